What follows belongs to an exercise in optimizing a design on an open flow for small area; a production flow would make more cautious choices. Only simulation tests tie the RTL to the original design; equivalence was not proved. The runs stand in the order in which they began. Some may have run side by side, so a run need not build on the results above it, and the first need not be the original design. Not every run is shown, and edits may drop behaviour that the tests do not exercise. Power and IR drop assume default switching activity.

[design/flow/run.sh]
#!/bin/bash
# synth_recipe.tcl (not shown) runs the flow's synth.tcl, then flattens the netlist and writes it again
# the make line also repeats each setting of config.mk as NAME=value (left out here)
make -C /OpenROAD-flow-scripts/flow DESIGN_CONFIG=/design/flow/config.mk WORK_HOME=/design/flow/orfs CLKGATE_MAP_FILE= SYNTH_SCRIPT=/design/flow/synth_recipe.tcl finish
[design/flow/config.mk]
export PLATFORM = sky130hd
export DESIGN_NAME = sd_data_engine
export DESIGN_NICKNAME = sd_data_engine
export VERILOG_FILES = /design/flow/design.v
export SDC_FILE = /design/flow/constraint.sdc
export NUM_CORES = 4
export LEC_CHECK = 0
export CAP_MARGIN = 20
export CORE_MARGIN = 2
export CORE_UTILIZATION = 40
export PLACE_DENSITY = 0.6
export SLEW_MARGIN = 20
[design/flow/constraint.sdc]
create_clock -name core_clock -period 12.0 [get_ports {clk}]
set_input_delay 2.4000 -clock core_clock [delete_from_list [all_inputs] [get_ports {clk}]]
set_output_delay 2.4000 -clock core_clock [all_outputs]
set_load 0.01 [all_outputs]
[design/flow/design.v]
module sd_data_fsm(
    in_sd_clk,               
    hrst_n,                  
    in_soft_reset,           
    in_data_ready,           
    sd_fifo_full,
    in_sd_data,              
    in_data_direction,       
    need_to_receive_byte,    
    need_to_receive_block,  
    need_to_send_byte,       
    need_to_send_block,      
    in_data_width,           
    in_read_to,              
    current_state,           
    next_state,              
    has_send_bit_counter_en, 
    send_crc_counter,        
    has_send_bit,            
    receive_crc_status_counter,  
    has_receive_bit,         
    out_transfer_complete,   
    interval_counter,        
    out_read_to_error,       
    one_bk_re_end
);                      
input           in_sd_clk;               
input           hrst_n;                  
input           in_soft_reset;           
input           in_data_ready;
input           sd_fifo_full;
input [3:0]     in_sd_data;              
input           in_data_direction;       
input [10:0]    need_to_receive_byte;    
input [31:0]    need_to_receive_block;  
input [31:0]    need_to_send_byte;       
input [31:0]    need_to_send_block;      
input           in_data_width;           
input [31:0]    in_read_to;              
output [3:0]    current_state;         
output [3:0]    next_state;             
output          has_send_bit_counter_en; 
output [3:0]    send_crc_counter;        
output [13:0]   has_send_bit;            
output [1:0]    receive_crc_status_counter;  
output [13:0]   has_receive_bit;         
output reg     out_transfer_complete;   
output [1:0]    interval_counter;        
output          out_read_to_error;       
output          one_bk_re_end; 
reg     [3:0]       current_state;
reg     [3:0]       next_state;
reg                 has_receive_bit_counter_en;
reg                 has_send_bit_counter_en;
reg                 has_receive_block_counter_en;
reg                 has_send_block_counter_en;
reg                 receive_crc_counter_en;
reg                 read_resp_time_counter_en;
reg                 send_crc_counter_en;
reg                 interval_counter_en;
reg                 receive_crc_status_counter_en;
reg     [13:0]      has_receive_bit;
reg     [13:0]      has_send_bit;
reg     [31:0]      has_receive_block;
reg     [31:0]      has_send_block;
reg     [3:0]       receive_crc_counter;
reg     [31:0]      read_resp_time_counter;
reg     [3:0]       send_crc_counter;
reg     [1:0]       interval_counter;
reg     [1:0]       receive_crc_status_counter;
reg                 out_read_to_error;
wire                one_bk_re_end_tp;
reg                 one_bk_re_end;
wire    [13:0]      need_to_send_bit;
wire    [13:0]      need_to_receive_bit;
wire    [13:0]      need_to_send_bit_4;
wire    [13:0]      need_to_receive_bit_4;
assign      need_to_send_bit = {need_to_send_byte,3'b0};
assign      need_to_receive_bit = {need_to_receive_byte,3'b0};
assign      need_to_send_bit_4 = {2'b0,need_to_send_byte,1'b0};
assign      need_to_receive_bit_4 = {2'b0,need_to_receive_byte,1'b0};
always @ (posedge in_sd_clk or negedge hrst_n) begin
    if(!hrst_n)
        current_state <= 4'b0000;
    else if(!in_soft_reset)
        current_state <= 4'b0000;
    else 
        current_state <= next_state;
end
always @(*) begin
    out_read_to_error = 1'b0;
    out_transfer_complete = 1'b0;
    case (current_state)
        4'b0000:  
        begin
            has_receive_bit_counter_en      = 1'b0;
            has_send_bit_counter_en         = 1'b0;
            has_receive_block_counter_en    = 1'b0;
            has_send_block_counter_en       = 1'b0;
            receive_crc_counter_en          = 1'b0;
            read_resp_time_counter_en       = 1'b0; 
            send_crc_counter_en             = 1'b0;
            interval_counter_en             = 1'b0;
            receive_crc_status_counter_en   = 1'b0;
            out_transfer_complete           = 1'b0;
            if(in_data_ready)
                next_state = 4'b0001;
            else
                next_state = 4'b0000;
        end
        4'b0001:  
        begin
            has_receive_bit_counter_en      = 1'b0;
            has_send_bit_counter_en         = 1'b0;
            has_receive_block_counter_en    = 1'b0;
            has_send_block_counter_en       = 1'b0;
            receive_crc_counter_en          = 1'b0;
            read_resp_time_counter_en       = 1'b0; 
            send_crc_counter_en             = 1'b0;
            interval_counter_en             = 1'b0;
            receive_crc_status_counter_en   = 1'b0;
            out_transfer_complete           = 1'b0;
            if(!in_data_direction)
                next_state = 4'b0010;
            else
                next_state = 4'b0110;
        end
        4'b0010:  
        begin
            has_receive_bit_counter_en      = 1'b0;
            has_send_bit_counter_en         = 1'b0;
            has_receive_block_counter_en    = 1'b0;
            has_send_block_counter_en       = 1'b0;
            receive_crc_counter_en          = 1'b0;
            read_resp_time_counter_en       = 1'b0; 
            send_crc_counter_en             = 1'b0;
            interval_counter_en             = 1'b0;
            receive_crc_status_counter_en   = 1'b0;
            if (has_receive_block == need_to_receive_block)
            begin
                next_state = 4'b0000;
                out_transfer_complete = 1'b1;
            end
            else if (read_resp_time_counter == in_read_to)
            begin
                next_state = 4'b0000;
                out_read_to_error = 1'b1;
            end
            else begin
                if(!in_sd_data[0])
                    next_state = 4'b0011;
                else begin
                    next_state = 4'b0010;
                    read_resp_time_counter_en = 1'b1;
                end
            end
        end
        4'b0011:  
        begin
            has_send_bit_counter_en         = 1'b0;
            has_receive_block_counter_en    = 1'b0;
            has_send_block_counter_en       = 1'b0;
            receive_crc_counter_en          = 1'b0;
            read_resp_time_counter_en       = 1'b0; 
            send_crc_counter_en             = 1'b0;
            interval_counter_en             = 1'b0;
            receive_crc_status_counter_en   = 1'b0;
            out_transfer_complete           = 1'b0;
            if(!in_data_width) begin
                if (has_receive_bit == need_to_receive_bit - 1)
                begin
                    next_state = 4'b0100;
                    has_receive_bit_counter_en = 1'b0;
                end
                else begin
                    next_state = 4'b0011;
                    has_receive_bit_counter_en = 1'b1;
                end
            end
            else begin
                if (has_receive_bit == (need_to_receive_bit_4 - 1))
                begin
                    next_state = 4'b0100;
                    has_receive_bit_counter_en = 1'b0;
                end
                else begin
                    next_state = 4'b0011;
                    has_receive_bit_counter_en = 1'b1;
                end
            end
        end
        4'b0100:  
        begin
            has_receive_bit_counter_en      = 1'b0;
            has_send_bit_counter_en         = 1'b0;
            has_receive_block_counter_en    = 1'b0;
            has_send_block_counter_en       = 1'b0;
            read_resp_time_counter_en       = 1'b0; 
            send_crc_counter_en             = 1'b0;
            interval_counter_en             = 1'b0;
            receive_crc_status_counter_en   = 1'b0;
            out_transfer_complete           = 1'b0;
            if(receive_crc_counter == 15) begin
                next_state =4'b0101;
                receive_crc_counter_en = 1'b0;
            end
            else begin
                next_state = 4'b0100;
                receive_crc_counter_en = 1'b1;
            end
        end
        4'b0101:  
        begin
            has_receive_bit_counter_en      = 1'b0;
            has_send_bit_counter_en         = 1'b0;
            has_send_block_counter_en       = 1'b0;
            receive_crc_counter_en          = 1'b0;
            read_resp_time_counter_en       = 1'b0; 
            send_crc_counter_en             = 1'b0;
            interval_counter_en             = 1'b0;
            receive_crc_status_counter_en   = 1'b0;
            out_transfer_complete           = 1'b0;
            if(has_receive_block == (need_to_receive_block - 1)) begin
                next_state = 4'b0000;
                has_receive_block_counter_en = 1'b0;
                out_transfer_complete = 1'b1;
            end
            else begin
                next_state = 4'b0010;
                has_receive_block_counter_en = 1'b1;
            end
        end
        4'b0110:  
        begin
            has_receive_bit_counter_en      = 1'b0;
            has_send_bit_counter_en         = 1'b0;
            has_receive_block_counter_en    = 1'b0;
            has_send_block_counter_en       = 1'b0;
            receive_crc_counter_en          = 1'b0;
            read_resp_time_counter_en       = 1'b0; 
            send_crc_counter_en             = 1'b0;
            interval_counter_en             = 1'b0;
            receive_crc_status_counter_en   = 1'b0;
            out_transfer_complete           = 1'b0;
            if(sd_fifo_full) begin
                if(has_send_block == need_to_send_block)
                begin
                    next_state = 4'b0000;
                    out_transfer_complete = 1'b1;
                end
                else begin
				    if (!in_sd_data[0])
                        next_state = 4'b0110;
                    else
                        next_state = 4'b1101;
                end
            end
            else
                next_state = 4'b0110;
        end
        4'b0111:  
        begin
            has_receive_bit_counter_en      = 1'b0;
            has_receive_block_counter_en    = 1'b0;
            has_send_block_counter_en       = 1'b0;
            receive_crc_counter_en          = 1'b0;
            read_resp_time_counter_en       = 1'b0; 
            send_crc_counter_en             = 1'b0;
            interval_counter_en             = 1'b0;
            receive_crc_status_counter_en   = 1'b0;
            out_transfer_complete           = 1'b0;
            if (!in_data_width)
            begin
                if (has_send_bit == (need_to_send_bit - 1)) 
                begin
                    next_state = 4'b1000;
                    has_send_bit_counter_en = 1'b0;
                end
                else begin
                    next_state = 4'b0111;
                    has_send_bit_counter_en = 1'b1;
                end
            end
            else begin
                if (has_send_bit == (need_to_send_bit_4 - 1))
                begin
                    next_state = 4'b1000;
                    has_send_bit_counter_en = 1'b0;
                end
                else begin
                    next_state = 4'b0111;
                    has_send_bit_counter_en = 1'b1;
                end
            end
        end
        4'b1000:  
        begin
            has_receive_bit_counter_en      = 1'b0;
            has_send_bit_counter_en         = 1'b0;
            has_receive_block_counter_en    = 1'b0;
            has_send_block_counter_en       = 1'b0;
            receive_crc_counter_en          = 1'b0;
            read_resp_time_counter_en       = 1'b0; 
            interval_counter_en             = 1'b0;
            receive_crc_status_counter_en   = 1'b0;
            out_transfer_complete           = 1'b0;
            if (send_crc_counter == 15)
            begin
                next_state = 4'b1001;
                send_crc_counter_en = 1'b0;
            end
            else begin
                next_state = 4'b1000;
                send_crc_counter_en = 1'b1;
            end
        end
        4'b1001:  
        begin
            has_receive_bit_counter_en      = 1'b0;
            has_send_bit_counter_en         = 1'b0;
            has_receive_block_counter_en    = 1'b0;
            has_send_block_counter_en       = 1'b0;
            receive_crc_counter_en          = 1'b0;
            read_resp_time_counter_en       = 1'b0; 
            send_crc_counter_en             = 1'b0;
            interval_counter_en             = 1'b0;
            receive_crc_status_counter_en   = 1'b0;
            out_transfer_complete           = 1'b0;
            if (interval_counter == 3)
            begin
                next_state = 4'b1010;
                interval_counter_en = 1'b0;
            end
            else begin
                next_state = 4'b1001;
                interval_counter_en = 1'b1;
            end
        end
        4'b1010 : 
        begin
            has_receive_bit_counter_en      = 1'b0;
            has_send_bit_counter_en         = 1'b0;
            has_receive_block_counter_en    = 1'b0;
            has_send_block_counter_en       = 1'b0;
            receive_crc_counter_en          = 1'b0;
            read_resp_time_counter_en       = 1'b0; 
            send_crc_counter_en             = 1'b0;
            interval_counter_en             = 1'b0;
            receive_crc_status_counter_en   = 1'b0;
            out_transfer_complete           = 1'b0;
            if (receive_crc_status_counter == 3)
            begin
                next_state = 4'b1011;
                receive_crc_status_counter_en = 1'b0;
            end
            else begin
                next_state = 4'b1010;
                receive_crc_status_counter_en = 1'b1;
            end
        end
        4'b1011:  
        begin
            has_receive_bit_counter_en      = 1'b0;
            has_send_bit_counter_en         = 1'b0;
            has_receive_block_counter_en    = 1'b0;
            receive_crc_counter_en          = 1'b0;
            read_resp_time_counter_en       = 1'b0; 
            send_crc_counter_en             = 1'b0;
            interval_counter_en             = 1'b0;
            receive_crc_status_counter_en   = 1'b0;
            out_transfer_complete           = 1'b0;
            if (has_send_block == (need_to_send_block - 1))
            begin
                next_state = 4'b0000;
                has_send_block_counter_en = 1'b0;
                out_transfer_complete = 1'b1;
            end
            else begin
                next_state = 4'b0110;
                has_send_block_counter_en = 1'b1;
            end
        end
        4'b1100:  
        begin
            has_receive_bit_counter_en      = 1'b0;
            has_send_bit_counter_en         = 1'b0;
            has_receive_block_counter_en    = 1'b0;
            has_send_block_counter_en       = 1'b0;
            receive_crc_counter_en          = 1'b0;
            read_resp_time_counter_en       = 1'b0; 
            send_crc_counter_en             = 1'b0;
            interval_counter_en             = 1'b0;
            receive_crc_status_counter_en   = 1'b0;
            out_transfer_complete           = 1'b0;
            next_state = 4'b0111;
        end
        4'b1101:
        begin
            has_receive_bit_counter_en      = 1'b0;
            has_send_bit_counter_en         = 1'b0;
            has_receive_block_counter_en    = 1'b0;
            has_send_block_counter_en       = 1'b0;
            receive_crc_counter_en          = 1'b0;
            read_resp_time_counter_en       = 1'b0; 
            send_crc_counter_en             = 1'b0;
            interval_counter_en             = 1'b0;
            receive_crc_status_counter_en   = 1'b0;
            out_transfer_complete           = 1'b0;
            next_state = 4'b1110;
        end
        4'b1110:
        begin
            has_receive_bit_counter_en      = 1'b0;
            has_send_bit_counter_en         = 1'b0;
            has_receive_block_counter_en    = 1'b0;
            has_send_block_counter_en       = 1'b0;
            receive_crc_counter_en          = 1'b0;
            read_resp_time_counter_en       = 1'b0; 
            send_crc_counter_en             = 1'b0;
            interval_counter_en             = 1'b0;
            receive_crc_status_counter_en   = 1'b0;
            out_transfer_complete           = 1'b0;
            next_state = 4'b1100;
        end
        default:
        begin
            has_receive_bit_counter_en      = 1'b0;
            has_send_bit_counter_en         = 1'b0;
            has_receive_block_counter_en    = 1'b0;
            has_send_block_counter_en       = 1'b0;
            receive_crc_counter_en          = 1'b0;
            read_resp_time_counter_en       = 1'b0; 
            send_crc_counter_en             = 1'b0;
            interval_counter_en             = 1'b0;
            receive_crc_status_counter_en   = 1'b0;
            out_transfer_complete = 1'b0;
            next_state = 4'b0000;
        end
    endcase
end
assign  one_bk_re_end_tp = (current_state == 4'b0101);
always @(posedge in_sd_clk or negedge hrst_n) begin
    if (!hrst_n)
		one_bk_re_end <= 1'b0;
	else 
		one_bk_re_end <= one_bk_re_end_tp;
end
always @(posedge in_sd_clk or negedge hrst_n) begin
    if (!hrst_n)
        has_receive_bit <= 14'b0;
    else if (!in_soft_reset)
        has_receive_bit <= 14'b0;
    else if (current_state == 4'b0100)
        has_receive_bit <= 14'b0;
    else if (has_receive_bit_counter_en)
        has_receive_bit <= has_receive_bit + 1;
end
always @(posedge in_sd_clk or negedge hrst_n) begin
    if (!hrst_n)
        read_resp_time_counter <= 32'b0;
    else if (!in_soft_reset)
        read_resp_time_counter <= 32'b0;
    else if (current_state == 4'b0000)
        read_resp_time_counter <= 32'b0;
    else if (read_resp_time_counter == in_read_to)
        read_resp_time_counter <= 32'b0;
    else if (read_resp_time_counter_en)
        read_resp_time_counter <= read_resp_time_counter + 1;
end       
always @(posedge in_sd_clk or negedge hrst_n) begin
    if (!hrst_n)
        has_send_bit <= 14'b0;
    else if (!in_soft_reset)
        has_send_bit <= 14'b0;
    else if (current_state == 4'b1000)
        has_send_bit <= 14'b0;
    else if (has_send_bit_counter_en)
        has_send_bit <= has_send_bit + 1;
end
always @(posedge in_sd_clk or negedge hrst_n) begin
    if (!hrst_n)
        receive_crc_counter <= 14'b0;
    else if (!in_soft_reset)
        receive_crc_counter <= 14'b0;
    else if (receive_crc_counter == 15)
        receive_crc_counter <= 14'b0;
    else if (receive_crc_counter_en)
        receive_crc_counter <= receive_crc_counter + 1;
end
always @(posedge in_sd_clk or negedge hrst_n) begin
    if (!hrst_n)
        has_receive_block <= 32'b0;
    else if (!in_soft_reset)
        has_receive_block <= 32'b0;
    else if (current_state == 4'b0000)
        has_receive_block <= 32'b0;
    else if (has_receive_block_counter_en)
        has_receive_block <= has_receive_block + 1;
end
always @(posedge in_sd_clk or negedge hrst_n) begin
    if (!hrst_n)
        has_send_block <= 32'b0;
    else if (!in_soft_reset)
        has_send_block <= 32'b0;
    else if (current_state == 4'b0000)
        has_send_block <= 32'b0;
    else if (has_send_block_counter_en)
        has_send_block <= has_send_block + 1;
end
always @(posedge in_sd_clk or negedge hrst_n) begin
    if (!hrst_n)
        interval_counter <= 2'b0;
    else if (!in_soft_reset)
        interval_counter <= 2'b0;
    else if (interval_counter == 3)
        interval_counter <= 2'b0;
    else if (interval_counter_en)
        interval_counter <= interval_counter + 1;
end
always @(posedge in_sd_clk or negedge hrst_n) begin
    if (!hrst_n)
        receive_crc_status_counter <= 2'b0;
    else if (!in_soft_reset)
        receive_crc_status_counter <= 2'b0;
    else if (receive_crc_status_counter == 3)
        receive_crc_status_counter <= 14'b0;
    else if (receive_crc_status_counter_en)
        receive_crc_status_counter <= receive_crc_status_counter + 1;
end
always @(posedge in_sd_clk or negedge hrst_n) begin
    if (!hrst_n)
        send_crc_counter <= 14'b0;
    else if (!in_soft_reset)
        send_crc_counter <= 14'b0;
    else if (send_crc_counter == 15)
        send_crc_counter <= 14'b0;
    else if (send_crc_counter_en)
        send_crc_counter <= send_crc_counter + 1;
end
endmodule
module sd_data_send_shift_register (
        in_sd_clk,
        hrst_n,
        in_soft_reset,
        in_sd_data,
        sd_fifo_rdata,
        in_current_state,
        in_next_state,
        in_data_width,
        in_send_crc_counter,
        in_has_send_bit,
        in_interval_counter,
        out_serial_data,
        sd_fifo_re,
        out_crc_status_wrong,
        out_data_dir,
        out_data_half_delay
);
input               in_sd_clk;               
input               hrst_n;                  
input               in_soft_reset;           
input   [3:0]       in_sd_data;              
input   [31:0]      sd_fifo_rdata;           
input   [3:0]       in_current_state;        
input   [3:0]       in_next_state;           
input               in_data_width;           
input   [3:0]       in_send_crc_counter;     
input   [13:0]      in_has_send_bit;         
input   [1:0]       in_interval_counter;     
output  [3:0]       out_serial_data;         
output              sd_fifo_re;              
output              out_crc_status_wrong;    
output  [3:0]       out_data_dir;            
output  [3:0]       out_data_half_delay;     
reg [3:0]   out_serial_data;
reg [31:0]  shift_reg0;
reg [15:0]  crc_reg0;
reg [15:0]  crc_reg1;
reg [15:0]  crc_reg2;
reg [15:0]  crc_reg3;
reg [15:0]  crc_shift_reg0;
reg [15:0]  crc_shift_reg1;
reg [15:0]  crc_shift_reg2;
reg [15:0]  crc_shift_reg3;
reg [0:31]  data_for_send;
reg [3:0]   crc_status_reg;
reg         sd_fifo_re;
reg         out_crc_status_wrong;
wire [31:0] sd_fifo_rdata_tp;
wire [3:0]  data_dir_pos;
assign out_data_half_delay = out_serial_data;
assign data_dir_pos[0] = (  (in_current_state == 4'b1110)            ||
                            (in_current_state == 4'b1100)    ||
                            (in_current_state == 4'b0111)              ||
                            (in_current_state == 4'b1000)          ||
                            ((in_current_state == 4'b1001)     &&
                            ((in_interval_counter == 0) || (in_interval_counter == 1)))
                        );
assign data_dir_pos[1] = in_data_width && ((in_current_state == 4'b1110) ||
                            (in_current_state == 4'b1100)        ||
                            (in_current_state == 4'b0111)                  ||
                            (in_current_state == 4'b1000)              ||
                            ((in_current_state == 4'b1001)         &&
                            ((in_interval_counter == 0) || (in_interval_counter == 1)))
                        );
assign data_dir_pos[2] = in_data_width && ((in_current_state == 4'b1110) ||
                            (in_current_state == 4'b1100)        ||
                            (in_current_state == 4'b0111)                  ||
                            (in_current_state == 4'b1000)              ||
                            ((in_current_state == 4'b1001)         &&
                            ((in_interval_counter == 0) || (in_interval_counter == 1)))
                        );
assign data_dir_pos[3] = in_data_width && ((in_current_state == 4'b1110) ||
                            (in_current_state == 4'b1100)        ||
                            (in_current_state == 4'b0111)                  ||
                            (in_current_state == 4'b1000)              ||
                            ((in_current_state == 4'b1001)         &&
                            ((in_interval_counter == 0) || (in_interval_counter == 1)))
                        );
assign out_data_dir = data_dir_pos;
always @(posedge in_sd_clk or negedge hrst_n) begin
    if (!hrst_n) begin
        shift_reg0 <= 32'b0;
        out_serial_data <= 4'b1111;
        crc_status_reg <= 4'b0;
        crc_shift_reg0 <= 16'b0;
        crc_shift_reg1 <= 16'b0;
        crc_shift_reg2 <= 16'b0;
        crc_shift_reg3 <= 16'b0;
    end
    else if (!in_soft_reset) 
    begin
        shift_reg0 <= 32'b0;
        out_serial_data <= 4'b1111;
        crc_status_reg <= 4'b0;
        crc_shift_reg0 <= 16'b0;
        crc_shift_reg1 <= 16'b0;
        crc_shift_reg2 <= 16'b0;
        crc_shift_reg3 <= 16'b0;
    end
    else 
    begin
        if(!in_data_width)
        begin
            if (in_current_state == 4'b1100)
                out_serial_data[0] <= 1'b0;
            else if (in_current_state == 4'b0111)
            begin
                if (in_has_send_bit[4:0] == 5'b0)
                    {out_serial_data[0],shift_reg0} <= {sd_fifo_rdata_tp,1'b0};
                else 
                    {out_serial_data[0],shift_reg0} <= {shift_reg0,1'b0};
            end
            else if (in_current_state == 4'b1000)
            begin
                if (in_send_crc_counter == 0)
                    {out_serial_data[0],crc_shift_reg0} <= {crc_reg0,1'b0};
                else 
                    {out_serial_data[0],crc_shift_reg0} <= {crc_shift_reg0,1'b0};
            end
            else if (in_current_state == 4'b1001)
            begin
                out_serial_data[0] <= 1'b1;
            end
            else if (in_current_state == 4'b1010)
            begin
                crc_status_reg <= {crc_status_reg[2:0], in_sd_data[0]};
            end
            else if (in_current_state == 4'b0110)
            begin
                crc_status_reg <= 4'b0;
            end
        end
        else
        begin
            if (in_current_state == 4'b1100)
                out_serial_data <= 4'b0;
            else if (in_current_state == 4'b0111)
            begin
                if (in_has_send_bit[2:0] == 3'b0)
                    {out_serial_data,shift_reg0} <= {sd_fifo_rdata_tp,4'b0};
                else
                    {out_serial_data,shift_reg0} <= {shift_reg0,4'b0};
            end
            else if (in_current_state == 4'b1000)
            begin
                if(in_send_crc_counter == 0)
                begin
                    {out_serial_data[3],crc_shift_reg3} <= {crc_reg3,1'b0};
                    {out_serial_data[2],crc_shift_reg2} <= {crc_reg2,1'b0};
                    {out_serial_data[1],crc_shift_reg1} <= {crc_reg1,1'b0};
                    {out_serial_data[0],crc_shift_reg0} <= {crc_reg0,1'b0};
                end
                else
                begin
                    {out_serial_data[3],crc_shift_reg3} <= {crc_shift_reg3,1'b0};
                    {out_serial_data[2],crc_shift_reg2} <= {crc_shift_reg2,1'b0};
                    {out_serial_data[1],crc_shift_reg1} <= {crc_shift_reg1,1'b0};
                    {out_serial_data[0],crc_shift_reg0} <= {crc_shift_reg0,1'b0};
                end
            end
            else if (in_current_state == 4'b1001)
                out_serial_data <= 4'b1111;
            else if (in_current_state == 4'b1010)
            begin
                crc_status_reg <= {crc_status_reg[2:0],in_sd_data[0]};
            end
            else if (in_current_state ==4'b0110)
                crc_status_reg <= 4'b0;
        end
    end
end
always @(posedge in_sd_clk or negedge hrst_n) begin
    if (!hrst_n) begin
        crc_reg3 <= 16'b0;
        crc_reg2 <= 16'b0;
        crc_reg1 <= 16'b0;
        crc_reg0 <= 16'b0;
    end
    else if (!in_soft_reset) begin
        crc_reg3 <= 16'b0;
        crc_reg2 <= 16'b0;
        crc_reg1 <= 16'b0;
        crc_reg0 <= 16'b0;
    end
    else if (in_current_state == 4'b0110) begin
        crc_reg3 <= 16'b0;
        crc_reg2 <= 16'b0;
        crc_reg1 <= 16'b0;
        crc_reg0 <= 16'b0;
    end
    else if (in_current_state == 4'b0111)
    begin
        if (!in_data_width)
        begin
            crc_reg0[0] <= data_for_send[in_has_send_bit[4:0]] ^ crc_reg0[15];
            crc_reg0[1] <= crc_reg0[0];
            crc_reg0[2] <= crc_reg0[1];
            crc_reg0[3] <= crc_reg0[2];
            crc_reg0[4] <= crc_reg0[3];
            crc_reg0[5] <= crc_reg0[4] ^ data_for_send[in_has_send_bit[4:0]] ^ crc_reg0[15];
            crc_reg0[6] <= crc_reg0[5];
            crc_reg0[7] <= crc_reg0[6];
            crc_reg0[8] <= crc_reg0[7];
            crc_reg0[9] <= crc_reg0[8];
            crc_reg0[10] <= crc_reg0[9];
            crc_reg0[11] <= crc_reg0[10];
            crc_reg0[12] <= crc_reg0[11] ^ data_for_send[in_has_send_bit[4:0]] ^ crc_reg0[15];
            crc_reg0[13] <= crc_reg0[12];
            crc_reg0[14] <= crc_reg0[13];
            crc_reg0[15] <= crc_reg0[14];
        end
        else
        begin
            crc_reg3[0] <= data_for_send[{in_has_send_bit[2:0],2'b0}] ^ crc_reg3[15];
            crc_reg3[1] <= crc_reg3[0];
            crc_reg3[2] <= crc_reg3[1];
            crc_reg3[3] <= crc_reg3[2];
            crc_reg3[4] <= crc_reg3[3];
            crc_reg3[5] <= crc_reg3[4] ^ data_for_send[{in_has_send_bit[2:0],2'b0}] ^ crc_reg3[15];
            crc_reg3[6] <= crc_reg3[5];
            crc_reg3[7] <= crc_reg3[6];
            crc_reg3[8] <= crc_reg3[7];
            crc_reg3[9] <= crc_reg3[8];
            crc_reg3[10] <= crc_reg3[9];
            crc_reg3[11] <= crc_reg3[10];
            crc_reg3[12] <= crc_reg3[11] ^ data_for_send[{in_has_send_bit[2:0],2'b0}] ^ crc_reg3[15];
            crc_reg3[13] <= crc_reg3[12];
            crc_reg3[14] <= crc_reg3[13];
            crc_reg3[15] <= crc_reg3[14];
            crc_reg2[0] <= data_for_send[{in_has_send_bit[2:0],2'b0}+1] ^ crc_reg2[15];
            crc_reg2[1] <= crc_reg2[0];
            crc_reg2[2] <= crc_reg2[1];
            crc_reg2[3] <= crc_reg2[2];
            crc_reg2[4] <= crc_reg2[3];
            crc_reg2[5] <= crc_reg2[4] ^ data_for_send[{in_has_send_bit[2:0],2'b0}+1] ^ crc_reg2[15];
            crc_reg2[6] <= crc_reg2[5];
            crc_reg2[7] <= crc_reg2[6];
            crc_reg2[8] <= crc_reg2[7];
            crc_reg2[9] <= crc_reg2[8];
            crc_reg2[10] <= crc_reg2[9];
            crc_reg2[11] <= crc_reg2[10];
            crc_reg2[12] <= crc_reg2[11] ^ data_for_send[{in_has_send_bit[2:0],2'b0}+1] ^ crc_reg2[15];
            crc_reg2[13] <= crc_reg2[12];
            crc_reg2[14] <= crc_reg2[13];
            crc_reg2[15] <= crc_reg2[14];
            crc_reg1[0] <= data_for_send[{in_has_send_bit[2:0],2'b0}+2] ^ crc_reg1[15];
            crc_reg1[1] <= crc_reg1[0];
            crc_reg1[2] <= crc_reg1[1];
            crc_reg1[3] <= crc_reg1[2];
            crc_reg1[4] <= crc_reg1[3];
            crc_reg1[5] <= crc_reg1[4] ^ data_for_send[{in_has_send_bit[2:0],2'b0}+2] ^ crc_reg1[15];
            crc_reg1[6] <= crc_reg1[5];
            crc_reg1[7] <= crc_reg1[6];
            crc_reg1[8] <= crc_reg1[7];
            crc_reg1[9] <= crc_reg1[8];
            crc_reg1[10] <= crc_reg1[9];
            crc_reg1[11] <= crc_reg1[10];
            crc_reg1[12] <= crc_reg1[11] ^ data_for_send[{in_has_send_bit[2:0],2'b0}+2] ^ crc_reg1[15];
            crc_reg1[13] <= crc_reg1[12];
            crc_reg1[14] <= crc_reg1[13];
            crc_reg1[15] <= crc_reg1[14];
            crc_reg0[0] <= data_for_send[{in_has_send_bit[2:0],2'b0}+3] ^ crc_reg0[15];
            crc_reg0[1] <= crc_reg0[0];
            crc_reg0[2] <= crc_reg0[1];
            crc_reg0[3] <= crc_reg0[2];
            crc_reg0[4] <= crc_reg0[3];
            crc_reg0[5] <= crc_reg0[4] ^ data_for_send[{in_has_send_bit[2:0],2'b0}+3] ^ crc_reg0[15];
            crc_reg0[6] <= crc_reg0[5];
            crc_reg0[7] <= crc_reg0[6];
            crc_reg0[8] <= crc_reg0[7];
            crc_reg0[9] <= crc_reg0[8];
            crc_reg0[10] <= crc_reg0[9];
            crc_reg0[11] <= crc_reg0[10];
            crc_reg0[12] <= crc_reg0[11] ^ data_for_send[{in_has_send_bit[2:0],2'b0}+3] ^ crc_reg0[15];
            crc_reg0[13] <= crc_reg0[12];
            crc_reg0[14] <= crc_reg0[13];
            crc_reg0[15] <= crc_reg0[14];
        end
    end
end
assign sd_fifo_rdata_tp = {sd_fifo_rdata[7:0],sd_fifo_rdata[15:8],sd_fifo_rdata[23:16],sd_fifo_rdata[31:24]};
always @(*) begin
    data_for_send = 32'b0;
    if (in_current_state == 4'b0111)
        data_for_send = sd_fifo_rdata_tp;
end
always @(*) begin
    sd_fifo_re = 1'b0;
    if (!in_data_width)
    begin
        if(((in_current_state == 4'b1100) && (in_has_send_bit[4:0] == 5'b0)) ||
            ((in_current_state == 4'b0111) && (in_next_state == 4'b0111) && (in_has_send_bit[4:0] == 5'b11111)))
            sd_fifo_re = 1'b1;
    end
    else begin
        if(((in_current_state == 4'b1100) && (in_has_send_bit[2:0] == 3'b0)) ||
            ((in_current_state == 4'b0111) && (in_next_state == 4'b0111) && (in_has_send_bit[2:0] == 3'b111)))
            sd_fifo_re = 1'b1;
    end
end
always @(*) begin
    out_crc_status_wrong =1'b0;
    if((in_current_state == 4'b1011) && !(crc_status_reg == 4'b0010))
        out_crc_status_wrong =1'b1;
end
endmodule
module sd_data_receive_shift_register(
        in_sd_clk,                   
        hrst_n,                     
        in_soft_reset,               
        in_current_state,            
        in_serial_data,              
        in_data_width,               
        in_has_receive_bit,          
        sd_fifo_wdata,               
        sd_fifo_we,                  
        out_receive_data_crc_error   
);
input               in_sd_clk;                   
input               hrst_n;                     
input               in_soft_reset;               
input   [3:0]       in_current_state;            
input   [3:0]       in_serial_data;              
input               in_data_width;               
input   [13:0]      in_has_receive_bit;          
output  [31:0]      sd_fifo_wdata;               
output              sd_fifo_we;                  
output              out_receive_data_crc_error;   
reg                 out_receive_data_crc_error;
reg                 sd_fifo_we;
reg     [15:0]      crc_reg0;
reg     [15:0]      crc_reg1;
reg     [15:0]      crc_reg2;
reg     [15:0]      crc_reg3;
reg     [15:0]      generate_crc_reg0;
reg     [15:0]      generate_crc_reg1;
reg     [15:0]      generate_crc_reg2;
reg     [15:0]      generate_crc_reg3;
reg     [31:0]      shift_reg;
reg                 out_write_receive_fifo;
assign sd_fifo_wdata = {shift_reg[7:0],shift_reg[15:8],shift_reg[23:16],shift_reg[31:24]};
always @(posedge in_sd_clk or negedge hrst_n) begin
    if (!hrst_n)
        sd_fifo_we <= 1'b0;
    else if (!in_soft_reset)
        sd_fifo_we <= 1'b0;
    else 
        sd_fifo_we <= out_write_receive_fifo;
end
always @(posedge in_sd_clk or negedge hrst_n) begin
    if(!hrst_n)
        shift_reg <= 32'b0;
    else if (!in_soft_reset)
        shift_reg <= 32'b0;
    else begin
        if (in_current_state == 4'b0011)
        begin
            if(!in_data_width)
                shift_reg <= {shift_reg[30:0],in_serial_data[0]};
            else
                shift_reg <= {shift_reg[27:0],in_serial_data};
        end
    end
end
always @(*) begin
    out_write_receive_fifo = 1'b0;
    if (!in_data_width) 
    begin
        if ((in_current_state == 4'b0011) && (in_has_receive_bit[4:0] == 5'b11111))
            out_write_receive_fifo = 1'b1;
    end
    else begin
        if((in_current_state == 4'b0011) && (in_has_receive_bit[2:0] == 3'b111))
            out_write_receive_fifo = 1'b1;
    end
end
always @(posedge in_sd_clk or negedge hrst_n)begin
    if (!hrst_n)
    begin
        crc_reg0 <= 16'b0;
        crc_reg1 <= 16'b0;
        crc_reg2 <= 16'b0;
        crc_reg3 <= 16'b0;
    end
    else if (!in_soft_reset)
    begin
        crc_reg0 <= 16'b0;
        crc_reg1 <= 16'b0;
        crc_reg2 <= 16'b0;
        crc_reg3 <= 16'b0;
    end
    else if ((in_current_state == 4'b0101))
    begin
        crc_reg0 <= 16'b0;
        crc_reg1 <= 16'b0;
        crc_reg2 <= 16'b0;
        crc_reg3 <= 16'b0;
    end
    else if (in_current_state == 4'b0100)
    begin
        if(in_data_width == 1'b0)
            crc_reg0 <= {crc_reg0[14:0],in_serial_data[0]};
        else begin
            crc_reg0 <= {crc_reg0[14:0],in_serial_data[0]};
            crc_reg1 <= {crc_reg1[14:0],in_serial_data[1]};
            crc_reg2 <= {crc_reg2[14:0],in_serial_data[2]};
            crc_reg3 <= {crc_reg3[14:0],in_serial_data[3]};
        end
    end
end
 always @(posedge in_sd_clk or negedge hrst_n) begin
     if (!hrst_n)
     begin
         generate_crc_reg0 <= 16'b0;
         generate_crc_reg1 <= 16'b0;
         generate_crc_reg2 <= 16'b0;
         generate_crc_reg3 <= 16'b0;
    end
    else if (!in_soft_reset)
    begin
         generate_crc_reg0 <= 16'b0;
         generate_crc_reg1 <= 16'b0;
         generate_crc_reg2 <= 16'b0;
         generate_crc_reg3 <= 16'b0;
     end
     else if ((in_current_state == 4'b0101))
     begin
         generate_crc_reg0 <= 16'b0;
         generate_crc_reg1 <= 16'b0;
         generate_crc_reg2 <= 16'b0;
         generate_crc_reg3 <= 16'b0;
     end
     else if (in_current_state == 4'b0011)
     begin
         if (in_data_width == 1'b0)
         begin
             generate_crc_reg0[0] <= in_serial_data[0] ^ generate_crc_reg0[15];
             generate_crc_reg0[1] <= generate_crc_reg0[0];
             generate_crc_reg0[2] <= generate_crc_reg0[1];
             generate_crc_reg0[3] <= generate_crc_reg0[2];
             generate_crc_reg0[4] <= generate_crc_reg0[3];
             generate_crc_reg0[5] <= generate_crc_reg0[4] ^ in_serial_data[0] ^ generate_crc_reg0[15];
             generate_crc_reg0[6] <= generate_crc_reg0[5];
             generate_crc_reg0[7] <= generate_crc_reg0[6];
             generate_crc_reg0[8] <= generate_crc_reg0[7];
             generate_crc_reg0[9] <= generate_crc_reg0[8];
             generate_crc_reg0[10] <= generate_crc_reg0[9];
             generate_crc_reg0[11] <= generate_crc_reg0[10];
             generate_crc_reg0[12] <= generate_crc_reg0[11] ^ in_serial_data[0] ^ generate_crc_reg0[15];
             generate_crc_reg0[13] <= generate_crc_reg0[12];
             generate_crc_reg0[14] <= generate_crc_reg0[13];
             generate_crc_reg0[15] <= generate_crc_reg0[14];
         end
         else begin
             generate_crc_reg0[0] <= in_serial_data[0] ^ generate_crc_reg0[15];
             generate_crc_reg0[1] <= generate_crc_reg0[0];
             generate_crc_reg0[2] <= generate_crc_reg0[1];
             generate_crc_reg0[3] <= generate_crc_reg0[2];
             generate_crc_reg0[4] <= generate_crc_reg0[3];
             generate_crc_reg0[5] <= generate_crc_reg0[4] ^ in_serial_data[0] ^ generate_crc_reg0[15];
             generate_crc_reg0[6] <= generate_crc_reg0[5];
             generate_crc_reg0[7] <= generate_crc_reg0[6];
             generate_crc_reg0[8] <= generate_crc_reg0[7];
             generate_crc_reg0[9] <= generate_crc_reg0[8];
             generate_crc_reg0[10] <= generate_crc_reg0[9];
             generate_crc_reg0[11] <= generate_crc_reg0[10];
             generate_crc_reg0[12] <= generate_crc_reg0[11] ^ in_serial_data[0] ^ generate_crc_reg0[15];
             generate_crc_reg0[13] <= generate_crc_reg0[12];
             generate_crc_reg0[14] <= generate_crc_reg0[13];
             generate_crc_reg0[15] <= generate_crc_reg0[14];
             generate_crc_reg1[0] <= in_serial_data[1] ^ generate_crc_reg1[15];
             generate_crc_reg1[1] <= generate_crc_reg1[0];
             generate_crc_reg1[2] <= generate_crc_reg1[1];
             generate_crc_reg1[3] <= generate_crc_reg1[2];
             generate_crc_reg1[4] <= generate_crc_reg1[3];
             generate_crc_reg1[5] <= generate_crc_reg1[4] ^ in_serial_data[1] ^ generate_crc_reg1[15];
             generate_crc_reg1[6] <= generate_crc_reg1[5];
             generate_crc_reg1[7] <= generate_crc_reg1[6];
             generate_crc_reg1[8] <= generate_crc_reg1[7];
             generate_crc_reg1[9] <= generate_crc_reg1[8];
             generate_crc_reg1[10] <= generate_crc_reg1[9];
             generate_crc_reg1[11] <= generate_crc_reg1[10];
             generate_crc_reg1[12] <= generate_crc_reg1[11] ^ in_serial_data[1] ^ generate_crc_reg1[15];
             generate_crc_reg1[13] <= generate_crc_reg1[12];
             generate_crc_reg1[14] <= generate_crc_reg1[13];
             generate_crc_reg1[15] <= generate_crc_reg1[14];
             generate_crc_reg2[0] <= in_serial_data[2] ^ generate_crc_reg2[15];
             generate_crc_reg2[1] <= generate_crc_reg2[0];
             generate_crc_reg2[2] <= generate_crc_reg2[1];
             generate_crc_reg2[3] <= generate_crc_reg2[2];
             generate_crc_reg2[4] <= generate_crc_reg2[3];
             generate_crc_reg2[5] <= generate_crc_reg2[4] ^ in_serial_data[2] ^ generate_crc_reg2[15];
             generate_crc_reg2[6] <= generate_crc_reg2[5];
             generate_crc_reg2[7] <= generate_crc_reg2[6];
             generate_crc_reg2[8] <= generate_crc_reg2[7];
             generate_crc_reg2[9] <= generate_crc_reg2[8];
             generate_crc_reg2[10] <= generate_crc_reg2[9];
             generate_crc_reg2[11] <= generate_crc_reg2[10];
             generate_crc_reg2[12] <= generate_crc_reg2[11] ^ in_serial_data[2] ^ generate_crc_reg2[15];
             generate_crc_reg2[13] <= generate_crc_reg2[12];
             generate_crc_reg2[14] <= generate_crc_reg2[13];
             generate_crc_reg2[15] <= generate_crc_reg2[14];
             generate_crc_reg3[0] <= in_serial_data[3] ^ generate_crc_reg3[15];
             generate_crc_reg3[1] <= generate_crc_reg3[0];
             generate_crc_reg3[2] <= generate_crc_reg3[1];
             generate_crc_reg3[3] <= generate_crc_reg3[2];
             generate_crc_reg3[4] <= generate_crc_reg3[3];
             generate_crc_reg3[5] <= generate_crc_reg3[4] ^ in_serial_data[3] ^ generate_crc_reg3[15];
             generate_crc_reg3[6] <= generate_crc_reg3[5];
             generate_crc_reg3[7] <= generate_crc_reg3[6];
             generate_crc_reg3[8] <= generate_crc_reg3[7];
             generate_crc_reg3[9] <= generate_crc_reg3[8];
             generate_crc_reg3[10] <= generate_crc_reg3[9];
             generate_crc_reg3[11] <= generate_crc_reg3[10];
             generate_crc_reg3[12] <= generate_crc_reg3[11] ^ in_serial_data[3] ^ generate_crc_reg3[15];
             generate_crc_reg3[13] <= generate_crc_reg3[12];
             generate_crc_reg3[14] <= generate_crc_reg3[13];
             generate_crc_reg3[15] <= generate_crc_reg3[14];
         end
     end
end
always @(*) begin
     out_receive_data_crc_error = 1'b0;
     if(!in_data_width)begin
         if ((in_current_state == 4'b0101) && !(crc_reg0 == generate_crc_reg0))
             out_receive_data_crc_error = 1'b1;
     end
     else begin
         if((in_current_state == 4'b0101) && ((crc_reg0 != generate_crc_reg0) || (crc_reg1 != generate_crc_reg1) || (crc_reg2 != generate_crc_reg2) || (crc_reg3 != generate_crc_reg3)))
             out_receive_data_crc_error = 1'b1;
     end
end
endmodule
module sd_data_engine (
    input         clk,
    input         rst_n,
    input         soft_rst_n,
    input         data_ready,
    input         tx_fifo_full,
    input         data_direction,
    input         data_width,
    input  [10:0] block_len,
    input  [31:0] block_number,
    input  [31:0] read_to,
    input  [3:0]  sd_dat_in,
    input  [31:0] tx_fifo_rdata,
    output [3:0]  sd_dat_out,
    output [3:0]  sd_dat_oe,
    output        tx_fifo_re,
    output [31:0] rx_fifo_wdata,
    output        rx_fifo_we,
    output        tx_crc_status_err,
    output        rx_crc_err,
    output        transfer_complete,
    output        read_to_error,
    output        block_rx_end
);
wire [3:0]  current_state;
wire [3:0]  next_state;
wire        has_send_bit_counter_en;
wire [3:0]  send_crc_counter;
wire [13:0] has_send_bit;
wire [1:0]  receive_crc_status_counter;
wire [13:0] has_receive_bit;
wire [1:0]  interval_counter;
sd_data_fsm u_fsm (
    .in_sd_clk                  (clk),
    .hrst_n                     (rst_n),
    .in_soft_reset              (soft_rst_n),
    .in_data_ready              (data_ready),
    .sd_fifo_full               (tx_fifo_full),
    .in_sd_data                 (sd_dat_in),
    .in_data_direction          (data_direction),
    .need_to_receive_byte       (block_len),
    .need_to_receive_block      (block_number),
    .need_to_send_byte          ({21'b0, block_len}),
    .need_to_send_block         (block_number),
    .in_data_width              (data_width),
    .in_read_to                 (read_to),
    .current_state              (current_state),
    .next_state                 (next_state),
    .has_send_bit_counter_en    (has_send_bit_counter_en),
    .send_crc_counter           (send_crc_counter),
    .has_send_bit               (has_send_bit),
    .receive_crc_status_counter (receive_crc_status_counter),
    .has_receive_bit            (has_receive_bit),
    .out_transfer_complete      (transfer_complete),
    .interval_counter           (interval_counter),
    .out_read_to_error          (read_to_error),
    .one_bk_re_end              (block_rx_end)
);
sd_data_send_shift_register u_send (
    .in_sd_clk                  (clk),
    .hrst_n                     (rst_n),
    .in_soft_reset              (soft_rst_n),
    .in_sd_data                 (sd_dat_in),
    .sd_fifo_rdata              (tx_fifo_rdata),
    .in_current_state           (current_state),
    .in_next_state              (next_state),
    .in_data_width              (data_width),
    .in_send_crc_counter        (send_crc_counter),
    .in_has_send_bit            (has_send_bit),
    .in_interval_counter        (interval_counter),
    .out_serial_data            (),
    .sd_fifo_re                 (tx_fifo_re),
    .out_crc_status_wrong       (tx_crc_status_err),
    .out_data_dir               (sd_dat_oe),
    .out_data_half_delay        (sd_dat_out)
);
sd_data_receive_shift_register u_recv (
    .in_sd_clk                  (clk),
    .hrst_n                     (rst_n),
    .in_soft_reset              (soft_rst_n),
    .in_current_state           (current_state),
    .in_serial_data             (sd_dat_in),
    .in_data_width              (data_width),
    .in_has_receive_bit         (has_receive_bit),
    .sd_fifo_wdata              (rx_fifo_wdata),
    .sd_fifo_we                 (rx_fifo_we),
    .out_receive_data_crc_error (rx_crc_err)
);
endmodule
==> results.txt, run 1 <==
final setup fails 0; drt pass-1 iters 6; post-route minimum period 9.56 ns; first-pass GRT wire length 128000 um; Worst setup EP type primary output; io pins 165; total track usage 22.4%; Worst Path Required 9.60 ns; Slew Viols, Final 0; initial core utilization 40.2%; hold slack 0.490 ns; setup ws final 2.44 ns; flops & latches, synth 465; Post-DRT Antenna Nets 0; Post-synth ARST share 100%; CTS resizes 0; CTS tree done; worst hold path stage count 2; reg-to-reg slack, setup 8.05 ns; post-DP HPWL 55300 um; row count 96; Fill cells 6437; clock insertion delay at the later pin of the skew report 0.63 ns; Place WS 2.37 ns; crit start category input port; Hold Crit Start u_send.crc_shift_reg3[1]; Max H-tree Level 2; Worst Tran Pin Value 1.09 ns; met3 Use GR 3.51%; Post-synth EDFFs 0; Clock Path Buffers 3; die footprint 0.0708 mm2; routing usage on met1 32.0%; Reg area 0.0116 mm2; min-delay worst type flip-flop to flip-flop; Net Count, Synth 3078; grt ovf 0; r2r startpoint u_fsm.has_receive_block[19]; Netlist cell types 82; status timing/DRC/antenna clean; Chip Width 266 um; share of cells above drive strength 1 6.67%; final net count 3105; Lkg Pwr 0.0141 uW; initial antenna violation count 2; MaxCap Viol Count 0; Area Overhead vs Synth 14.9%; drc violations 0; VDD IR max 0.000119 V; vias in the first global route 21875; DIE HEIGHT 266 um; synth warn 3; Sink Count 465; setup_tns 0 ns; Wirelength per Cell 20.5 um; met2 GRT Util 35.8%; sequential element share of the synthesized area 42.4%; Port Buffer Count 164; Root Buffer clkbuf_16; grt peak-use layer met2; final hold violation count 0; cells after synthesis 2941; R2R depth 9; CTS clk-pin slew, worst paths 0.06 ns; ys flop type dfrtp_1; CP Class input port to primary output; Max Clock Skew 0.0402 ns; PwrDens 133 mW/mm2; crit-path max FO 8; area occupied by multi-input gates 0.0148 mm2; Core Footprint 0.0683 mm2; TritonCTS buffer count 54; via count 22491; Worst R2R End u_fsm.has_receive_block[2]; Mapped Area 0.0275 mm2; final worst path period share 79.7%; Post-CTS Setup Bufs 0; Mapped Avg Cell Area 9.34 um2; drt total wl 79700 um; Hold Path Sink u_send.crc_shift_reg3[1]; largest net degree at the start of global routing 167; slew margin rel. 27.1%; f_max 105 MHz; CTS hold repair buffers 0; RSZ-0062 raised after global routing false; Initial DRC Count 1834; Via-to-Cell Ratio 5.77; WP data arrival 7.16 ns; GPL Wtd Cong 0.939
[critical path, stage by stage]
cell             delay [ns]
clkdlybuf4s50_1        0.61
inv_1                  0.13
ha_1                   0.32
or4b_2                 0.71
nor4_1                 0.57
xor2_1                 0.20
o211ai_1               0.12
or4_1                  0.49
nor4_1                 0.57
nand3_1                0.16
o311ai_0               0.20
clkdlybuf4s50_1        0.66
[worst max path at each step]
stage | startpoint | end | slack (ns) | cells past startpoint
2_1_floorplan | block_number[0] | transfer_complete | 4.22 | 12
3_3_place_gp | block_number[1] | transfer_complete | 2.44 | 12
3_5_place_dp | block_number[0] | transfer_complete | 2.37 | 12
4_1_cts | block_number[0] | transfer_complete | 2.37 | 12
5_1_grt | block_number[0] | transfer_complete | 2.24 | 12
6_report | block_number[0] | transfer_complete | 2.44 | 12
[report_power, final]
part           internal [uW]  switching, uW
Combinational            279            515
Clock                   1010            694
Sequential              1620           72.0
Total                   2910           1280
[layout make-up]
cell class / instances / area share, %
Multi-Input combinational cell: 2192 / 47.0
Tap cell: 882 / 3.50
Antenna cell: 1 / 0.00793
Timing Repair Buffer: 197 / 6.08
Inverter: 58 / 0.690
Clock buffer: 79 / 4.93
Clock inverter: 21 / 0.951
Sequential cell: 465 / 36.9
[through the flow]
stage | area (um2) | power (uW) | instances | util, %
3_3_place_gp | 29700 | 2490 | 3793 | 43.4
4_1_cts | 31500 | 4230 | 3893 | 46.1
5_1_grt | 31600 | 4380 | 3894 | 46.2
2_1_floorplan | 27500 | 2220 | 2941 | -
6_report | 31600 | 4190 | 3895 | 46.2
3_5_place_dp | 29700 | 2510 | 3793 | 43.4
[layout by cell type, fill, tap and decap left out, types with 33 or more instances in the layout]
cell / synthesis / routed
nor3_1: 53 / 51
a22o_1: 164 / 164
xnor2_1: 153 / 153
o211a_1: 45 / 45
a211oi_1: 34 / 33
clkbuf_16: 0 / 54
inv_1: 57 / 57
nor2_1: 210 / 210
mux2i_1: 130 / 130
a21oi_1: 92 / 90
clkdlybuf4s50_1: 0 / 161
nand4_1: 69 / 69
nand3_1: 83 / 82
nand2_1: 358 / 357
dfrtp_1: 461 / 461
nor2b_1: 74 / 72
xor2_1: 161 / 161
nor4_1: 68 / 66
o21ai_0: 125 / 125
[cell usage after synthesis, drive strengths merged (13+ instances only)]
library cell,number,area [um2]
o211ai,13,111
nand2,359,1350
o211a,45,450
inv,57,214
nand2b,14,87.6
ha,19,238
or4,26,206
nor3b,13,97.6
a211oi,34,255
nor4,69,447
dfrtp,461,11500
a311oi,27,236
mux2,15,169
a22o,164,1440
a31oi,13,81.3
nor2b,74,463
a21oi,92,460
and2,22,138
a21boi,13,97.6
xor2,161,1410
nor2,210,788
and3,23,144
or3,16,100
clkbuf,197,739
nand3,83,415
nand4,70,453
buf,29,146
xnor2,153,1340
or2,18,113
mux2i,130,1300
nor3,53,265
mux4,13,293
o21ai,128,641
[per-layer routing]
metal,vias to the layer above,share of wire (%)
met1,11347,47
li1,10566,-
met4,4,2.0
met5,-,0.029
met3,97,4.7
met2,477,47
[cells by family (layout without fill, tap and decap cells)]
group / after synthesis / in the layout / share of synthesized area, %
simple gates: 1087 / 1087 / 19.7
compound gates: 608 / 608 / 16.2
flops: 465 / 465 / 42.4
xor+xnor: 319 / 319 / 10.4
buf+inv: 284 / 355 / 4.02
mux: 158 / 158 / 6.42
fa+ha+maj: 20 / 20 / 0.902
other cells: 0 / 1 / 0
==> run 2, diff against run 1 <==
==> design/flow/design.v (replaced) <==
module sd_data_engine (
    input         clk,
    input         rst_n,
    input         soft_rst_n,
    input         data_ready,
    input         tx_fifo_full,
    input         data_direction,
    input         data_width,
    input  [10:0] block_len,
    input  [31:0] block_number,
    input  [31:0] read_to,
    input  [3:0]  sd_dat_in,
    input  [31:0] tx_fifo_rdata,
    output [3:0]  sd_dat_out,
    output [3:0]  sd_dat_oe,
    output        tx_fifo_re,
    output [31:0] rx_fifo_wdata,
    output        rx_fifo_we,
    output        tx_crc_status_err,
    output        rx_crc_err,
    output        transfer_complete,
    output        read_to_error,
    output        block_rx_end
);
wire dir = data_direction;
wire w   = data_width;
reg  [2:0]  state;
reg  [2:0]  nxt;
reg         adv;
reg  [13:0] cnt;         
reg  [31:0] rem;         
reg  [31:0] to_left;     
reg  [31:0] rx_sr;       
reg  [3:0]  out_q;       
reg         crc_bad;     
reg         tok_ok;      
reg         we_q;
reg         bend_q;
wire st_stop = (state == 3'd0);
wire st_wait = (state == 3'd2);
wire st_pre  = (state == 3'd3);
wire st_data = (state == 3'd4);
wire st_crc  = (state == 3'd5);
wire st_post = (state == 3'd6);
wire st_endb = (state == 3'd7);
wire rem0 = (rem == 32'd0);
wire rem1 = (rem == 32'd1);
wire to0  = (to_left == 32'd0);
wire [13:0] cnt_inc = cnt + ((st_data && w) ? 14'd4 : 14'd1);
wire        data_last = (cnt_inc == {block_len, 3'b000});
wire        word_last = (cnt[4:2] == 3'b111) && (w || cnt[1:0] == 2'b11);
always @(*) begin
    adv = 1'b0;
    nxt = state;
    case (state)
    3'd0: if (data_ready) begin adv = 1'b1; nxt = 3'd1; end
    3'd1: begin adv = 1'b1; nxt = 3'd2; end
    3'd2:
        if (!dir) begin
            if (rem0 || to0 || !sd_dat_in[0]) begin
                adv = 1'b1;
                nxt = (rem0 || to0) ? 3'd0 : 3'd4;
            end
        end else if (tx_fifo_full && (rem0 || sd_dat_in[0])) begin
            adv = 1'b1;
            nxt = rem0 ? 3'd0 : 3'd3;
        end
    3'd3:  if (cnt[1]) begin adv = 1'b1; nxt = 3'd4; end
    3'd4: if (data_last) begin adv = 1'b1; nxt = 3'd5; end
    3'd5:  if (cnt[3:0] == 4'hf) begin adv = 1'b1; nxt = dir ? 3'd6 : 3'd7; end
    3'd6: if (cnt[2:0] == 3'b111) begin adv = 1'b1; nxt = 3'd7; end
    default:  begin adv = 1'b1; nxt = rem1 ? 3'd0 : 3'd2; end
    endcase
end
always @(posedge clk or negedge rst_n) begin
    if (!rst_n)
        state <= 3'd0;
    else if (!soft_rst_n)
        state <= 3'd0;
    else
        state <= nxt;
end
always @(posedge clk) begin
    cnt     <= adv ? 14'd0 : cnt_inc;
    rem     <= st_stop ? block_number : rem - {31'd0, st_endb};
    to_left <= st_stop ? read_to : to_left - {31'd0, st_wait && sd_dat_in[0]};
end
wire [31:0] tx_word = {tx_fifo_rdata[7:0], tx_fifo_rdata[15:8],
                       tx_fifo_rdata[23:16], tx_fifo_rdata[31:24]};
wire [3:0]  tx_nib  = tx_word[{~cnt[4:2], 2'b00} +: 4];
wire [3:0]  tx_bits = {tx_nib[3:1], w ? tx_nib[0] : tx_nib[~cnt[1:0]]};
always @(posedge clk) begin
    if (st_pre && cnt[1])
        out_q <= 4'b0000;                        
    else if (st_data)
        out_q <= tx_bits;
    else if (st_crc)
        out_q <= crc_msb;
    else
        out_q <= 4'b1111;
end
wire oe = dir && ((st_pre && cnt[1:0] != 2'b00) || st_data || st_crc ||
                  (st_post && cnt[2:1] == 2'b00));
assign sd_dat_out = out_q;
assign sd_dat_oe  = {{3{oe && w}}, oe};
assign tx_fifo_re = (st_pre && cnt[1]) || (st_data && dir && word_last && !data_last);
always @(posedge clk)
    tok_ok <= (tok_ok || cnt[1:0] == 2'b00) && (sd_dat_in[0] == (cnt[1:0] == 2'b10));
assign tx_crc_status_err = st_endb && dir && !tok_ok;
wire [3:0] crc_in = dir ? tx_bits : sd_dat_in;
wire [3:0] crc_diff;
wire [3:0] crc_msb;
genvar i;
generate
    for (i = 0; i < 4; i = i + 1) begin : g_crc
        reg  [15:0] crc;     
        assign crc_msb[i]  = crc[15];
        assign crc_diff[i] = crc_in[i] ^ crc[15];
        wire fb = st_data && crc_diff[i];
        always @(posedge clk)
            if (st_data || st_crc)
                crc <= {crc[14:0], 1'b0} ^ {3'b000, fb, 6'b000000, fb, 4'b0000, fb};
            else
                crc <= 16'd0;
    end
endgenerate
always @(posedge clk) begin
    rx_sr   <= w ? {rx_sr[27:0], sd_dat_in} : {rx_sr[30:0], sd_dat_in[0]};
    crc_bad <= st_crc && (crc_bad || crc_diff[0] || (w && (crc_diff[1] || crc_diff[2] || crc_diff[3])));
end
always @(posedge clk or negedge rst_n) begin
    if (!rst_n) begin
        we_q   <= 1'b0;
        bend_q <= 1'b0;
    end else begin
        we_q   <= soft_rst_n && st_data && !dir && word_last;
        bend_q <= st_endb && !dir;
    end
end
assign rx_fifo_wdata = {rx_sr[7:0], rx_sr[15:8], rx_sr[23:16], rx_sr[31:24]};
assign rx_fifo_we    = we_q;
assign block_rx_end  = bend_q;
assign rx_crc_err    = st_endb && !dir && crc_bad;
assign transfer_complete = (st_wait && rem0 && (!dir || tx_fifo_full)) || (st_endb && rem1);
assign read_to_error     = st_wait && !dir && !rem0 && to0;
endmodule
==> run 2 against run 1 <==
Compared with the run above:
- still clean on timing, DRC and antenna
- worst setup slack improved by 1.0 ns
- sequential share of layout area shrank 0.98 points
- wire length fell by 77%
- combinational power fell by 27%
- sequential cell count decreased by 280
- critical endpoint is now tx_fifo_re
- largest power group is now registers
==> results.txt, run 2 <==
Post-synth ARST share 2.70% (-97 points); synth warn 1 (-2); post-synthesis mux area share 7.67% (+1.3 points); Clock power frac 28.1% (-13 points); number of flip-flops in the largest register 64; XOR/XNOR Fraction of Synth Area 10.4% (about the same); Chip Width 145 um (-46%); f_max 117 MHz (+12%); first-pass GRT wire length 28700 um (-78%); most frequent cell after synthesis dfxtp_1; setup_tns 0 ns (unchanged); CTS tree done; slew margin rel. 36.2% (+9.1 points); Wirelength per Cell 14.3 um (-30%); crit start category input port; Netlist cell types 58 (-29%); synth cell count leaders dfxtp_1 (180), nor2_1 (133), a21oi_1 (74); Yosys top cell area share 45.4% (+3.4 points); Worst setup EP type primary output; Post-synth EDFFs 0 (unchanged); Via-to-Cell Ratio 4.88 (-15%); cell family with most CP delay buffers and inverters; MaxCap Viol Count 0 (unchanged); final worst path period share 71.1% (-8.6 points); ys flop type dfxtp_1; GPL Wtd Cong 0.817 (-13%); initial core utilization 40.8% (+0.55 points); Port Buffer Count 164 (unchanged); Synth Area in Compound Gates 9.02% (-7.2 points); Post-CTS Setup Bufs 0 (unchanged); clock insertion delay at the later pin of the skew report 0.43 ns (-0.20 ns); WP data arrival 6.13 ns (-1.03 ns); die footprint 0.0210 mm2 (-70%); drc violations 0 (unchanged); Simple-Gate Fraction of Synth Area 21.9% (+2.2 points); largest stage delay on the critical path 0.54 ns (-0.17 ns); Clock Path Buffers 2 (-1); drt pass-1 iters 4 (-2); io pins 165 (unchanged); grt ovf 0 (unchanged); TritonCTS buffer count 17 (-69%); CTS hold repair buffers 0 (unchanged); post-synth top area cell dfxtp_1; Initial DRC Count 308 (-83%); flops & latches, synth 185 (-60%); crit path cell chain clkdlybuf4s50_1, buf_4, nand2_1, ha_1, ha_1, a21oi_1, or3_1, and4b_1, a311oi_1, or4_4, nand3_1, o21ai_0, clkdlybuf4s50_1; Largest Register g_crc.crc; most frequent cells in the layout dfxtp_1 (180), clkdlybuf4s50_1 (164), nor2_1 (133), a21oi_1 (74), xnor2_1 (58); row count 51 (-47%); Worst Tran Pin Value 0.955 ns (-0.135 ns); final hold violation count 0 (unchanged); Inserted Diodes 0 (-1); combinational share of power 27.7% (+8.7 points); CTS clk-pin slew, worst paths 0.07 ns (about the same); initial antenna violation count 0 (-2); Root Buffer clkbuf_16; Sink Count 185 (-60%); slowest stage cell, crit path clkdlybuf4s50_1; Worst Path Required 9.60 ns (about the same); Net Count, Synth 975 (-68%); sequential group share of total power 44.2% (+3.9 points); Mapped Area 0.00793 mm2 (-71%); most common cell after layout, fill and taps aside dfxtp_1; hold slack 0.428 ns (-0.0619 ns); area share of fa/ha/maj cells after synthesis 1.10% (+0.20 points); Switching Power 715 uW (-44%); cells after synthesis 850 (-71%); largest net degree at the start of global routing 81 (-51%); CTS resizes 0 (unchanged); total track usage 17.4% (-5.0 points); PwrDens 203 mW/mm2 (+53%); sequential element share of the synthesized area 47.0% (+4.6 points); post-route minimum period 8.53 ns (-1.03 ns); share of cells above drive strength 1 8.96% (+2.3 points); Max H-tree Level 4 (+2); RSZ-0062 raised after global routing false; status timing/DRC/antenna clean; worst path buffer plus inverter count 3 (unchanged); switching share of total power 34.0% (+3.4 points); Place WS 3.48 ns (+1.10 ns); Post-DRT Antenna Nets 0 (unchanged); min-delay worst type flip-flop to flip-flop; VDD IR max 0.000108 V (-8.8%); Lkg Pwr 0.00380 uW (-73%); Mapped Avg Cell Area 9.33 um2 (-0.13%); drt total wl 18200 um (-77%); setup ws final 3.47 ns (+1.03 ns); crit-path max FO 38 (+30); largest family of logic cells by synthesized area simple AND/OR/NAND/NOR gates; final setup fails 0 (unchanged); Max Clock Skew 0.0135 ns (-0.0267 ns); final net count 1117 (-64%); Area contributors post-synth dfxtp_1 (45%), xnor2_1 (6.4%), nor2_1 (6.3%); post-DP HPWL 12900 um (-77%); DIE HEIGHT 145 um (-46%); Slew Viols, Final 0 (unchanged); vias in the first global route 5707 (-74%); via count 6199 (-72%); Area Overhead vs Synth 31.0%; CP Class input port to primary output; internal cell power 1390 uW (-52%); Core Footprint 0.0195 mm2 (-72%)
## run 2: power groups by stage
| stage | Sequential [uW] | Clock (uW) | Combinational (uW) |
|---|---|---|---|
| floorplan | 900 | 0 | 430 |
| global placement | 940 | 0 | 581 |
| detailed placement | 941 | 0 | 587 |
| CTS | 929 | 607 | 591 |
| global route | 956 | 634 | 657 |
| finish | 929 | 592 | 583 |
## run 2: worst paths after layout
path	end	slack (ns)	cells past startpoint	startpoint
worst max register to register	state[0]	7.86	12	state[1]
min in group asynchronous	we_q	2.21	1	rst_n
max in group asynchronous	state[2]	9.59	1	rst_n
worst max-delay path	tx_fifo_re	3.47	13	data_width
worst min-delay path	g_crc[3].crc[2]	0.43	1	g_crc[3].crc[1]
worst min register to register	g_crc[3].crc[2]	0.43	1	g_crc[3].crc[1]
## run 2: metrics by stage
step	std cells	util (%)	area (um2)	total power (uW)
6_report	1270	53.4	10400	2100
5_1_grt	1270	53.4	10400	2250
4_1_cts	1270	53.4	10400	2130
3_5_place_dp	1238	50.1	9740	1530
3_3_place_gp	1238	50.1	9740	1520
2_1_floorplan	850	-	7930	1330
## run 2: layout make-up
cell class,instances,area (um2)
fill,1806,9080
multi-input combinational,611,3990
sequential,185,3730
timing repair buffer,166,1660
clock buffer,18,439
tap,265,332
clock inverter,14,204
inverter,11,41.3
## run 2: cell families (layout without fill, tap and decap cells)
| family | Yosys count | after routing |
|---|---|---|
| and+or+nand+nor | 343 | 343 |
| DFF | 185 | 185 |
| AOI/OAI and AO/OA | 122 | 122 |
| xor gates and xnor gates | 88 | 88 |
| buffers and inverters | 54 | 209 |
| muxes | 51 | 51 |
| adders and majority gates | 7 | 7 |
## run 2: worst register-to-register path: stages (launching register included)
cell and delay (ns):
dfrtp_1 0.59, nand2b_1 0.47, nor2_1 0.12, nand2_1 0.14
inv_1 0.05, ha_1 0.35, a31oi_1 0.22, or3_4 0.47
o31ai_1 0.25, nand4_1 0.12, or4_4 0.56, o211ai_4 0.48
mux2i_1 0.24
## run 2: metal layers
metal  wire [um]  part of all wire, %  track usage (%)  vias up
met4         282                  1.5             5.83        0
met5           0                    0                0        -
li1            -                    -                -     3186
met2        8350                   46             27.5      122
met1        8690                   48             23.7     2874
met3         891                  4.9             3.85       17
==> run 3, diff against run 2 <==
==> design/flow/flow/run.sh (new file) <==
#!/bin/bash
# Own layout flow: the standard flow (standard.sh, unchanged synthesis),
# with smaller port buffers and a clock tree built from small buffers without
# dummy loads. Each step's full output goes to a log file in this folder.
set -euo pipefail
bash standard.sh synth > synth.log 2>&1
bash standard.sh \
    "BUFFER_PORTS_ARGS=-buffer_cell sky130_fd_sc_hd__buf_1" \
    "CTS_ARGS=-sink_clustering_enable -repair_clock_nets -dont_use_dummy_load -root_buf sky130_fd_sc_hd__clkbuf_8 -buf_list {sky130_fd_sc_hd__clkbuf_4 sky130_fd_sc_hd__clkbuf_8}" \
    finish > layout.log 2>&1
==> design/flow/standard.sh (new file) <==
#!/bin/bash
# synth_recipe.tcl (not shown) runs the flow's synth.tcl, then flattens the netlist and writes it again
# the make line also repeats each setting of config.mk as NAME=value (left out here)
make -C /OpenROAD-flow-scripts/flow DESIGN_CONFIG=/design/flow/config.mk WORK_HOME=/design/flow/orfs CLKGATE_MAP_FILE= SYNTH_SCRIPT=/design/flow/synth_recipe.tcl "${@:-finish}"
removed: design/flow/run.sh
==> run 3 against run 2 <==
Compared with the run above:
- synthesized cell count stayed put
- sequential power is essentially flat
- synthesized area did not move
- critical path depth is the same
- still clean on timing, DRC and antenna
- first-iteration DRC count decreased by 20%
- register-to-register slack better by 0.06 ns
- clock skew rose by 0.025 ns
- cell area decreased by 14%
- cell count is 1.2% lower
- sequential share of layout area rose by 5.7 points
- die area is the same
- largest power group unchanged
==> results.txt, run 3 <==
status timing/DRC/antenna clean; row count 51 (unchanged); PwrDens 197 mW/mm2 (-3.0%); Wirelength per Cell 13.7 um (-4.4%); largest net degree at the start of global routing 110 (+36%); drt total wl 17200 um (-5.6%); DIE HEIGHT 145 um (unchanged); Max H-tree Level 4 (unchanged); Chip Width 145 um (unchanged); MaxCap Viol Count 0 (unchanged); internal cell power 1130 uW (-19%); slew margin rel. 32.6% (-3.6 points); sequential group share of total power 52.7% (+8.5 points); Net Count, Synth 975 (unchanged); die footprint 0.0210 mm2 (unchanged); Lkg Pwr 0.00317 uW (-17%); crit start category input port; CTS resizes 0 (unchanged); CTS tree done; CP Class input port to primary output; share of cells above drive strength 1 7.68% (-1.3 points); Max Clock Skew 0.0381 ns (+0.0246 ns); CTS clk-pin slew, worst paths 0.11 ns (+0.04 ns); Yosys top cell area share 45.4% (unchanged); Inserted Diodes 0 (unchanged); most common cell after layout, fill and taps aside dfxtp_1; Area contributors post-synth dfxtp_1 (45%), xnor2_1 (6.4%), nor2_1 (6.3%); Area Overhead vs Synth 12.9%; Worst setup EP type primary output; initial antenna violation count 0 (unchanged); post-route minimum period 7.76 ns (-0.768 ns); Post-synth EDFFs 0 (unchanged); sequential element share of the synthesized area 47.0% (unchanged); min-delay worst type flip-flop to flip-flop; final net count 1117 (unchanged); cell family with most CP delay simple AND/OR/NAND/NOR gates; post-synth top area cell dfxtp_1; combinational share of power 29.6% (+1.9 points); Netlist cell types 58 (unchanged); final worst path period share 64.7% (-6.4 points); grt ovf 0 (unchanged); Switching Power 630 uW (-12%); Post-CTS Setup Bufs 0 (unchanged); drc violations 0 (unchanged); cells after synthesis 850 (unchanged); worst path buffer plus inverter count 3 (unchanged); Initial DRC Count 247 (-20%); Fill cells 1979 (+9.6%); Worst Path Required 9.60 ns (about the same); f_max 129 MHz (+9.9%); synth warn 1 (unchanged); hold slack 0.408 ns (-0.0206 ns); first-pass GRT wire length 27500 um (-4.2%); flops & latches, synth 185 (unchanged); switching share of total power 35.8% (+1.8 points); Clock Path Buffers 2 (unchanged); synth cell count leaders dfxtp_1 (180), nor2_1 (133), a21oi_1 (74); most frequent cell after synthesis dfxtp_1; final hold violation count 0 (unchanged); WP data arrival 5.36 ns (-0.77 ns); Core Footprint 0.0195 mm2 (unchanged); GPL Wtd Cong 0.772 (-5.4%); TritonCTS buffer count 17 (unchanged); Via-to-Cell Ratio 4.82 (-1.2%); Mapped Avg Cell Area 9.33 um2 (unchanged); via count 6053 (-2.4%); number of flip-flops in the largest register 64 (unchanged); Worst Tran Pin Value 1.01 ns (+0.0556 ns); ys flop type dfxtp_1; most frequent cells in the layout dfxtp_1 (180), buf_1 (163), nor2_1 (133), a21oi_1 (74), xnor2_1 (58); clock insertion delay at the later pin of the skew report 0.46 ns (+0.03 ns); VDD IR max 0.000134 V (+24%); Sink Count 185 (unchanged); vias in the first global route 5682 (-0.44%); post-DP HPWL 12400 um (-3.8%); total track usage 16.7% (-0.73 points); Mapped Area 0.00793 mm2 (unchanged); crit path cell chain clkbuf_2, buf_4, nand2_1, ha_1, ha_1, a21oi_1, or3_1, and4b_1, a311oi_1, or4_4, nand3_1, o21ai_0, buf_1; final setup fails 0 (unchanged); Post-synth ARST share 2.70% (unchanged); Slew Viols, Final 0 (unchanged); Port Buffer Count 164 (unchanged); io pins 165 (unchanged); Post-DRT Antenna Nets 0 (unchanged); largest stage delay on the critical path 0.53 ns (about the same); setup_tns 0 ns (unchanged); RSZ-0062 raised after global routing false; crit-path max FO 38 (unchanged); Clock power frac 17.7% (-10 points); initial core utilization 40.8% (unchanged); Root Buffer clkbuf_8; slowest stage cell, crit path or4_4; CTS hold repair buffers 0 (unchanged); Largest Register g_crc.crc; drt pass-1 iters 6 (+2); cell mode on critical path ha_1
## run 3: cell count changes in the layout (fill, tap and decap cells not counted), sizes merged
| cell | delta |
|---|---|
| clkdlybuf4s50 | -164 |
| buf | +163 |
| inv | -5 |
| clkinvlp | -1 |
| bufinv | -2 |
| clkinv | -6 |
## run 3: metal layers
layer / part of all wire [%] / vias to the layer above / GRT usage (%)
li1: - / 3174 / -
met1: 48 / 2763 / 22.1
met2: 46 / 103 / 27.0
met3: 4.4 / 13 / 4.18
met4: 1.5 / 0 / 4.85
met5: 0 / - / 0
## run 3: cell type report
cell class | count | area [um2] | area share, %
sequential | 185 | 3730 | 41.6
multi-input combinational | 611 | 3990 | 44.5
clock buffer | 17 | 234 | 2.61
timing repair buffer | 166 | 632 | 7.06
inverter | 11 | 41.3 | 0.461
tap | 265 | 332 | 3.70
## run 3: logic make-up after synthesis
kind of cell / synth area share, %
DFF: 47.0
muxes: 7.67
adders and majority gates: 1.10
AOI/OAI and AO/OA: 9.02
and+or+nand+nor: 21.9
xor gates and xnor gates: 10.4
buffers and inverters: 2.90
## run 3: power groups by stage
stage	Combinational (uW)	Sequential, uW	Clock [uW]
floorplan	430	900	0
global placement	518	937	0
detailed placement	527	940	0
CTS	530	928	323
global route	594	953	348
finish	521	928	311
## run 3: per-stage QoR
| step | total power (uW) | area (um2) | util (%) | std cells | worst slack, ns |
|---|---|---|---|---|---|
| final | 1760 | 8950 | 46.0 | 1255 | 4.24 |
| after global routing | 1900 | 8950 | 46.0 | 1255 | 3.98 |
| after CTS | 1780 | 8950 | 46.0 | 1255 | 4.22 |
| after detailed placement | 1470 | 8720 | 44.8 | 1238 | 4.23 |
| after global placement | 1450 | 8720 | 44.8 | 1238 | 4.25 |
| after floorplan | 1330 | 7930 | - | 850 | 4.51 |
## run 3: final timing paths
check,from,endpoint,slack (ns),depth (start not counted)
worst max-delay path,data_width,tx_fifo_re,4.24,13
worst min register to register,g_crc[1].crc[10],g_crc[1].crc[11],0.41,1
max in group asynchronous,rst_n,state[0],9.92,1
min in group asynchronous,rst_n,state[2],1.84,1
worst max register to register,state[2],state[0],7.92,12
worst min-delay path,g_crc[1].crc[10],g_crc[1].crc[11],0.41,1
==> run 4, diff against run 3 <==
==> design/flow/flow/run.sh (replaced) <==
#!/bin/bash
# Own layout flow: the standard flow (standard.sh, unchanged synthesis),
# with smaller port buffers and a clock tree built from small buffers without
# dummy loads. Each step's full output goes to a log file in this folder.
set -euo pipefail
bash standard.sh synth > synth.log 2>&1
bash standard.sh \
    "BUFFER_PORTS_ARGS=-buffer_cell sky130_fd_sc_hd__buf_1" \
    "CTS_ARGS=-sink_clustering_enable -repair_clock_nets -dont_use_dummy_load -sink_clustering_size 30 -sink_clustering_max_diameter 150 -root_buf sky130_fd_sc_hd__clkbuf_8 -buf_list {sky130_fd_sc_hd__clkbuf_4 sky130_fd_sc_hd__clkbuf_8}" \
    finish > layout.log 2>&1
==> run 4 against run 3 <==
Compared with the run above:
- fmax stayed put
- count of clock-buffer cells in the layout is the same
- non-clock buffer count stayed put
- power did not move
- critical path type unchanged
==> results.txt, run 4 <==
status timing/DRC/antenna clean; switching share of total power 35.8% (unchanged); internal cell power 1130 uW (unchanged); total power draw 1760 uW (unchanged); clock insertion delay at the later pin of the skew report 0.46 ns (about the same); final net count 1117 (unchanged); combinational share of power 29.6% (about the same); Worst Tran Pin Value 1.01 ns (unchanged); slowest stage cell, crit path or4_4; Netlist cell types 58 (unchanged); number of flip-flops in the largest register 64 (unchanged); post-synth top area cell dfxtp_1; Worst R2R End state[0]; post-route minimum period 7.76 ns (unchanged); Max Clock Skew 0.0381 ns (unchanged); f_max 129 MHz (unchanged); largest family of logic cells by synthesized area simple AND/OR/NAND/NOR gates; min-delay worst type flip-flop to flip-flop; PwrDens 197 mW/mm2 (unchanged); fin cells 1255 (unchanged); Placed Area 0.00872 mm2 (unchanged); crit-path max FO 38 (unchanged); largest stage delay on the critical path 0.53 ns (about the same); routed wl met2 7950 um (unchanged); Mapped Area 0.00793 mm2 (unchanged); final core occ 46.0% (unchanged); MaxCap Viol Count 0 (unchanged); initial antenna violation count 0 (unchanged); Root Buffer clkbuf_8; Synth Area in Compound Gates 9.02% (unchanged); drt pass-1 iters 6 (unchanged); Largest Register g_crc.crc; Yosys top cell area share 45.4% (unchanged); Area Overhead vs Synth 12.9% (unchanged); setup_tns 0 ns (unchanged); row count 51 (unchanged); top layer reached by signal wires met4; most frequent cells in the layout dfxtp_1 (180), buf_1 (163), nor2_1 (133), a21oi_1 (74), xnor2_1 (58); crit start category input port; cell mode on critical path ha_1; XOR/XNOR Fraction of Synth Area 10.4% (unchanged); most common cell after layout, fill and taps aside dfxtp_1; CTS clk-pin slew, worst paths 0.11 ns (about the same); Initial DRC Count 247 (unchanged); worst hold path stage count 1 (unchanged); R2R depth 12 (unchanged); Inserted Diodes 0 (unchanged); area share of fa/ha/maj cells after synthesis 1.10% (unchanged); post-synthesis mux area share 7.67% (unchanged); RSZ-0062 raised after global routing false; Worst Path Required 9.60 ns (about the same); grt ovf 0 (unchanged); cells after synthesis 850 (unchanged); Switching Power 630 uW (unchanged); post-DP HPWL 12400 um (unchanged); Core Footprint 0.0195 mm2 (unchanged); CTS hold repair buffers 0 (unchanged); drc violations 0 (unchanged); Met1 Routed Length 8240 um (unchanged); slew margin rel. 32.6% (unchanged); DIE HEIGHT 145 um (unchanged); Via-to-Cell Ratio 4.82 (unchanged); sequential group share of total power 52.7% (about the same); reg-to-reg slack, setup 7.92 ns (about the same); final worst path period share 64.7% (unchanged); Wirelength per Cell 13.7 um (unchanged); Worst setup EP type primary output; Hold Crit Start g_crc[1].crc[10]; post-route cell area 0.00895 mm2 (unchanged); vias in the first global route 5682 (unchanged); Clock power frac 17.7% (about the same); worst path buffer plus inverter count 3 (unchanged); Slew Viols, Final 0 (unchanged); cell family with most CP delay simple AND/OR/NAND/NOR gates; initial core utilization 40.8% (unchanged); WP data arrival 5.36 ns (about the same); Post-CTS Setup Bufs 0 (unchanged); VDD IR max 0.000134 V (unchanged); Fill cells 1979 (unchanged); Post-synth EDFFs 0 (unchanged); TritonCTS buffer count 17 (unchanged); Mapped Avg Cell Area 9.33 um2 (unchanged); final setup fails 0 (unchanged); crit path cell chain clkbuf_2, buf_4, nand2_1, ha_1, ha_1, a21oi_1, or3_1, and4b_1, a311oi_1, or4_4, nand3_1, o21ai_0, buf_1; area occupied by multi-input gates 0.00399 mm2 (unchanged); Hold Path Sink g_crc[1].crc[11]; Clock Path Buffers 2 (unchanged); CTS tree done; share of cells above drive strength 1 7.68% (unchanged); CP Class input port to primary output; first-pass GRT wire length 27500 um (unchanged); most frequent cell after synthesis dfxtp_1; r2r startpoint state[2]; ys flop type dfxtp_1; Chip Width 145 um (unchanged); via count 6053 (unchanged); GPL Wtd Cong 0.772 (unchanged); largest net degree at the start of global routing 110 (unchanged); Net Count, Synth 975 (unchanged); io pins 165 (unchanged); Placed Cells incl. Taps 1238 (unchanged); synth warn 1 (unchanged); sequential element share of the synthesized area 47.0% (unchanged); Post-DRT Antenna Nets 0 (unchanged); die footprint 0.0210 mm2 (unchanged); Lkg Pwr 0.00317 uW (unchanged); Post-synth ARST share 2.70% (unchanged); Port Buffer Count 164 (unchanged); CTS resizes 0 (unchanged); synth cell count leaders dfxtp_1 (180), nor2_1 (133), a21oi_1 (74); WL met3 756 um (unchanged); total track usage 16.7% (unchanged); Simple-Gate Fraction of Synth Area 21.9% (unchanged); Reg area 0.00373 mm2 (unchanged); flops & latches, synth 185 (unchanged); Max H-tree Level 4 (unchanged); drt total wl 17200 um (unchanged); final hold violation count 0 (unchanged); Area contributors post-synth dfxtp_1 (45%), xnor2_1 (6.4%), nor2_1 (6.3%); Sink Count 185 (unchanged)
run 4: kinds of logic after synthesis:
family | Yosys count
xor+xnor | 88
buf+inv | 54
mux | 51
fa+ha+maj | 7
flops | 185
simple gates | 343
compound gates | 122
run 4: worst register-to-register path, stage by stage, from the launching register on:
cell and delay (ns):
dfrtp_1 0.61, nand2b_1 0.37, nor2_1 0.23, nand2_1 0.11, ha_1 0.27, ha_1 0.22, a21oi_1 0.48, or3_1 0.23
and4b_1 0.20, a311oi_1 0.05, or4_4 0.53, o211ai_4 0.46, mux2i_1 0.25
run 4: worst max-delay path by stage:
| stage | depth (start not counted) | slack, ns | start | endpoint |
|---|---|---|---|---|
| 2_1_floorplan | 12 | 4.51 | data_width | tx_fifo_re |
| 3_3_place_gp | 13 | 4.25 | data_width | tx_fifo_re |
| 3_5_place_dp | 13 | 4.23 | data_width | tx_fifo_re |
| 4_1_cts | 13 | 4.22 | data_width | tx_fifo_re |
| 5_1_grt | 13 | 3.98 | data_width | tx_fifo_re |
| 6_report | 13 | 4.24 | data_width | tx_fifo_re |
run 4: area by class of cell:
cell class / count / share of cell area (%)
inverters: 11 / 0.461
well taps: 265 / 3.70
repair buffers: 166 / 7.06
clock buffers: 17 / 2.61
multi-input cells: 611 / 44.5
flip-flops and latches: 185 / 41.6
run 4: power by group through the flow:
stage                     combinational [uW]  clock (uW)  sequential (uW)
after floorplan                          430           0              900
after detailed placement                 527           0              940
after CTS                                530         323              928
final                                    521         311              928
after global placement                   518           0              937
after global routing                     594         348              953
run 4: routing by layer:
metal / up-vias / track usage, %
met2: 103 / 27.0
met1: 2763 / 22.1
met5: - / 0
met4: 0 / 4.85
met3: 13 / 4.18
li1: 3174 / -
run 4: through the flow:
step | worst slack, ns | hold slack (ns)
floorplan | 4.51 | 0.406
global placement | 4.25 | 0.407
detailed placement | 4.23 | 0.410
CTS | 4.22 | 0.417
global route | 3.98 | 0.433
finish | 4.24 | 0.408
==> run 5, diff against run 4 <==
--- a/design/flow/config.mk
+++ b/design/flow/config.mk
@@ -7,6 +7,6 @@
 export LEC_CHECK = 0
 export CAP_MARGIN = 20
 export CORE_MARGIN = 2
-export CORE_UTILIZATION = 40
-export PLACE_DENSITY = 0.6
+export CORE_UTILIZATION = 60
+export PLACE_DENSITY = 0.7
 export SLEW_MARGIN = 20
==> run 5 against run 4 <==
Compared with the run above:
- clock skew down 0.0030 ns
- critical path type unchanged
- largest power group unchanged
- worst hold slack improved by 0.0016 ns
- wire length increased by 1.5%
- still clean on timing, DRC and antenna
- synthesized area is the same
- critical endpoint unchanged
- critical path depth is 1 lower
==> results.txt, run 5 <==
status timing/DRC/antenna clean; WP data arrival 5.63 ns (+0.27 ns); final setup fails 0 (unchanged); worst hold path stage count 1 (unchanged); ys flop type dfxtp_1; slew margin rel. 38.0% (+5.4 points); die footprint 0.0142 mm2 (-33%); Initial DRC Count 401 (+62%); Max H-tree Level 4 (unchanged); TritonCTS buffer count 17 (unchanged); Lkg Pwr 0.00317 uW (about the same); Hold Crit Start g_crc[1].crc[13]; Inserted Diodes 0 (unchanged); synth cell count leaders dfxtp_1 (180), nor2_1 (133), a21oi_1 (74); Sink Count 185 (unchanged); Wirelength per Cell 15.0 um (+9.4%); CTS resizes 0 (unchanged); CP Class input port to primary output; Area contributors post-synth dfxtp_1 (45%), xnor2_1 (6.4%), nor2_1 (6.3%); sequential element share of the synthesized area 47.0% (unchanged); Post-DRT Antenna Nets 0 (unchanged); Max Clock Skew 0.0351 ns (-0.00296 ns); Place WS 4.00 ns (-0.234 ns); drt total wl 17500 um (+1.5%); most common cell after layout, fill and taps aside dfxtp_1; CTS hold repair buffers 0 (unchanged); io pins 165 (unchanged); share of cells above drive strength 1 7.58% (-0.093 points); Hold Path Sink g_crc[1].crc[14]; Slew Viols, Final 0 (unchanged); final net count 1116 (-0.090%); hold slack 0.409 ns (+0.00157 ns); Placed Cells incl. Taps 1147 (-7.4%); fin cells 1165 (-7.2%); post-synth top area cell dfxtp_1; drt pass-1 iters 5 (-1); DIE HEIGHT 119 um (-18%); Netlist cell types 58 (unchanged); R2R depth 12 (unchanged); r2r startpoint state[1]; post-route minimum period 8.03 ns (+0.266 ns); grt ovf 0 (unchanged); Largest Register g_crc.crc; final worst path period share 66.9% (+2.2 points); area occupied by multi-input gates 0.00399 mm2 (unchanged); largest stage delay on the critical path 0.67 ns (+0.14 ns); flops & latches, synth 185 (unchanged); total track usage 25.1% (+8.4 points); Post-synth ARST share 2.70% (unchanged); Worst Path Required 9.60 ns (about the same); Reg area 0.00373 mm2 (unchanged); most frequent cells in the layout dfxtp_1 (180), buf_1 (163), nor2_1 (133), a21oi_1 (74), xnor2_1 (58); Root Buffer clkbuf_8; Area Overhead vs Synth 11.6%; f_max 125 MHz (-3.3%); Core Footprint 0.0131 mm2 (-33%); final hold violation count 0 (unchanged); Chip Width 119 um (-18%); setup ws final 3.97 ns (-0.266 ns); synth warn 1 (unchanged); MaxCap Viol Count 0 (unchanged); Via-to-Cell Ratio 5.43 (+13%); Post-CTS Setup Bufs 0 (unchanged); first-pass GRT wire length 28800 um (+4.7%); clock insertion delay at the later pin of the skew report 0.47 ns (about the same); number of flip-flops in the largest register 64 (unchanged); Clock Path Buffers 2 (unchanged); most frequent cell after synthesis dfxtp_1; PwrDens 200 mW/mm2 (+1.9%); slowest stage cell, crit path clkbuf_2; row count 42 (-18%); Yosys top cell area share 45.4% (unchanged); VDD IR max 0.000163 V (+22%); Worst setup EP type primary output; RSZ-0062 raised after global routing false; Worst R2R End state[0]; Fill cells 1120 (-43%); GPL Wtd Cong 0.867 (+12%); reg-to-reg slack, setup 7.86 ns (-0.06 ns); crit start category input port; cell mode on critical path ha_1; crit-path max FO 38 (unchanged); Post-synth EDFFs 0 (unchanged); Mapped Avg Cell Area 9.33 um2 (unchanged); min-delay worst type flip-flop to flip-flop; cells after synthesis 850 (unchanged); Mapped Area 0.00793 mm2 (unchanged); vias in the first global route 6100 (+7.4%); initial antenna violation count 0 (unchanged); post-DP HPWL 12800 um (+3.3%); via count 6328 (+4.5%); CTS tree done; setup_tns 0 ns (unchanged); drc violations 0 (unchanged); largest net degree at the start of global routing 128 (+16%); CTS clk-pin slew, worst paths 0.09 ns (-0.02 ns); initial core utilization 60.6% (+20 points); Port Buffer Count 164 (unchanged); crit path cell chain clkbuf_2, nand2_1, ha_1, ha_1, a21oi_1, or3_1, and4b_1, a311oi_1, or4_4, nand3_1, o21ai_0, buf_1; Worst Tran Pin Value 0.930 ns (-0.0807 ns); Net Count, Synth 975 (unchanged)
-- run 5: cell counts after synthesis --
Identical to the previous run, type by type.
-- run 5: where the power goes --
group | switching, uW | internal (uW) | total, uW
registers | 158 | 774 | 932
logic | 298 | 237 | 535
clock network | 181 | 125 | 306
-- run 5: per-stage QoR --
stage          util (%)  instance area, um2  total power, uW
6_report           67.7                8850             1770
4_1_cts            67.5                8830             1770
2_1_floorplan         -                7930             1330
3_3_place_gp       65.7                8590             1430
3_5_place_dp       65.7                8590             1470
5_1_grt            67.7                8850             1890
-- run 5: cell type report --
class | instances | share of cell area (%)
Clock buffer | 17 | 2.64
Inverter | 11 | 0.466
Multi-Input combinational cell | 611 | 45.0
Sequential cell | 185 | 42.1
Tap cell | 176 | 2.49
Timing Repair Buffer | 165 | 7.28
-- run 5: worst max-delay path, delay by kind of cell --
| kind | cells | cell delay, ns |
|---|---|---|
| AOI/OAI and AO/OA | 3 | 0.64 |
| adders and majority gates | 2 | 0.51 |
| buffers and inverters | 2 | 0.82 |
| and+or+nand+nor | 5 | 1.23 |
-- run 5: kinds of logic after synthesis --
logic type,after synthesis,synth area share (%)
AOI/OAI and AO/OA,122,9.02
xor gates and xnor gates,88,10.4
adders and majority gates,7,1.10
buffers and inverters,54,2.90
DFF,185,47.0
muxes,51,7.67
and+or+nand+nor,343,21.9
-- run 5: worst max path at each step --
stage,startpoint,end,slack [ns],depth (start not counted)
after CTS,data_width,tx_fifo_re,4.01,12
after global placement,data_width,tx_fifo_re,4.13,12
after floorplan,data_width,tx_fifo_re,4.51,12
after global routing,data_width,tx_fifo_re,3.75,12
final,data_width,tx_fifo_re,3.97,12
after detailed placement,data_width,tx_fifo_re,4.00,12
-- run 5: per-layer routing --
| metal | wire length [um] | up-vias | track usage, % |
|---|---|---|---|
| met5 | 0 | - | 0 |
| met4 | 272 | 0 | 7.29 |
| met3 | 711 | 23 | 4.84 |
| met2 | 8790 | 144 | 43.6 |
| met1 | 7690 | 2987 | 31.8 |
| li1 | - | 3174 | - |

## static timing again, ports no longer ideal
No port has a modelled driver above. Below, the same layouts with a new extraction and two added sets of constraints.
Step 1 assumes that a clkbuf_16 drives the clock port and a buf_2 every other input.
Step 2 moves the port delays by t, midway between the first and last clock arrival at a register: inputs arrive t later, outputs are due t later. That takes back most of the time a late clock gives input paths.
a / b / c = no drivers / after step 1 / after step 2; a / b = the first two.
| run | t, ns | setup slack, ns | worst slew at a driven data input, ns |
|---|---|---|---|
| run 1 | 0.675 | 2.440 / 2.417 / 2.417 | 0.10 |
| run 2 | 0.469 | 3.470 / 3.443 / 3.443 | 0.08 |
| run 3 | 0.480 | 4.238 / 4.201 / 4.201 | 0.06 |
| run 4 | 0.480 | 4.238 / 4.201 / 4.201 | 0.06 |
| run 5 | 0.486 | 3.972 / 3.948 / 3.948 | 0.07 |
After both steps every run listed still meets setup and hold.
